From an optimization exercise on the open Yosys and OpenROAD flow, aimed at small area; shortcuts taken in it are not production practice. Function was checked by simulation only, so behaviour that the tests miss may differ from the original. Order is by start time. A run may have started before the one above it ended, and the first run may already hold edits. The series may have gaps, and a smaller design here may also do less where the tests do not look. Power figures rest on the tool's default switching activity, not on a simulated workload.

==> flow/design.v <==
module ClK_initialize(
    input wire clk_in,
    input wire rst,          
    input wire sys_rst,      
    output wire en_1kHz,     
    output reg clk_10Hz      
    );
    reg [5:0] count2;
    assign en_1kHz = ~rst;
    always @(posedge clk_in) begin
        if (rst | sys_rst) begin
            count2 <= 0;
            clk_10Hz <= 0;
        end
        else if (count2 < 49) begin
            count2 <= count2 + 1;
        end
        else begin
            count2 <= 0;
            clk_10Hz <= ~clk_10Hz;
        end
    end
endmodule
module clk_divider(
    input clk,           
    input sys_rst,       
    input clk_in,        
    input rst,           
    output Tx2, Tx4, Tx8, Tx16, Tx32
);
    reg [4:0] T;
    reg clk_in_q;
    always @(posedge clk) begin
        if (sys_rst) clk_in_q <= 1'b0;
        else clk_in_q <= clk_in;
        if (sys_rst | !rst) begin
            T <= 5'b00000;
        end else if (clk_in & ~clk_in_q) begin
            T <= T + 1;
        end
    end
    assign Tx2 = T[0];
    assign Tx4 = T[1];
    assign Tx8 = T[2];
    assign Tx16 = T[3];
    assign Tx32 = T[4];
endmodule
module level_select(
    input clk,
    input en,
    input keypad_1,
    input keypad_2,
    input keypad_3,
    input keypad_0,
    output reg [2:0] level,
    output reg rst,
    output reg end_signal
);
    reg k1, k2, k3;
    wire k_on;
    assign k_on = keypad_1 | keypad_2 | keypad_3;
    wire verify, not_multi_inp, inp_on_signal;
    assign inp_on_signal = (k1 | k2 | k3);
    assign not_multi_inp = (k1 + k2 + k3 < 2);
    assign verify = inp_on_signal & not_multi_inp & (~end_signal);
    reg hold_rst;
    always @(posedge clk) begin
        if (keypad_0) begin
            rst <= 1'b0;
            hold_rst <= 1'b1;
            end_signal <= 1'b0;
            level <= 3'b000;
            k1 <= 1'b0;
            k2 <= 1'b0;
            k3 <= 1'b0;
        end else if (!en) begin
        end else if (k_on) begin
            if (keypad_1) k1 <= 1'b1;
            if (keypad_2) k2 <= 1'b1;
            if (keypad_3) k3 <= 1'b1;
        end else if (hold_rst) begin
            rst <= 1'b0;
            hold_rst <= 1'b0;
        end else begin
            rst <= 1'b1;
            if (verify) begin
                level <= {k3, k2, k1};
                end_signal <= 1'b1;
            end
            k3 <= 1'b0;
            k2 <= 1'b0;
            k1 <= 1'b0;
        end
    end
endmodule
module counter(
    input clk,
    input keypad_0,
    output reg [19:0] count
);
    always @(posedge clk) begin
        if (keypad_0) count <= 0;
        else count <= count + 20'b11001001101001001111;
    end
endmodule
module random_number(
    input clk_2,
    input sys_rst,
    input keypad_0,
    input inp,   
    output reg [19:0] random_num
);
    wire [19:0] count;
    counter counter(
        .clk(clk_2),
        .keypad_0(keypad_0),
        .count(count)
    );
    reg inp_q;
    always @(posedge clk_2) begin
        if (sys_rst) begin
            inp_q <= 1'b0;
            random_num <= 20'd0;
        end else begin
            inp_q <= inp;
            if (inp & ~inp_q)
                random_num <= count ^ (count << 7) ^ (count >> 5);
        end
    end
endmodule
module pattern_generator (
    input clk,
    input sys_rst,
    input rst,
    input enable,
    input keypad_0,
    input lv_sel,
    output reg [2:0] pattern_1,
    output reg [2:0] pattern_2,
    output reg [2:0] pattern_3,
    output reg [2:0] pattern_4,
    output reg [2:0] pattern_5,
    output reg [2:0] pattern_6,
    output reg [2:0] pattern_7,
    output reg [2:0] pattern_8,
    output reg [2:0] pattern_9,
    output reg [2:0] pattern_10,
    output reg [2:0] pattern_11,
    output reg [2:0] pattern_12,
    output reg [2:0] pattern_13,
    output reg [2:0] pattern_14,
    output reg [2:0] pattern_15,
    output reg [2:0] pattern_16,
    output reg pattern_gen_end
);
    wire [19:0] random_num;
    random_number random_number(
        .clk_2(clk),
        .sys_rst(sys_rst),
        .keypad_0(keypad_0),
        .inp(lv_sel),
        .random_num(random_num)
    );
    reg enable_q;
    always @(posedge clk) begin
        if (sys_rst) enable_q <= 1'b0;
        else enable_q <= enable;
    end
    always @(posedge clk) begin
        if (sys_rst) begin
            {pattern_1, pattern_2, pattern_3, pattern_4, pattern_5, pattern_6, pattern_7, pattern_8} <= 24'd0;
            {pattern_9, pattern_10, pattern_11, pattern_12, pattern_13, pattern_14, pattern_15, pattern_16} <= 24'd0;
            pattern_gen_end <= 0;
        end
        else if (!rst) pattern_gen_end <= 0;
        else if (enable & ~enable_q) begin
            pattern_1 <= random_num[2:0] ^ random_num[6:4];
            pattern_2 <= random_num[3:1] ^ random_num[7:5];
            pattern_3 <= random_num[4:2] ^ random_num[8:6]; 
            pattern_4 <= random_num[5:3] ^ random_num[9:7];
            pattern_5 <= random_num[6:4] ^ random_num[10:8];
            pattern_6 <= random_num[7:5] ^ random_num[11:9];
            pattern_7 <= random_num[8:6] ^ random_num[12:10]; 
            pattern_8 <= random_num[9:7] ^ random_num[13:11];
            pattern_9 <= random_num[10:8] ^ random_num[14:12];
            pattern_10 <= random_num[11:9] ^ random_num[15:13];
            pattern_11 <= random_num[12:10] ^ random_num[16:14]; 
            pattern_12 <= random_num[13:11] ^ random_num[17:15];
            pattern_13 <= random_num[14:12] ^ random_num[18:16];
            pattern_14 <= random_num[15:13] ^ random_num[19:17];
            pattern_15 <= random_num[16:14] ^ {random_num[0], random_num[19:18]}; 
            pattern_16 <= random_num[17:15] ^ {random_num[1:0], random_num[19]};
            pattern_gen_end <= 1;
        end
    end
endmodule
module print_pattern(
    input clk_1,     
    input sys_rst,   
    input clk_3,     
    input rst,
    input enable,
    input [2:0] level,
    input [2:0] pattern_1,
    input [2:0] pattern_2,
    input [2:0] pattern_3,
    input [2:0] pattern_4,
    input [2:0] pattern_5,
    input [2:0] pattern_6,
    input [2:0] pattern_7,
    input [2:0] pattern_8,
    input [2:0] pattern_9,
    input [2:0] pattern_10,
    input [2:0] pattern_11,
    input [2:0] pattern_12,
    input [2:0] pattern_13,
    input [2:0] pattern_14,
    input [2:0] pattern_15,
    input [2:0] pattern_16,
    output reg led_1,
    output reg led_2,
    output reg led_3,
    output reg led_4,
    output reg led_5,
    output reg led_6,
    output reg led_7,
    output reg led_8,
    output reg print_pattern_end
);
    wire clk_x2, clk_x4, clk_x8, clk_x16, clk_x32;
    clk_divider clk_divider(
        .clk(clk_1),
        .sys_rst(sys_rst),
        .clk_in(clk_3),
        .rst(enable),
        .Tx2(clk_x2),
        .Tx4(clk_x4),
        .Tx8(clk_x8),
        .Tx16(clk_x16),
        .Tx32(clk_x32)
    );
    wire [3:0] max;
    assign max = 3 + 12 * level[2] + 8 * level[1]  + 4 * level[0];
    wire clk;
    assign clk = ((clk_x8 & level[2]) | (clk_x16 & level[1]) | (clk_x32 & level[0])) & enable;
    reg [2:0] pattern [15:0];
    reg pulse;
    reg [4:0] i;
    reg [1:0] delay_enable;
    reg clk_q;
    always @(posedge clk_1) begin
        if (sys_rst) clk_q <= 1'b0;
        else clk_q <= clk;
    end
    always @(posedge clk_1) begin
        if (sys_rst | !rst) begin
            pulse <= 0;
            i <= 4'b0000;
            pattern[0] <= 3'b000;
            pattern[1] <= 3'b000;
            pattern[2] <= 3'b000;
            pattern[3] <= 3'b000;
            pattern[4] <= 3'b000;
            pattern[5] <= 3'b000;
            pattern[6] <= 3'b000;
            pattern[7] <= 3'b000;
            pattern[8] <= 3'b000;
            pattern[9] <= 3'b000;
            pattern[10] <= 3'b000;
            pattern[11] <= 3'b000;
            pattern[12] <= 3'b000;
            pattern[13] <= 3'b000;
            pattern[14] <= 3'b000;
            pattern[15] <= 3'b000;
            led_1 <= 0;
            led_2 <= 0;
            led_3 <= 0;
            led_4 <= 0;
            led_5 <= 0;
            led_6 <= 0;
            led_7 <= 0;
            led_8 <= 0;
            delay_enable <= 2'b00;
            print_pattern_end <= 0;
        end else if (!(clk & ~clk_q)) begin
        end else if ((delay_enable == 2'b11) & pulse & (i <= max)) begin
            case (pattern[i])
                3'b000: led_1 <= 1;
                3'b001: led_2 <= 1;
                3'b010: led_3 <= 1;
                3'b011: led_4 <= 1;
                3'b100: led_5 <= 1;
                3'b101: led_6 <= 1;
                3'b110: led_7 <= 1;
                3'b111: led_8 <= 1;
            endcase
            pulse <= 0;
            i <= i + 1;
        end else if ((delay_enable == 2'b11) & (~pulse) & (i <= max)) begin
            led_1 <= 0;
            led_2 <= 0;
            led_3 <= 0;
            led_4 <= 0;
            led_5 <= 0;
            led_6 <= 0;
            led_7 <= 0;
            led_8 <= 0;
            pulse <= 1;
        end else if ((delay_enable == 2'b11))begin
            led_1 <= 0;
            led_2 <= 0;
            led_3 <= 0;
            led_4 <= 0;
            led_5 <= 0;
            led_6 <= 0;
            led_7 <= 0;
            led_8 <= 0;
            print_pattern_end <= 1;
        end else if ((delay_enable != 2'b11) & enable) begin
            delay_enable <= delay_enable + 1;
            pattern[0] <= pattern_1;
            pattern[1] <= pattern_2;
            pattern[2] <= pattern_3;
            pattern[3] <= pattern_4;
            pattern[4] <= pattern_5;
            pattern[5] <= pattern_6;
            pattern[6] <= pattern_7;
            pattern[7] <= pattern_8;
            pattern[8] <= pattern_9;
            pattern[9] <= pattern_10;
            pattern[10] <= pattern_11;
            pattern[11] <= pattern_12;
            pattern[12] <= pattern_13;
            pattern[13] <= pattern_14;
            pattern[14] <= pattern_15;
            pattern[15] <= pattern_16;
            led_1 <= led_1;
            led_2 <= led_2;
            led_3 <= led_3;
            led_4 <= led_4;
            led_5 <= led_5;
            led_6 <= led_6;
            led_7 <= led_7;
            led_8 <= led_8;
        end else begin
            led_1 <= led_1;
            led_2 <= led_2;
            led_3 <= led_3;
            led_4 <= led_4;
            led_5 <= led_5;
            led_6 <= led_6;
            led_7 <= led_7;
            led_8 <= led_8;
        end
    end
endmodule
module input_trim(
    input clk,
    input en,
    input sys_rst,
    input rst,
    input enable,
    input [2:0] level,
    input botton_1,
    input botton_2,
    input botton_3,
    input botton_4,
    input botton_5,
    input botton_6,
    input botton_7,
    input botton_8,
    output reg [2:0] trimmed_inp_1,
    output reg [2:0] trimmed_inp_2,
    output reg [2:0] trimmed_inp_3,
    output reg [2:0] trimmed_inp_4,
    output reg [2:0] trimmed_inp_5,
    output reg [2:0] trimmed_inp_6,
    output reg [2:0] trimmed_inp_7,
    output reg [2:0] trimmed_inp_8,
    output reg [2:0] trimmed_inp_9,
    output reg [2:0] trimmed_inp_10,
    output reg [2:0] trimmed_inp_11,
    output reg [2:0] trimmed_inp_12,
    output reg [2:0] trimmed_inp_13,
    output reg [2:0] trimmed_inp_14,
    output reg [2:0] trimmed_inp_15,
    output reg [2:0] trimmed_inp_16,
    output reg end_signal
);
    reg b1, b2, b3, b4, b5, b6, b7, b8;
    reg [4:0] i;
    wire [3:0] max;
    assign max = 3 + 12 * level[2] + 8 * level[1]  + 4 * level[0];
    wire verify, inp_on_signal, not_multi_inp;
    assign inp_on_signal = b1|b2|b3|b4|b5|b6|b7|b8;
    assign not_multi_inp = (b1+b2+b3+b4+b5+b6+b7+b8 < 2);
    assign verify = enable & inp_on_signal & not_multi_inp & (~end_signal);
    wire inp_bt ;
    assign inp_bt = botton_1 | botton_2 | botton_3 | botton_4 | botton_5 | botton_6 | botton_7 | botton_8;
    reg [2:0] tmp_trim;
    reg load;
    always @(posedge clk) begin
        if (sys_rst | !rst) begin
            tmp_trim <= 3'b000;
            load <= 1'b0;
            trimmed_inp_1  <= 3'b000;
            trimmed_inp_2  <= 3'b000;
            trimmed_inp_3  <= 3'b000;
            trimmed_inp_4  <= 3'b000;
            trimmed_inp_5  <= 3'b000;
            trimmed_inp_6  <= 3'b000;
            trimmed_inp_7  <= 3'b000;
            trimmed_inp_8  <= 3'b000;
            trimmed_inp_9  <= 3'b000;
            trimmed_inp_10 <= 3'b000;
            trimmed_inp_11 <= 3'b000;
            trimmed_inp_12 <= 3'b000;
            trimmed_inp_13 <= 3'b000;
            trimmed_inp_14 <= 3'b000;
            trimmed_inp_15 <= 3'b000;
            trimmed_inp_16 <= 3'b000;
            b1 <= 1'b0;
            b2 <= 1'b0;
            b3 <= 1'b0;
            b4 <= 1'b0;
            b5 <= 1'b0;
            b6 <= 1'b0;
            b7 <= 1'b0;
            b8 <= 1'b0;
            i <= 5'b00000;
            end_signal <= 1'b0;
        end else if (!en) begin
        end else if (inp_bt) begin
            if (botton_1) b1 <= 1'b1;
            if (botton_2) b2 <= 1'b1;
            if (botton_3) b3 <= 1'b1;
            if (botton_4) b4 <= 1'b1;
            if (botton_5) b5 <= 1'b1;
            if (botton_6) b6 <= 1'b1;
            if (botton_7) b7 <= 1'b1;
            if (botton_8) b8 <= 1'b1;
        end else begin
            if (verify) begin    
                case({b1, b2, b3, b4, b5, b6, b7, b8})
                    8'b00000001: begin 
                        tmp_trim <= 7; 
                        b8 <= 0; 
                    end
                    8'b00000010: begin 
                        tmp_trim <= 6; 
                        b7 <= 0; 
                    end
                    8'b00000100: begin 
                        tmp_trim <= 5; 
                        b6 <= 0; 
                    end
                    8'b00001000: begin 
                        tmp_trim <= 4; 
                        b5 <= 0; 
                    end
                    8'b00010000: begin 
                        tmp_trim <= 3; 
                        b4 <= 0; 
                    end
                    8'b00100000: begin 
                        tmp_trim <= 2; 
                        b3 <= 0; 
                    end
                    8'b01000000: begin 
                        tmp_trim <= 1; 
                        b2 <= 0; 
                    end
                    8'b10000000: begin 
                        tmp_trim <= 0; 
                        b1 <= 0; 
                    end
                endcase
                if (i <= max) begin
                    i <= i + 1;
                    load <= 1;
                end
            end else begin
                {b1, b2, b3, b4, b5, b6, b7, b8} <= 8'b00000000;
                load <= 0;
            end
            if (i > max) begin
                end_signal <= 1;
            end
            if (load) begin
                case (i-1)
                    4'b0000: trimmed_inp_1  <= tmp_trim;
                    4'b0001: trimmed_inp_2  <= tmp_trim;
                    4'b0010: trimmed_inp_3  <= tmp_trim;
                    4'b0011: trimmed_inp_4  <= tmp_trim;
                    4'b0100: trimmed_inp_5  <= tmp_trim;
                    4'b0101: trimmed_inp_6  <= tmp_trim;
                    4'b0110: trimmed_inp_7  <= tmp_trim;
                    4'b0111: trimmed_inp_8  <= tmp_trim;
                    4'b1000: trimmed_inp_9  <= tmp_trim;
                    4'b1001: trimmed_inp_10 <= tmp_trim;
                    4'b1010: trimmed_inp_11 <= tmp_trim;
                    4'b1011: trimmed_inp_12 <= tmp_trim;
                    4'b1100: trimmed_inp_13 <= tmp_trim;
                    4'b1101: trimmed_inp_14 <= tmp_trim;
                    4'b1110: trimmed_inp_15 <= tmp_trim;
                    4'b1111: trimmed_inp_16 <= tmp_trim;
                endcase
            end
        end
    end
endmodule
module print_score_7seg(
	CLK,
	EN,
	a,
	N_Reset,
	SEG_COM, SEG_DATA
);
input CLK,EN,N_Reset;
input [6:0] a;
output [7:0] SEG_COM, SEG_DATA;  
wire [3:0] T_hunds,T_tens,T_ones;
wire [6:0] H, T, O; 
binary_to_BCD_7bit u1(a, T_hunds, T_tens, T_ones);
BCD_to_7segment u_100(T_ones[3],T_ones[2],T_ones[1],T_ones[0],H[6],H[5],H[4],H[3],H[2],H[1],H[0]);
BCD_to_7segment u_10(T_tens[3],T_tens[2],T_tens[1],T_tens[0],T[6],T[5],T[4],T[3],T[2],T[1],T[0]);
BCD_to_7segment u_1(T_hunds[3],T_hunds[2],T_hunds[1],T_hunds[0],O[6],O[5],O[4],O[3],O[2],O[1],O[0]);
SevenSeg_CTRL u4(CLK, EN, N_Reset,8'b0,8'b0,8'b0,8'b0,8'b0,{H,1'b0},{T,1'b0},{O,1'b0}, SEG_COM, SEG_DATA);
endmodule
module SevenSeg_CTRL(
	iCLK,
	iEN,
	nRST,
	iSEG7,
	iSEG6,
	iSEG5,
	iSEG4,
	iSEG3,
	iSEG2,
	iSEG1,
	iSEG0,
	oS_COM,
	oS_ENS
);
input iCLK, iEN, nRST;
input [7:0] iSEG7, iSEG6, iSEG5, iSEG4, iSEG3, iSEG2, iSEG1, iSEG0;
output [7:0] oS_COM;
output [7:0] oS_ENS;  
reg [7:0] oS_COM;
reg [7:0] oS_ENS;
integer CNT_SCAN; 
always @(posedge iCLK)
begin
	if (nRST)
	  begin
		oS_COM <= 8'b00000000;
		oS_ENS <= 0;
	    CNT_SCAN = 0;
	  end
	else if (iEN)
	  begin
	  	if (CNT_SCAN >= 7)
	  	  CNT_SCAN = 0;
	  	else
	  	  CNT_SCAN = CNT_SCAN + 1;
	  	case (CNT_SCAN)
	  	  0 : 
	  	    begin
				oS_COM <= 8'b11111110;
				oS_ENS <= iSEG0;
	  	    end
	  	  1 : 
	  	    begin
				oS_COM <= 8'b11111101;
				oS_ENS <= iSEG1;
	  	    end
	  	  2 : 
	  	    begin
				oS_COM <= 8'b11111011;
				oS_ENS <= iSEG2;
	  	    end
	  	  3 : 
	  	    begin
				oS_COM <= 8'b11110111;
				oS_ENS <= iSEG3;
	  	    end
	  	  4 : 
	  	    begin
				oS_COM <= 8'b11101111;
				oS_ENS <= iSEG4;
	  	    end
	  	  5 : 
	  	    begin
				oS_COM <= 8'b11011111;
				oS_ENS <= iSEG5;
	  	    end
	  	  6 : 
	  	    begin
				oS_COM <= 8'b10111111;
				oS_ENS <= iSEG6;
	  	    end
	  	  7 : 
	  	    begin
				oS_COM <= 8'b01111111;
				oS_ENS <= iSEG7;
	  	    end			 
	  	  default : 
	  	    begin
	  	      oS_COM <= 8'b11111111;
				oS_ENS <= iSEG7;
	  	    end
	  	endcase
      end
end
endmodule 
module BCD_to_7segment (T3,T2,T1,T0, A1,B1,C1,D1,E1,F1,G1); 
input T3,T2,T1,T0;   
output A1,B1,C1,D1,E1,F1,G1;  
reg [6:0] out; 
always @(T3,T2,T1,T0) 
begin
case({T3,T2,T1,T0})
4'b0000 : out <= 7'b1111110;  
4'b0001 : out <= 7'b0110000;  
4'b0010 : out <= 7'b1101101;  
4'b0011 : out <= 7'b1111001;  
4'b0100 : out <= 7'b0110011;  
4'b0101 : out <= 7'b1011011;  
4'b0110 : out <= 7'b1011111;  
4'b0111 : out <= 7'b1110010;  
4'b1000 : out <= 7'b1111111;  
4'b1001 : out <= 7'b1111011;  
default : out <= 7'b0000000;  
endcase 
end
assign {A1,B1,C1,D1,E1,F1,G1} = out;
endmodule 
module linedecoder 
(
	A3,A2,A1,A0,
	S3,S2,S1,S0
);
input A3,A2,A1,A0;  
output S3,S2,S1,S0;  
reg [3:0] out; 
always @(A3,A2,A1,A0)
begin
case({A3,A2,A1,A0})  
4'b0000 : out <= 4'b0000; 
4'b0001 : out <= 4'b0001; 
4'b0010 : out <= 4'b0010; 
4'b0011 : out <= 4'b0011; 
4'b0100 : out <= 4'b0100; 
4'b0101 : out <= 4'b1000; 
4'b0110 : out <= 4'b1001; 
4'b0111 : out <= 4'b1010; 
4'b1000 : out <= 4'b1011; 
4'b1001 : out <= 4'b1100; 
default : out <= 4'b0000; 
endcase 
end
assign {S3,S2,S1,S0} = out; 
endmodule 
module binary_to_BCD_7bit (
    input  [6:0] score,
    output [3:0] hundreds,
    output [3:0] tens,
    output [3:0] units
);
    assign hundreds = (score >= 7'd100) ? 4'd1 : 4'd0;
    assign tens = (score >= 7'd100) ? ((score - 7'd100) / 7'd10) : (score / 7'd10);
    assign units = (score >= 7'd100) ? ((score - 7'd100) % 7'd10) : (score % 7'd10);
endmodule
module GameManager(
    input clk_2,
    input botton_1,
    input botton_2,
    input botton_3,
    input botton_4,
    input botton_5,
    input botton_6,
    input botton_7,
    input botton_8,
    input dip1,
    input dip2,
    input dip3,
    input dip_rst,
    input dip_clk,
    output led_1,
    output led_2,
    output led_3,
    output led_4,
    output led_5,
    output led_6,
    output led_7,
    output led_8,
    output [7:0] SEG_COM,
    output [7:0] SEG_DATA
);
    wire clk_1, en_1, clk_3;
    assign clk_1 = clk_2;
    ClK_initialize ClK_initialize(
        .clk_in(clk_2),
        .rst(dip_clk),
        .sys_rst(dip_rst),
        .en_1kHz(en_1),
        .clk_10Hz(clk_3)
        );
    wire keypad_1, keypad_2, keypad_3;
    assign keypad_1 = dip1;
    assign keypad_2 = dip2;
    assign keypad_3 = dip3;
    wire [2:0] level;
    wire rst, level_select_end;
    level_select level_select(
        .clk(clk_1),
        .en(en_1),
        .keypad_1(keypad_1),
        .keypad_2(keypad_2),
        .keypad_3(keypad_3),
        .keypad_0(dip_rst),
        .level(level),
        .rst(rst),
        .end_signal(level_select_end)
    );
    reg [15:0] pattern_lv_enable;
    wire pattern_gen_end;
    always @(posedge clk_1) begin
        if (dip_rst | (en_1 & !rst)) pattern_lv_enable <=16'b0000000000000000;
        else if (en_1 & pattern_gen_end)
            case (level)
                3'b001: pattern_lv_enable <= 16'b0000000011111111;
                3'b010: pattern_lv_enable <= 16'b0000111111111111;
                3'b100: pattern_lv_enable <= 16'b1111111111111111;
            endcase
    end
    reg [4:0] round_count;
    reg [3:0] answer_count;
    wire game_end;
    assign game_end = (round_count > 9);
    reg lpge;
    reg lrst;
    wire update_pattern;
    wire input_trim_end;
    assign update_pattern = input_trim_end;
    wire lv_sel;
    assign lv_sel = keypad_1 | keypad_2 | keypad_3;
    wire [2:0] pattern_1, pattern_2, pattern_3, pattern_4, pattern_5, pattern_6, pattern_7, pattern_8;
    wire [2:0] pattern_9, pattern_10, pattern_11, pattern_12, pattern_13, pattern_14, pattern_15, pattern_16;
    pattern_generator pattern_generator(
        .clk(clk_2),
        .sys_rst(dip_rst),
        .rst(rst & lrst),
        .enable(level_select_end & lpge), 
        .keypad_0(dip_rst),
        .lv_sel(lv_sel | update_pattern),
        .pattern_1(pattern_1),
        .pattern_2(pattern_2),
        .pattern_3(pattern_3),
        .pattern_4(pattern_4),
        .pattern_5(pattern_5),
        .pattern_6(pattern_6),
        .pattern_7(pattern_7),
        .pattern_8(pattern_8),
        .pattern_9(pattern_9),
        .pattern_10(pattern_10),
        .pattern_11(pattern_11),
        .pattern_12(pattern_12),
        .pattern_13(pattern_13),
        .pattern_14(pattern_14),
        .pattern_15(pattern_15),
        .pattern_16(pattern_16),
        .pattern_gen_end(pattern_gen_end)
    );
    wire print_pattern_end;
    print_pattern print_pattern(
        .clk_1(clk_1),
        .sys_rst(dip_rst),
        .clk_3(clk_3),
        .rst(rst & lrst),
        .enable(pattern_gen_end & (!game_end)),
        .level(level),
        .pattern_1(pattern_1),
        .pattern_2(pattern_2),
        .pattern_3(pattern_3),
        .pattern_4(pattern_4),
        .pattern_5(pattern_5),
        .pattern_6(pattern_6),
        .pattern_7(pattern_7),
        .pattern_8(pattern_8),
        .pattern_9(pattern_9),
        .pattern_10(pattern_10),
        .pattern_11(pattern_11),
        .pattern_12(pattern_12),
        .pattern_13(pattern_13),
        .pattern_14(pattern_14),
        .pattern_15(pattern_15),
        .pattern_16(pattern_16),
        .led_1(led_1),
        .led_2(led_2),
        .led_3(led_3),
        .led_4(led_4),
        .led_5(led_5),
        .led_6(led_6),
        .led_7(led_7),
        .led_8(led_8),
        .print_pattern_end(print_pattern_end)
    );
    wire [2:0] trimmed_inp_1, trimmed_inp_2, trimmed_inp_3, trimmed_inp_4, trimmed_inp_5;
    wire [2:0] trimmed_inp_6, trimmed_inp_7, trimmed_inp_8, trimmed_inp_9, trimmed_inp_10, trimmed_inp_11; 
    wire [2:0] trimmed_inp_12, trimmed_inp_13, trimmed_inp_14, trimmed_inp_15, trimmed_inp_16;
    input_trim input_trim(
        .clk(clk_1),
        .en(en_1),
        .sys_rst(dip_rst),
        .rst(rst & lrst),
        .enable(print_pattern_end),
        .level(level),
        .botton_1(botton_1),
        .botton_2(botton_2),
        .botton_3(botton_3),
        .botton_4(botton_4),
        .botton_5(botton_5),
        .botton_6(botton_6),
        .botton_7(botton_7),
        .botton_8(botton_8),
        .trimmed_inp_1(trimmed_inp_1),
        .trimmed_inp_2(trimmed_inp_2),
        .trimmed_inp_3(trimmed_inp_3),
        .trimmed_inp_4(trimmed_inp_4),
        .trimmed_inp_5(trimmed_inp_5),
        .trimmed_inp_6(trimmed_inp_6),
        .trimmed_inp_7(trimmed_inp_7),
        .trimmed_inp_8(trimmed_inp_8),
        .trimmed_inp_9(trimmed_inp_9),
        .trimmed_inp_10(trimmed_inp_10),
        .trimmed_inp_11(trimmed_inp_11),
        .trimmed_inp_12(trimmed_inp_12),
        .trimmed_inp_13(trimmed_inp_13),
        .trimmed_inp_14(trimmed_inp_14),
        .trimmed_inp_15(trimmed_inp_15),
        .trimmed_inp_16(trimmed_inp_16),
        .end_signal(input_trim_end)
    );
    wire round_win; 
    assign round_win =  ((pattern_1 & {3{pattern_lv_enable[0]}}) == trimmed_inp_1) &
                        ((pattern_2 & {3{pattern_lv_enable[1]}}) == trimmed_inp_2) &
                        ((pattern_3 & {3{pattern_lv_enable[2]}}) == trimmed_inp_3) &
                        ((pattern_4 & {3{pattern_lv_enable[3]}}) == trimmed_inp_4) &
                        ((pattern_5 & {3{pattern_lv_enable[4]}}) == trimmed_inp_5) &
                        ((pattern_6 & {3{pattern_lv_enable[5]}}) == trimmed_inp_6) &
                        ((pattern_7 & {3{pattern_lv_enable[6]}}) == trimmed_inp_7) &
                        ((pattern_8 & {3{pattern_lv_enable[7]}}) == trimmed_inp_8) &
                        ((pattern_9 & {3{pattern_lv_enable[8]}}) == trimmed_inp_9) &
                        ((pattern_10 & {3{pattern_lv_enable[9]}}) == trimmed_inp_10) &
                        ((pattern_11 & {3{pattern_lv_enable[10]}}) == trimmed_inp_11) &
                        ((pattern_12 & {3{pattern_lv_enable[11]}}) == trimmed_inp_12) &
                        ((pattern_13 & {3{pattern_lv_enable[12]}}) == trimmed_inp_13) &
                        ((pattern_14 & {3{pattern_lv_enable[13]}}) == trimmed_inp_14) &
                        ((pattern_15 & {3{pattern_lv_enable[14]}}) == trimmed_inp_15) &
                        ((pattern_16 & {3{pattern_lv_enable[15]}}) == trimmed_inp_16);
    reg [1:0] delay;
    always @(posedge clk_1) begin
        if (dip_rst | (en_1 & !rst)) begin
            round_count <= 5'b00000;
            answer_count <= 4'b0000;
            delay <= 2'b00;
        end else if (!en_1) begin
        end else if (!lrst) delay <= 2'b00;
        else if (input_trim_end) begin
            if (delay == 2'b10) begin
                round_count <= round_count + 1;
                answer_count <= answer_count + round_win;
                delay <= delay + 1;
            end
            else if (delay != 2'b11)
                delay <= delay + 1;
        end
    end
    reg [1:0] delay_pge;
    reg inp_trim_end_enable;
    reg [2:0] pre_delay;
    always @(posedge clk_1) begin
    if (dip_rst) begin
        lrst <= 1'b1;
        lpge <= 1'b1;
        delay_pge <= 2'b00;
        inp_trim_end_enable <= 1'b1;
        pre_delay <= 3'b000;
    end
    else if (!en_1) begin
    end
    else if (!rst) begin
        delay_pge <= 2'b11;
        inp_trim_end_enable <= 1'b1;
        pre_delay <= 3'b000;
    end
    else if (!lrst) begin
        delay_pge <= 2'b00;
        lrst <= 1'b1;
        inp_trim_end_enable <= 1'b1;
        pre_delay <= 3'b000;
    end
    else begin
        if (delay_pge == 2'b10) begin
            lpge <= 1'b0;
            delay_pge <= delay_pge + 1;
        end
        else if (delay_pge != 2'b11) begin
            delay_pge <= delay_pge + 1;
        end
        else if (delay_pge == 2'b11) begin
            lpge <= 1'b1;
        end
        if (input_trim_end & inp_trim_end_enable) begin
            if (pre_delay[2]) begin
                lrst <= 1'b0;
                inp_trim_end_enable <= 1'b0;
            end
            else begin
                pre_delay <= pre_delay + 1;
            end
        end
    end
end
    reg [6:0] score;
    always @(posedge clk_1) begin
        if (dip_rst) score <= 0;
        else if (en_1) score <= 10 * answer_count;
    end
    print_score_7seg print_score_7seg(
        .CLK(clk_1),
        .EN(en_1),
	    .a(score),
	    .N_Reset(dip_rst),
	    .SEG_COM(SEG_COM), 
        .SEG_DATA(SEG_DATA)
    );
endmodule
==> flow/run.sh <==
#!/bin/bash
# synth_recipe.tcl (not shown) runs the flow's synth.tcl, then flattens the netlist and writes it again
# the make line also repeats each setting of config.mk as NAME=value (left out here)
make -C /OpenROAD-flow-scripts/flow DESIGN_CONFIG=/design/flow/config.mk WORK_HOME=/design/flow/orfs CLKGATE_MAP_FILE= SYNTH_SCRIPT=/design/flow/synth_recipe.tcl finish
==> flow/config.mk <==
export PLATFORM = sky130hd
export DESIGN_NAME = GameManager
export DESIGN_NICKNAME = GameManager
export VERILOG_FILES = /design/flow/design.v
export SDC_FILE = /design/flow/constraint.sdc
export NUM_CORES = 4
export LEC_CHECK = 0
export CAP_MARGIN = 20
export CORE_MARGIN = 2
export CORE_UTILIZATION = 40
export SLEW_MARGIN = 20
==> flow/constraint.sdc <==
create_clock -name core_clock -period 10.0 [get_ports {clk_2}]
set_input_delay 2.0000 -clock core_clock [delete_from_list [all_inputs] [get_ports {clk_2}]]
set_output_delay 2.0000 -clock core_clock [all_outputs]
set_load 0.01 [all_outputs]
==> results_dict.tcl, run 1 <==
set metrics [dict create \
    status "finished clean" \
    fin_ws_ns 5.120 \
    viasPerCell 5.456 \
    hp-class "flip-flop to flip-flop" \
    synth-edff-count 0 \
    maxSlewHeadroom 0.3117 \
    fmax_mhz 204.9 \
    fin_nets 1730 \
    cts_setup_buffers 0 \
    clock_skew_ns 0.01943 \
    post-route-min-period_ns 4.880 \
    io_pins 38 \
    start_util 0.4087 \
    place_congestion 0.8460 \
    leakagePower_nw 5.332 \
    yosys_register_bits 260 \
    crit_type "flip-flop to flip-flop" \
    synth.cell_area_um2 13770 \
    grtUsageTotal 0.1795 \
    dp_hpwl_um 22810 \
    die_area_um2 35930 \
    arrival_ns 5.31 \
    synth_cell_types 72 \
    yosys.area.top_type "dfxtp_1" \
    postSynthAreaPerCell_um2 8.097 \
    ys_seq_area_frac 0.3779 \
    netlist.area_leader.share 0.3779 \
    antenna_found_initial 1 \
    path_max_fanout 15 \
    cts_root_buffer "clkbuf_16" \
    cts_sinks 260 \
    post_cts_resized 0 \
    route.vias.total 11640 \
    tightest_slew_ns 1.032 \
    yosys-top-cells-area "dfxtp_1, nor2_1, mux2i_1" \
    rows 67 \
    port_buffers 36 \
    cts_hold_buf 0 \
    clock_latency_ns 0.55 \
    area_delta_synth_final_pct 11.47 \
    endpoint_kind "flip-flop" \
    grt_pass1_wl_um 54480 \
    finalCritPeriodShare 0.4880 \
    drtIter0Drc 716 \
    antennaDiodeCount 0 \
    htreeDepth 1 \
    die_y_um 189.6 \
    cts_tree "yes" \
    fillers 3327 \
    fp.dieW_um 189.6 \
    grt_max_degree 96 \
    startpoint_type "flip-flop" \
    ant_nets 0 \
    cts_buffers 30 \
    cp.required_ns 10.43 \
    clk_pin_slew_ns 0.06 \
    setup_viol 0 \
    rsz0062_at_grt "false" \
    grt_pass1_vias 10690 \
    grt-ovfl-total 0 \
    dp_slack_ns 5.229 \
    cts_max_path_buffers 3 \
    core-area_um2 33700 \
    fin_setup_tns_ns 0 \
    async_flop_share 0 \
    maxSlewViolCount 0 \
    syn_nets 1768 \
    ys_warn_count 12 \
    wl_um 32760 \
    dr.pass1.iters 6 \
    ir_drop_v 0.0001280 \
    synth_ff_type "dfxtp_1" \
    hold_viol 0 \
    drive_above_1_share 0.05279 \
    drv_cap 0 \
    power_density_nw_per_um2 158.6 \
    wire_per_inst_um 15.35 \
    synth_cells 1701 \
    drc 0 \
]
==> metal layers <==
metal / vias up / wire (um) / track usage
met5: - / 0 / 0
met4: 0 / 490 / 0.03697
met3: 38 / 1504 / 0.02380
met2: 254 / 14640 / 0.2987
met1: 5438 / 16130 / 0.2491
li1: 5913 / - / -
==> layout by cell type (no fill, tap or decap), types with 9 or more instances in the layout <==
master	netlist	final
and3_1	11	11
clkbuf_16	0	31
ha_1	49	49
o21ai_0	80	80
nand2_1	142	142
nand3_1	39	39
mux2i_1	87	87
a31oi_1	17	17
nor2b_1	15	15
nor2_1	285	284
xor2_1	29	29
or3_1	12	12
inv_1	58	58
nand2b_1	16	15
nor3_1	39	37
a22o_1	9	9
nand4_1	26	26
o211ai_1	9	9
o31ai_1	10	10
dfxtp_1	260	260
a22oi_1	13	13
a21oi_1	99	99
clkdlybuf4s50_1	0	34
nor4_1	16	16
a221oi_1	12	12
or2_2	13	13
a211oi_1	48	48
xnor2_1	71	71
==> sequential cells by signal, summed over array words and instances, names as in the netlist, 4 cells and up <==
register	cells
print_score_7seg.u4.CNT_SCAN	32
pattern_generator.random_number.counter.count	20
pattern_generator.random_number.random_num	20
print_pattern.pattern	18
print_score_7seg.u4.oS_COM	8
print_score_7seg.u4.oS_ENS	7
ClK_initialize.count2	6
score	6
input_trim.i	5
print_pattern.clk_divider.T	5
print_pattern.i	5
round_count	5
answer_count	4
==> cells by family after synthesis <==
family          share of synthesized area
buf+inv                           0.04787
simple gates                       0.2188
other cells                     0.0002723
flops                              0.3779
mux                               0.06568
xor+xnor                          0.06359
fa+ha+maj                         0.05033
compound gates                     0.1756
==> power by group <==
group	total [W]	internal [W]	switching, W
combinational	0.000184	0.0000938	0.0000904
clock	0.00113	0.000700	0.000431
sequential	0.00112	0.00107	0.0000482
==> cells in the mapped netlist, types with 11 or more instances <==
| library cell | instances |
|---|---|
| buf_1 | 11 |
| clkbuf_1 | 96 |
| and3_1 | 11 |
| nor2_1 | 285 |
| nor3_1 | 39 |
| nand2b_1 | 16 |
| nand2_1 | 142 |
| xnor2_1 | 71 |
| nor2b_1 | 15 |
| nand3_1 | 39 |
| a22oi_1 | 13 |
| nand4_1 | 26 |
| xor2_1 | 29 |
| dfxtp_1 | 260 |
| or3_1 | 12 |
| a211oi_1 | 48 |
| inv_1 | 58 |
| o21ai_0 | 80 |
| ha_1 | 49 |
| a221oi_1 | 12 |
| or2_2 | 13 |
| a21oi_1 | 99 |
| mux2i_1 | 87 |
| a31oi_1 | 17 |
| nor4_1 | 16 |
==> metrics by stage <==
stage	power [W]	utilization	cell area [um^2]	hold slack [ns]	cells
2_1_floorplan	0.001275	-	13770	0.4273	1701
3_3_place_gp	0.001323	0.4246	14310	0.4338	2079
3_5_place_dp	0.001327	0.4246	14310	0.4422	2079
4_1_cts	0.002465	0.4552	15340	0.4552	2134
5_1_grt	0.002537	0.4556	15350	0.4799	2134
6_report	0.002434	0.4556	15350	0.4511	2134
==> critical path: stages (launching register included) <==
cell and delay (ns):
dfxtp_1 0.65, clkinv_1 0.33, ha_1 0.34, nor2b_1 0.11, o21ai_0 0.20, nand3_1 0.18, nor3b_1 0.25, o32ai_1 0.19
ha_1 0.29, or3b_2 0.45, a211oi_1 0.22, o21ai_0 0.12, o2111ai_1 0.24, a31o_2 0.25, inv_1 0.09, ha_1 0.20
nor2_1 0.10, a211oi_1 0.08, a21oi_1 0.13, o21ai_0 0.10, a22oi_1 0.18, nand2b_1 0.07
==> path summary, 6_finish.rpt <==
| check | start | endpoint | slack [ns] | cells after the start |
|---|---|---|---|---|
| min | level_select.hold_rst | level_select.hold_rst | 0.45 | 1 |
| max reg2reg | score[2] | print_score_7seg.u4.oS_ENS[2] | 5.12 | 21 |
| min reg2reg | level_select.hold_rst | level_select.hold_rst | 0.45 | 1 |
| max | score[2] | print_score_7seg.u4.oS_ENS[2] | 5.12 | 21 |
==> layout make-up <==
| class | count | area (um^2) | area share |
|---|---|---|---|
| multi-input cells | 1270 | 7938 | 0.5170 |
| flip-flops and latches | 260 | 5205 | 0.3390 |
| clock buffers | 47 | 915.9 | 0.05965 |
| well taps | 448 | 560.5 | 0.03651 |
| repair buffers | 42 | 397.9 | 0.02591 |
| inverters | 59 | 221.5 | 0.01442 |
| clock inverters | 8 | 115.1 | 0.007497 |
==> inputs of run 2 (changes only) <==
==> flow/design.v (replaced) <==
module GameManager(
    input clk_2,
    input botton_1,
    input botton_2,
    input botton_3,
    input botton_4,
    input botton_5,
    input botton_6,
    input botton_7,
    input botton_8,
    input dip1,
    input dip2,
    input dip3,
    input dip_rst,
    input dip_clk,
    output led_1,
    output led_2,
    output led_3,
    output led_4,
    output led_5,
    output led_6,
    output led_7,
    output led_8,
    output [7:0] SEG_COM,
    output [7:0] SEG_DATA
);
    wire rs = dip_rst;
    wire en = ~dip_clk;
    wire [7:0] btn = {botton_8, botton_7, botton_6, botton_5,
                      botton_4, botton_3, botton_2, botton_1};
    reg [5:0] count2;
    reg clk10;
    always @(posedge clk_2) begin
        if (dip_clk | rs) begin
            count2 <= 6'd0;
            clk10 <= 1'b0;
        end else if (count2[5] & count2[4] & count2[0]) begin    
            count2 <= 6'd0;
            clk10 <= ~clk10;
        end else
            count2 <= count2 + 6'd1;
    end
    wire tick = clk10 & (count2 == 6'd0);
    reg [1:0] L;
    reg [2:0] k;
    reg grst, hold;
    wire dip_on = dip1 | dip2 | dip3;
    wire k_one = (k == 3'b001) | (k == 3'b010) | (k == 3'b100);
    always @(posedge clk_2) begin
        if (rs) begin
            grst <= 1'b0;
            hold <= 1'b1;
            L <= 2'd0;
            k <= 3'b000;
        end else if (en) begin
            if (dip_on)
                k <= k | {dip3, dip2, dip1};
            else if (hold) begin
                grst <= 1'b0;
                hold <= 1'b0;
            end else begin
                grst <= 1'b1;
                if (k_one & (L == 2'd0))
                    L <= {k[1] | k[2], k[0] | k[2]};
                k <= 3'b000;
            end
        end
    end
    wire [3:0] max = {L, 2'b11};
    reg [3:0] c;
    reg iend;
    wire lrst = (c != 4'd9);
    wire rr = grst & lrst;
    always @(posedge clk_2) begin
        if (rs)
            c <= 4'd4;
        else if (en) begin
            if (!grst)
                c <= 4'd4;
            else if (c == 4'd9)
                c <= 4'd0;
            else if (c < 4'd4)
                c <= c + 4'd1;
            else if (iend)
                c <= c + 4'd1;
        end
    end
    reg [3:0] rc;     
    reg [3:0] acd;    
    reg mm, cur;      
    wire win = ~mm & cur;
    wire game_end = rc[3] & rc[1];
    always @(posedge clk_2) begin
        if (rs) begin
            rc <= 4'd0;
            acd <= 4'd0;
        end else if (en & grst & iend & (c == 4'd8)) begin
            rc <= rc + 4'd1;
            acd <= acd + {3'd0, win};
        end
    end
    reg [19:0] count;
    always @(posedge clk_2) begin
        if (rs) count <= 20'd0;
        else count <= count + 20'b11001001101001001111;
    end
    wire lvs = dip_on | iend;
    reg inp_q;
    always @(posedge clk_2) begin
        if (rs) inp_q <= 1'b0;
        else inp_q <= lvs;
    end
    wire [15:0] P = count[15:0] ^ count[19:4];
    wire [17:0] rdn;
    assign rdn[0]  = P[0] ^ P[5];
    assign rdn[1]  = P[1] ^ P[6];
    assign rdn[2]  = P[2] ^ P[7];
    assign rdn[3]  = P[3] ^ P[8] ^ count[0];
    assign rdn[4]  = P[4] ^ P[9] ^ count[1];
    assign rdn[5]  = P[5] ^ P[10] ^ count[2];
    assign rdn[6]  = P[6] ^ P[11] ^ count[3];
    assign rdn[7]  = P[7] ^ P[12] ^ P[0];
    assign rdn[8]  = P[8] ^ P[13] ^ P[1];
    assign rdn[9]  = P[9] ^ P[14] ^ P[2];
    assign rdn[10] = P[10] ^ P[15] ^ P[3];
    assign rdn[11] = P[11] ^ P[4] ^ count[16];
    assign rdn[12] = P[12] ^ P[5] ^ count[17];
    assign rdn[13] = P[13] ^ P[6] ^ count[18];
    assign rdn[14] = P[14] ^ P[7] ^ count[19];
    assign rdn[15] = P[15] ^ P[8];
    assign rdn[16] = P[5] ^ count[0] ^ count[16];
    assign rdn[17] = P[6] ^ count[1] ^ count[17];
    reg [17:0] RD;
    always @(posedge clk_2) begin
        if (!rs & lvs & ~inp_q) RD <= rdn;
    end
    wire pen = (L != 2'd0) & (c != 4'd3);
    reg enq, pge;
    reg [17:0] D;
    wire cap = pen & ~enq;
    always @(posedge clk_2) begin
        if (rs) enq <= 1'b0;
        else enq <= pen;
        if (rs | ~rr) pge <= 1'b0;
        else if (cap) pge <= 1'b1;
        if (!rs & rr & cap) D <= RD;
    end
    wire ppen = pge & ~game_end;
    reg [4:0] T;
    always @(posedge clk_2) begin
        if (rs | ~ppen) T <= 5'd0;
        else if (tick) T <= T + 5'd1;
    end
    wire clkp = ppen & ((L == 2'd3) ? T[2] : (L == 2'd2) ? T[3] : (L == 2'd1) ? T[4] : 1'b0);
    reg clk_q;
    always @(posedge clk_2) begin
        if (rs) clk_q <= 1'b0;
        else clk_q <= clkp;
    end
    wire step = clkp & ~clk_q;
    reg [5:0] s;
    reg pend;
    wire s_last = (s == {1'b0, max, 1'b0});
    wire [2:0] w = D[s[4:1] +: 3];
    reg [7:0] b;
    reg [2:0] tmp;
    reg load;
    wire inp_bt = |btn;
    wire b_one = (b != 8'd0) & ((b & (b - 8'd1)) == 8'd0);
    wire verify = pend & b_one & ~iend;
    wire [2:0] benc = {b[4] | b[5] | b[6] | b[7], b[2] | b[3] | b[6] | b[7], b[1] | b[3] | b[5] | b[7]};
    wire match = (tmp == w);
    wire freeze = (c > 4'd5);
    always @(posedge clk_2) begin
        if (rs | ~rr) begin
            s <= 6'd59;
            pend <= 1'b0;
            b <= 8'd0;
            load <= 1'b0;
            iend <= 1'b0;
            mm <= 1'b0;
            cur <= 1'b1;
        end else begin
            if (step & ~pend) begin
                if (s_last) begin
                    pend <= 1'b1;
                    s <= 6'd62;
                end else
                    s <= s + 6'd1;
            end
            if (en) begin
                if (inp_bt)
                    b <= b | btn;
                else begin
                    b <= 8'd0;
                    if (verify) begin
                        tmp <= benc;
                        if (!s_last) begin
                            s <= s + 6'd2;
                            load <= 1'b1;
                            mm <= mm | ~(load ? match : cur);
                        end
                    end else
                        load <= 1'b0;
                    if (pend & s_last)
                        iend <= 1'b1;
                    if (load & ~freeze)
                        cur <= match;
                end
            end
        end
    end
    wire on = ~pend & ~s[5] & ~s[0];
    assign {led_8, led_7, led_6, led_5, led_4, led_3, led_2, led_1} = on ? (8'd1 << w) : 8'd0;
    reg [2:0] cnt;
    reg started;
    always @(posedge clk_2) begin
        if (rs) begin
            cnt <= 3'd0;
            started <= 1'b0;
        end else if (en) begin
            cnt <= cnt + 3'd1;
            started <= 1'b1;
        end
    end
    function [6:0] seg;
        input [3:0] v;
        case (v)
            4'd0: seg = 7'b1111110;
            4'd1: seg = 7'b0110000;
            4'd2: seg = 7'b1101101;
            4'd3: seg = 7'b1111001;
            4'd4: seg = 7'b0110011;
            4'd5: seg = 7'b1011011;
            4'd6: seg = 7'b1011111;
            4'd7: seg = 7'b1110010;
            4'd8: seg = 7'b1111111;
            4'd9: seg = 7'b1111011;
            default: seg = 7'b1111110;
        endcase
    endfunction
    wire hund = acd[3] & acd[1];
    reg [6:0] dig;
    always @(*) begin
        case (cnt)
            3'd0: dig = hund ? 7'b0110000 : 7'b1111110;
            3'd1: dig = seg(acd);
            3'd2: dig = 7'b1111110;
            default: dig = 7'b0000000;
        endcase
    end
    assign SEG_COM = started ? ~(8'd1 << cnt) : 8'd0;
    assign SEG_DATA = started ? {dig, 1'b0} : 8'd0;
endmodule
==> results_dict.tcl, run 2 <==
set metrics [dict create \
    dp_hpwl_um 8743 \
    wl_um 12100 \
    grtUsageTotal 0.1552 \
    rsz0062_at_grt "false" \
    rows 45 \
    die_area_um2 16700 \
    antennaDiodeCount 0 \
    clock_latency_ns 0.41 \
    core-area_um2 15260 \
    dr.pass1.iters 4 \
    yosys_register_bits 124 \
    layout_common_cells "dfxtp_1, nor2_1, xnor2_1" \
    wire_per_inst_um 13.78 \
    clock_skew_ns 0.009579 \
    synth_common_cells "dfxtp_1, nor2_1, xnor2_1, a21oi_1, nand2_1" \
    syn_nets 668 \
    viasPerCell 4.962 \
    start_util 0.4111 \
    ys_seq_area_frac 0.4580 \
    clk_pin_slew_ns 0.05 \
    power_density_nw_per_um2 193.7 \
    ant_nets 0 \
    stdcell_count 878 \
    setup_viol 0 \
    maxSlewHeadroom 0.3878 \
    hp-class "flip-flop to flip-flop" \
    cts_buffers 17 \
    postSynthAreaPerCell_um2 9.909 \
    drc 0 \
    drtIter0Drc 253 \
    fin_setup_tns_ns 0 \
    crit_type "flip-flop to output port" \
    synth-edff-count 39 \
    cts_setup_buffers 0 \
    grt_pass1_vias 4316 \
    fp.dieW_um 129.2 \
    antenna_found_initial 0 \
    port_buffers 36 \
    fin_util 0.4811 \
    cts_sinks 124 \
    area_delta_synth_final_pct 17.04 \
    post-route-min-period_ns 5.298 \
    io_pins 38 \
    maxSlewViolCount 0 \
    fillers 1414 \
    cp.required_ns 8.00 \
    leakagePower_nw 2.677 \
    status "finished clean" \
    place_congestion 0.8888 \
    grt_max_degree 62 \
    die_y_um 129.2 \
    async_flop_share 0 \
    endpoint_kind "output port" \
    cts_hold_buf 0 \
    route.vias.total 4357 \
    fin_nets 689 \
    yosysMostFrequentCell "dfxtp_1" \
    arrival_ns 3.30 \
    final_common_cell "dfxtp_1" \
    synth_ff_type "dfxtp_1" \
    cts_max_path_buffers 2 \
    grt-ovfl-total 0 \
    cts_tree "yes" \
    yosys.area.top_type "dfxtp_1" \
    drv_cap 0 \
    synth_cells 633 \
    synth.cell_area_um2 6272 \
    netlist.area_leader.share 0.2713 \
    hold_viol 0 \
    tightest_slew_ns 0.9170 \
    cts_root_buffer "clkbuf_16" \
    largest_reg_flops 20 \
    grt_pass1_wl_um 20510 \
    ir_drop_v 0.0001204 \
    synth_cell_types 68 \
    fmax_mhz 188.8 \
    post-place-cells 846 \
    path_max_fanout 19 \
    htreeDepth 4 \
    yosys-top-cells-area "dfxtp_1, edfxtp_1, xnor2_1" \
    ys_warn_count 1 \
    startpoint_type "flip-flop" \
    finalCritPeriodShare 0.5298 \
    post_cts_resized 0 \
    drive_above_1_share 0.09145 \
]
run 2: changes by cell type after synthesis, sizes merged, moves of 28 or more:
cell	change
edfxtp	+39
nand2	-97
dfxtp	-175
mux2i	-69
a211oi	-45
clkbuf	-72
a21oi	-52
inv	-40
nor2	-201
o21ai	-69
ha	-28
run 2: through the flow:
stage               area (um^2)  setup slack [ns]  total power, W  hold slack (ns)
floorplan                  6272             5.684       0.0007773           0.4003
global placement           6739             5.188       0.0008180           0.4097
detailed placement         6739             5.085       0.0008220           0.4063
CTS                        7341             4.668        0.001438           0.4154
global route               7341             4.467        0.001488           0.4241
finish                     7341             4.702        0.001422           0.4138
run 2: routing by layer:
| layer | GRT usage | vias up | share of wire | wire [um] |
|---|---|---|---|---|
| met5 | 0 | - | 0 | 0 |
| met4 | 0.05371 | 0 | 0.015 | 178 |
| met3 | 0.04459 | 14 | 0.033 | 404 |
| met2 | 0.2511 | 78 | 0.47 | 5692 |
| met1 | 0.1995 | 2021 | 0.48 | 5821 |
| li1 | - | 2244 | - | - |
run 2: cell families (layout without fill, tap and decap cells):
family                   Yosys count  in the layout  synth area share
AND/OR/NAND/NOR                  218            218            0.1692
AO/OA/AOI/OAI                    102            102            0.1077
other                              1              1         0.0005979
adder cells (fa/ha/maj)           22             22           0.04349
multiplexers                      30             30           0.06902
buffers and inverters             55             89           0.03890
XOR/XNOR                          81             81            0.1131
flip-flops                       124            124            0.4580
run 2: layout make-up:
type                    count  area [um^2]  area share
clock buffers              26        519.2     0.07073
inverters                  19        71.32    0.009715
flip-flops and latches    124         2873      0.3913
well taps                 211        264.0     0.03596
multi-input cells         454         3161      0.4305
clock inverters             6        82.58     0.01125
repair buffers             38        370.4     0.05045
run 2: where the power goes:
group / leakage (nW) / switching, W / internal, W
registers: 1.06 / 0.0000375 / 0.000572
logic: 1.32 / 0.0000938 / 0.000106
clock network: 0.296 / 0.000207 / 0.000405
run 2: path summary, 6_finish.rpt:
kind | start | endpoint | slack, ns | depth (start not counted)
setup / recovery | s[1] | led_2 | 4.70 | 6
hold / removal | RD[14] | D[14] | 0.41 | 0
setup reg to reg | s[1] | mm | 7.32 | 6
hold reg to reg | RD[14] | D[14] | 0.41 | 0
run 2: critical path: stages (launching register included):
cell             delay [ns]
dfxtp_1                0.92
mux4_2                 0.62
mux2i_1                0.23
mux2i_4                0.13
or2_2                  0.33
nor2_1                 0.11
clkdlybuf4s50_1        0.54
==> inputs of run 3 (changes only) <==
--- a/flow/design.v
+++ b/flow/design.v
@@ -135,16 +135,15 @@
         if (!rs & lvs & ~inp_q) RD <= rdn;
     end
     wire pen = (L != 2'd0) & (c != 4'd3);
-    reg enq, pge;
+    reg enq;
     reg [17:0] D;
     wire cap = pen & ~enq;
     always @(posedge clk_2) begin
         if (rs) enq <= 1'b0;
         else enq <= pen;
-        if (rs | ~rr) pge <= 1'b0;
-        else if (cap) pge <= 1'b1;
         if (!rs & rr & cap) D <= RD;
     end
+    wire pge = enq & (c >= 4'd4) & (c <= 4'd8);
     wire ppen = pge & ~game_end;
     reg [4:0] T;
     always @(posedge clk_2) begin
@@ -223,32 +222,16 @@
             started <= 1'b1;
         end
     end
-    function [6:0] seg;
-        input [3:0] v;
-        case (v)
-            4'd0: seg = 7'b1111110;
-            4'd1: seg = 7'b0110000;
-            4'd2: seg = 7'b1101101;
-            4'd3: seg = 7'b1111001;
-            4'd4: seg = 7'b0110011;
-            4'd5: seg = 7'b1011011;
-            4'd6: seg = 7'b1011111;
-            4'd7: seg = 7'b1110010;
-            4'd8: seg = 7'b1111111;
-            4'd9: seg = 7'b1111011;
-            default: seg = 7'b1111110;
-        endcase
-    endfunction
+    wire [3:0] v = acd;
+    wire v1 = (v == 4'd1), v2 = (v == 4'd2), v4 = (v == 4'd4), v5 = (v == 4'd5);
+    wire v6 = (v == 4'd6), v7 = (v == 4'd7), v3 = (v == 4'd3);
+    wire v0 = (v == 4'd0) | (v == 4'd10), v8 = (v == 4'd8);
+    wire [6:0] seg_t = {~(v1 | v4), ~(v5 | v6), ~v2, ~(v1 | v4 | v7),
+                        v0 | v2 | v6 | v8, ~(v1 | v2 | v3), ~(v0 | v1 | v7)};
     wire hund = acd[3] & acd[1];
-    reg [6:0] dig;
-    always @(*) begin
-        case (cnt)
-            3'd0: dig = hund ? 7'b0110000 : 7'b1111110;
-            3'd1: dig = seg(acd);
-            3'd2: dig = 7'b1111110;
-            default: dig = 7'b0000000;
-        endcase
-    end
+    wire [6:0] dig = (cnt == 3'd0) ? (hund ? 7'b0110000 : 7'b1111110) :
+                     (cnt == 3'd1) ? seg_t :
+                     (cnt == 3'd2) ? 7'b1111110 : 7'b0000000;
     assign SEG_COM = started ? ~(8'd1 << cnt) : 8'd0;
     assign SEG_DATA = started ? {dig, 1'b0} : 8'd0;
 endmodule
--- a/flow/config.mk
+++ b/flow/config.mk
@@ -8,4 +8,5 @@
 export CAP_MARGIN = 20
 export CORE_MARGIN = 2
 export CORE_UTILIZATION = 40
+export CTS_BUF_LIST = sky130_fd_sc_hd__clkbuf_4
 export SLEW_MARGIN = 20
==> results_dict.tcl, run 3 <==
set metrics [dict create \
    ys_seq_area_frac 0.4384 \
    viasPerCell 5.144 \
    hold_start "RD[8]" \
    dp_hpwl_um 8450 \
    cts_buffers 17 \
    yosysMostFrequentCell "nor2_1" \
    synth_ff_type "dfxtp_1" \
    tightest_slew_ns 0.9870 \
    status "finished clean" \
    synth_top_family_by_area "simple AND/OR/NAND/NOR gates" \
    post_cts_resized 0 \
    ys_warn_count 1 \
    path_max_fanout 22 \
    wl_met2_um 5690 \
    reg2reg_setup_slack_ns 7.12 \
    dr.max_layer_used "met4" \
    fin_ws_ns 4.459 \
    syn_nets 661 \
    stdcell_count 852 \
    wl_met3_um 366 \
    fmax_mhz 180.5 \
    crit_type "flip-flop to output port" \
    muxShareOfSynthArea 0.07968 \
    layout_common_cells "nor2_1, dfxtp_1, xnor2_1" \
    startpoint_type "flip-flop" \
    fin_setup_tns_ns 0 \
    cp.required_ns 8.00 \
    synth_compound_area_frac 0.1116 \
    met1Wirelength_um 5495 \
    yosys_register_bits 116 \
    cts_tree "yes" \
    r2r_cells 6 \
    min_path_cells 0 \
    cts_sinks 116 \
    rr_startpoint "s[1]" \
    rows 45 \
    synthAdderAreaFrac 0.03397 \
    grt-ovfl-total 0 \
    die_area_um2 16480 \
    post-place-cells 819 \
    grt_pass1_vias 4259 \
    final_area_um2 6923 \
    drv_cap 0 \
    largest_reg_flops 20 \
    clock_skew_ns 0.01422 \
    synth_cell_types 71 \
    ir_drop_v 0.00007886 \
    synthXorXnorAreaFrac 0.1232 \
    fp.dieW_um 128.4 \
    drive_above_1_share 0.1086 \
    clock_latency_ns 0.52 \
    clk_pin_slew_ns 0.10 \
    die_y_um 128.4 \
    drc 0 \
    async_flop_share 0 \
    r2r_end "s[5]" \
    cts_hold_buf 0 \
    synth_cells 631 \
    maxSlewHeadroom 0.3411 \
    route.vias.total 4383 \
    hp-class "flip-flop to flip-flop" \
    synth_common_cells "nor2_1, dfxtp_1, xnor2_1, edfxtp_1, a21oi_1" \
    dp_slack_ns 4.985 \
    synth-edff-count 39 \
    fin_nets 680 \
    place_congestion 0.8389 \
    final_common_cell "nor2_1" \
    netlist.area_leader.share 0.2491 \
    hold_path_end "D[8]" \
    area_delta_synth_final_pct 11.89 \
    dr.pass1.iters 4 \
    power_density_nw_per_um2 160.8 \
    cts_root_buffer "clkbuf_4" \
    synth.cell_area_um2 6187 \
    rsz0062_at_grt "false" \
    endpoint_kind "output port" \
    io_pins 38 \
    drtIter0Drc 246 \
    leakagePower_nw 2.462 \
    yosys-top-cells-area "dfxtp_1, edfxtp_1, xnor2_1" \
    cts_max_path_buffers 2 \
    fillers 1386 \
    htreeDepth 4 \
    cts_setup_buffers 0 \
    arrival_ns 3.54 \
    power.total_w 0.001113 \
    finalCritPeriodShare 0.5541 \
    ant_nets 0 \
    maxSlewViolCount 0 \
    setup_viol 0 \
    post-route-min-period_ns 5.541 \
    port_buffers 36 \
    start_util 0.4085 \
    wl_um 11700 \
    synthSimpleGateAreaFrac 0.1729 \
    antenna_found_initial 1 \
    hold_viol 0 \
    placed_cell_area_um2 6648 \
    core-area_um2 15150 \
    grt_max_degree 57 \
    yosys.area.top_type "dfxtp_1" \
    grt_pass1_wl_um 19810 \
    postSynthAreaPerCell_um2 9.805 \
    wire_per_inst_um 13.73 \
    grtUsageTotal 0.1508 \
]
-- run 3: changes by cell type after synthesis, moves of 6 or more --
cell | previous run | this run
mux2_2 | 2 | 11
nand2_1 | 44 | 35
a21oi_1 | 46 | 38
dfxtp_1 | 85 | 77
and2_1 | 0 | 7
xor2_1 | 21 | 28
nand3_1 | 15 | 9
-- run 3: metal layers --
metal	GRT usage	up-vias
met5	0	-
met4	0.05688	0
met3	0.04782	11
met2	0.2456	57
met1	0.1880	2058
li1	-	2257
-- run 3: worst max-delay path by stage --
stage	to	slack, ns	cells past startpoint	start
after global routing	led_1	4.11	6	s[1]
after floorplan	D[0]	5.77	3	dip_rst
final	led_4	4.46	7	s[1]
after global placement	led_4	5.09	7	s[1]
after detailed placement	led_7	4.99	6	s[1]
after CTS	led_4	4.38	7	s[1]
-- run 3: final cells by class --
type                       count  area, um^2  area share
antenna                        1       2.502   0.0003615
clock inverter                15       145.1     0.02097
inverter                      20       75.07     0.01084
tap                          188       235.2     0.03398
multi-input combinational    455        3239      0.4679
timing repair buffer          40       385.4     0.05567
sequential                   116        2713      0.3918
clock buffer                  17       127.6     0.01843
-- run 3: cells by family after synthesis --
group,after synthesis
simple gates,210
flops,116
compound gates,104
xor+xnor,87
buf+inv,60
mux,36
fa+ha+maj,17
other cells,1
-- run 3: worst max-delay path, stage by stage (launching register included) --
cell	delay (ns)
dfxtp_1	0.98
mux2_2	0.44
mux4_2	0.51
nor2_1	0.14
a21o_1	0.12
and2_1	0.13
and3_1	0.16
clkdlybuf4s50_1	0.53
-- run 3: report_power, final --
group	internal [W]	switching [W]
logic	0.000108	0.0000976
clock network	0.000166	0.000166
registers	0.000541	0.0000354
-- run 3: through the flow --
stage,hold slack [ns],util
floorplan,0.4003,-
global placement,0.4046,0.4389
detailed placement,0.4045,0.4389
CTS,0.4311,0.4569
global route,0.4388,0.4571
finish,0.4272,0.4571
==> inputs of run 4 (changes only) <==
==> flow/flow/run.sh (new file) <==
#!/bin/bash
# Own layout flow: the standard flow (standard.sh) with three changes:
#  * synthesis maps the logic with an area-oriented ABC script (flow/my_synth.tcl,
#    flow/abc_area.script); everything else in synthesis is the standard flow's
#  * the port buffers are sky130_fd_sc_hd__buf_1 (every port still gets one)
#  * clock tree synthesis uses clkbuf_4 buffers and inserts no dummy loads
# Each tool's full output goes to the ORFS logs (orfs/logs/...) and to
# flow_make.log / flow_def.log in this folder.
set -euo pipefail
W=$(pwd)
export MY_ABC_SCRIPT="$W/flow/abc_area.script"
export BUFFER_PORTS_ARGS="-buffer_cell sky130_fd_sc_hd__buf_1"
export CTS_ARGS="-sink_clustering_enable -repair_clock_nets -dont_use_dummy_load -buf_list sky130_fd_sc_hd__clkbuf_4"
# standard.sh with the synthesis script swapped for flow/my_synth.tcl
sed "s#SYNTH_SCRIPT=[^ ]*#SYNTH_SCRIPT=$W/flow/my_synth.tcl#" standard.sh > my_standard.sh
grep -q "SYNTH_SCRIPT=$W/flow/my_synth.tcl" my_standard.sh
bash my_standard.sh finish > flow_make.log 2>&1 || { tail -50 flow_make.log; exit 1; }
test -s out/final.def
==> flow/flow/abc_area.script (new file) <==
strash
&get -n
&fraig -x
&put
scorr
dc2
strash
&get -n
&dch -f
&nf
&put
==> flow/flow/my_synth.tcl (new file) <==
# The standard synthesis (synth_recipe.tcl), with one change: ABC maps the
# logic with flow/abc_area.script (an area-oriented script) in place of ORFS's
# abc_speed.script. Registers are mapped before ABC runs, so they are the
# standard synthesis's registers, with the same names and cells.
proc synth {args} { yosys synth -nofsm -noshare {*}$args }
proc abc {args} {
  set i [lsearch -exact $args -script]
  if {$i >= 0} { lset args [expr {$i + 1}] $::env(MY_ABC_SCRIPT) }
  yosys abc {*}$args
}
source $::env(SCRIPTS_DIR)/synth.tcl
# left out here: clear keep_hierarchy, flatten, clean up, hide names made inside functions, write 1_2_yosys.v
==> flow/standard.sh (new file) <==
#!/bin/bash
# synth_recipe.tcl (not shown) runs the flow's synth.tcl, then flattens the netlist and writes it again
# the make line also repeats each setting of config.mk as NAME=value (left out here)
make -C /OpenROAD-flow-scripts/flow DESIGN_CONFIG=/design/flow/config.mk WORK_HOME=/design/flow/orfs CLKGATE_MAP_FILE= SYNTH_SCRIPT=/design/flow/synth_recipe.tcl "${@:-finish}"
--- a/flow/config.mk
+++ b/flow/config.mk
@@ -8,5 +8,4 @@
 export CAP_MARGIN = 20
 export CORE_MARGIN = 2
 export CORE_UTILIZATION = 40
-export CTS_BUF_LIST = sky130_fd_sc_hd__clkbuf_4
 export SLEW_MARGIN = 20
removed: flow/run.sh
==> results_dict.tcl, run 4 <==
set metrics [dict create \
    fin_ws_ns 4.832 \
    ys_seq_area_frac 0.4800 \
    yosysMostFrequentCell "nor2_1" \
    maxSlewViolCount 0 \
    place_congestion 0.8350 \
    crit_type "flip-flop to output port" \
    seq_area_um2 2713 \
    grt_max_degree 52 \
    postSynthAreaPerCell_um2 9.881 \
    rr_startpoint "s[1]" \
    fin_util 0.4459 \
    fp.dieW_um 122.9 \
    synth.cell_area_um2 5652 \
    fin_nets 659 \
    synthSimpleGateAreaFrac 0.1886 \
    cts_max_path_buffers 2 \
    dr.pass1.iters 4 \
    fillers 1329 \
    io_pins 38 \
    synth_cells 572 \
    fin_setup_tns_ns 0 \
    reg2reg_setup_slack_ns 6.82 \
    async_flop_share 0 \
    startpoint_type "flip-flop" \
    rows 43 \
    final_area_um2 6166 \
    die_area_um2 15100 \
    area_delta_synth_final_pct 9.099 \
    largest_reg_flops 20 \
    grt_pass1_wl_um 18570 \
    fmax_mhz 193.5 \
    netlist.area_leader.share 0.2727 \
    multi_input_area_um2 2874 \
    post_cts_resized 0 \
    path_max_fanout 20 \
    start_util 0.4087 \
    endpoint_kind "output port" \
    rsz0062_at_grt "false" \
    layout_common_cells "nor2_1, dfxtp_1, xnor2_1" \
    antenna_found_initial 0 \
    cp-startpoint "s[1]" \
    hold_slack_ns 0.3902 \
    synth-edff-count 39 \
    setup_viol 0 \
    maxSlewHeadroom 0.3398 \
    drtIter0Drc 206 \
    ys_warn_count 1 \
    drive_above_1_share 0.04625 \
    ant_nets 0 \
    power_density_nw_per_um2 150.0 \
    dp_hpwl_um 8078 \
    cts_root_buffer "clkbuf_4" \
    yosys_register_bits 116 \
    synth_compound_area_frac 0.1282 \
    cts_setup_buffers 0 \
    clk_pin_slew_ns 0.10 \
    wire_per_inst_um 13.57 \
    hold_viol 0 \
    leakagePower_nw 2.136 \
    cts_hold_buf 0 \
    antennaDiodeCount 0 \
    viasPerCell 5.269 \
    crit_end "led_1" \
    synth_ff_type "dfxtp_1" \
    finalCritPeriodShare 0.5168 \
    cts_tree "yes" \
    placed_cell_area_um2 6038 \
    cp.required_ns 8.00 \
    dp_slack_ns 5.281 \
    arrival_ns 3.17 \
    yosys-top-cells-area "dfxtp_1, edfxtp_1, xnor2_1" \
    synthAdderAreaFrac 0.03719 \
    yosys.area.top_type "dfxtp_1" \
    status "finished clean" \
    port_buffers 36 \
    cts_sinks 116 \
    wl_um 10950 \
    r2r_cells 7 \
    ir_drop_v 0.00009668 \
    hold_start "RD[17]" \
    post-route-min-period_ns 5.168 \
    htreeDepth 4 \
    synth_common_cells "nor2_1, dfxtp_1, xnor2_1, a21oi_1, edfxtp_1" \
    hp-class "flip-flop to flip-flop" \
    grt_pass1_vias 4064 \
    route.vias.total 4252 \
    die_y_um 122.9 \
    grtUsageTotal 0.1564 \
    r2r_end "cur" \
    grt-ovfl-total 0 \
    synth_top_family_by_area "simple AND/OR/NAND/NOR gates" \
    drv_cap 0 \
    synthXorXnorAreaFrac 0.1100 \
    synth_cell_types 52 \
    final_common_cell "nor2_1" \
    muxShareOfSynthArea 0.04206 \
    cts_buffers 17 \
    syn_nets 602 \
    clock_latency_ns 0.50 \
    tightest_slew_ns 0.9813 \
    clock_skew_ns 0.04870 \
    drc 0 \
    core-area_um2 13830 \
]
## run 4: how the worst min path moves through the flow
| stage | cells past startpoint | end |
|---|---|---|
| global placement | 0 | D[16] |
| finish | 0 | D[17] |
| global route | 0 | D[16] |
| floorplan | 0 | D[0] |
| detailed placement | 0 | D[17] |
| CTS | 0 | D[17] |
## run 4: stage by stage
stage | instances | power [W]
2_1_floorplan | 572 | 0.0006843
4_1_cts | 807 | 0.0009409
3_5_place_dp | 790 | 0.0007235
3_3_place_gp | 790 | 0.0007198
6_report | 807 | 0.0009251
5_1_grt | 807 | 0.0009824
## run 4: cell type report
cell class,instances,area share
tap,180,0.03653
inverter,18,0.01096
clock buffer,17,0.02070
timing repair buffer,39,0.02577
multi-input combinational,437,0.4661
sequential,116,0.4399
## run 4: worst max-delay path, stage by stage (launching register included)
cell,delay (ns)
dfxtp_1,0.89
mux4_2,0.59
nor2b_1,0.14
o31ai_1,0.36
nand3_1,0.20
or2_0,0.27
nor2_1,0.11
buf_1,0.16
## run 4: per-layer routing
metal / wire length (um) / global-route usage / vias up
li1: - / - / 2173
met1: 4938 / 0.1832 / 1988
met2: 5353 / 0.2704 / 80
met3: 483 / 0.04554 / 11
met4: 177 / 0.05747 / 0
met5: 0 / 0 / -
## run 4: report_power, final
part | switching, W | internal, W
logic | 0.0000774 | 0.0000729
registers | 0.0000289 | 0.000531
clock network | 0.000137 | 0.0000775
total | 0.000244 | 0.000681
## run 4: kinds of logic after synthesis
| family | after synthesis |
|---|---|
| mux | 16 |
| other cells | 1 |
| fa+ha+maj | 17 |
| xor+xnor | 71 |
| flops | 116 |
| compound gates | 116 |
| simple gates | 216 |
| buf+inv | 19 |
==> inputs of run 5 (changes only) <==
--- a/flow/design.v
+++ b/flow/design.v
@@ -138,10 +138,12 @@
     reg enq;
     reg [17:0] D;
     wire cap = pen & ~enq;
+    wire rot;    
     always @(posedge clk_2) begin
         if (rs) enq <= 1'b0;
         else enq <= pen;
         if (!rs & rr & cap) D <= RD;
+        else if (!rs & rr & rot) D <= {D[0], D[17:1]};
     end
     wire pge = enq & (c >= 4'd4) & (c <= 4'd8);
     wire ppen = pge & ~game_end;
@@ -159,22 +161,28 @@
     wire step = clkp & ~clk_q;
     reg [5:0] s;
     reg pend;
-    wire s_last = (s == {1'b0, max, 1'b0});
-    wire [2:0] w = D[s[4:1] +: 3];
-    reg [7:0] b;
+    wire s_last = (s == {1'b0, max, 1'b1});
+    wire [2:0] w = ~pend ? {D[1], D[0], D[17]} :
+                   (L == 2'd1) ? D[11:9] : (L == 2'd2) ? D[7:5] : D[3:1];
+    reg bv, bm;
+    reg [2:0] bi;
     reg [2:0] tmp;
     reg load;
     wire inp_bt = |btn;
-    wire b_one = (b != 8'd0) & ((b & (b - 8'd1)) == 8'd0);
-    wire verify = pend & b_one & ~iend;
-    wire [2:0] benc = {b[4] | b[5] | b[6] | b[7], b[2] | b[3] | b[6] | b[7], b[1] | b[3] | b[5] | b[7]};
+    wire bl_any = |btn[3:0], bh_any = |btn[7:4];
+    wire bl_le1 = ~((btn[0] | btn[1]) & (btn[2] | btn[3])) & ~(btn[0] & btn[1]) & ~(btn[2] & btn[3]);
+    wire bh_le1 = ~((btn[4] | btn[5]) & (btn[6] | btn[7])) & ~(btn[4] & btn[5]) & ~(btn[6] & btn[7]);
+    wire btn_one = ~(bl_any & bh_any) & bl_le1 & bh_le1;
+    wire [2:0] btn_enc = {bh_any, btn[2] | btn[3] | btn[6] | btn[7], btn[1] | btn[3] | btn[5] | btn[7]};
+    wire verify = pend & bv & ~bm & ~iend;
     wire match = (tmp == w);
     wire freeze = (c > 4'd5);
     always @(posedge clk_2) begin
         if (rs | ~rr) begin
-            s <= 6'd59;
+            s <= 6'd60;
             pend <= 1'b0;
-            b <= 8'd0;
+            bv <= 1'b0;
+            bm <= 1'b0;
             load <= 1'b0;
             iend <= 1'b0;
             mm <= 1'b0;
@@ -183,17 +191,20 @@
             if (step & ~pend) begin
                 if (s_last) begin
                     pend <= 1'b1;
-                    s <= 6'd62;
+                    s <= 6'd63;
                 end else
                     s <= s + 6'd1;
             end
             if (en) begin
-                if (inp_bt)
-                    b <= b | btn;
-                else begin
-                    b <= 8'd0;
+                if (inp_bt) begin
+                    bv <= 1'b1;
+                    if (!bv) bi <= btn_enc;
+                    if (~btn_one | (bv & (btn_enc != bi))) bm <= 1'b1;
+                end else begin
+                    bv <= 1'b0;
+                    bm <= 1'b0;
                     if (verify) begin
-                        tmp <= benc;
+                        tmp <= bi;
                         if (!s_last) begin
                             s <= s + 6'd2;
                             load <= 1'b1;
@@ -209,7 +220,9 @@
             end
         end
     end
-    wire on = ~pend & ~s[5] & ~s[0];
+    assign rot = (step & ~pend & ~s[5] & ~s[0]) |
+                 (en & ~inp_bt & verify & ~s_last);
+    wire on = ~pend & ~s[5] & s[0];
     assign {led_8, led_7, led_6, led_5, led_4, led_3, led_2, led_1} = on ? (8'd1 << w) : 8'd0;
     reg [2:0] cnt;
     reg started;
==> flow/flow/abc_area.script (replaced) <==
strash
&get -n
&fraig -x
&put
scorr
dc2
dc2
strash
&get -n
&dch -f
&nf -a -R 1000
&put
==> results_dict.tcl, run 5 <==
set metrics [dict create \
    start_util 0.4099 \
    clk_pin_slew_ns 0.09 \
    maxSlewHeadroom 0.4400 \
    rsz0062_at_grt "false" \
    postSynthAreaPerCell_um2 9.785 \
    netlist.area_leader.share 0.2608 \
    status "finished clean" \
    fin_setup_tns_ns 0 \
    rows 42 \
    hp-class "flip-flop to flip-flop" \
    yosys.area.top_type "dfxtp_1" \
    arrival_ns 2.52 \
    dr.pass1.iters 5 \
    grtUsageTotal 0.1568 \
    fillers 1313 \
    fin_nets 645 \
    port_buffers 36 \
    antenna_found_initial 1 \
    area_delta_synth_final_pct 9.734 \
    reg2reg_setup_slack_ns 7.15 \
    grt-ovfl-total 0 \
    async_flop_share 0 \
    post_cts_resized 0 \
    tightest_slew_ns 0.8312 \
    cp_num_buf_inv 2 \
    cts_buffers 17 \
    dp_hpwl_um 7945 \
    layout_common_cells "dfxtp_1, nor2_1, xnor2_1" \
    wire_per_inst_um 13.64 \
    hold_viol 0 \
    fin_ws_ns 5.479 \
    endpoint_kind "output port" \
    syn_nets 586 \
    min_path_cells 2 \
    ys_warn_count 1 \
    ir_drop_v 0.00007058 \
    synth.cell_area_um2 5450 \
    viasPerCell 5.208 \
    largest_reg_flops 20 \
    path_max_fanout 6 \
    fmax_mhz 221.2 \
    cts_tree "yes" \
    leakagePower_nw 2.074 \
    die_y_um 120.7 \
    place_congestion 0.8913 \
    grt_max_degree 53 \
    cpLargestDelayFamily "simple AND/OR/NAND/NOR gates" \
    cp_cell_sequence "clkinv_1 -> nor2_1 -> nor3_1 -> o21ai_0 -> o21ai_0 -> or2_0 -> nor2_1 -> buf_1" \
    cts_root_buffer "clkbuf_4" \
    maxSlewViolCount 0 \
    cts_hold_buf 0 \
    synth_cell_types 45 \
    synth_ff_type "dfxtp_1" \
    drtIter0Drc 210 \
    r2r_cells 11 \
    hold_start "hold" \
    cts_max_path_buffers 2 \
    drv_cap 0 \
    drc 0 \
    core-area_um2 13300 \
    fp.dieW_um 120.7 \
    crit_type "flip-flop to output port" \
    hold_path_end "hold" \
    r2r_end "count[19]" \
    ant_nets 0 \
    cts_setup_buffers 0 \
    finalCritPeriodShare 0.4521 \
    synth_cells 557 \
    clock_skew_ns 0.03913 \
    synth_common_cells "dfxtp_1, nor2_1, xnor2_1, a21oi_1, edfxtp_1" \
    grt_pass1_vias 3871 \
    cpPeakStageDelay_ns 0.46 \
    setup_viol 0 \
    cp-startpoint "L[1]" \
    rr_startpoint "count[2]" \
    ys_seq_area_frac 0.4922 \
    io_pins 38 \
    drive_above_1_share 0.04072 \
    die_area_um2 14580 \
    dp_slack_ns 5.385 \
    startpoint_type "flip-flop" \
    post-route-min-period_ns 4.521 \
    cp.required_ns 8.00 \
    route.vias.total 4125 \
    yosys_register_bits 113 \
    clock_latency_ns 0.51 \
    wl_um 10800 \
    synth-edff-count 42 \
    slowest_stage "dfxtp_1" \
    cts_sinks 113 \
    htreeDepth 4 \
    grt_pass1_wl_um 18040 \
    power_density_nw_per_um2 151.3 \
    yosys-top-cells-area "dfxtp_1, edfxtp_1, xnor2_1" \
]
run 5: cell types whose count changed after synthesis, moves of 8 or more:
cell     change
xnor2_1      -8
o21ai_0     +14
xor2_1       +8
mux2_1      +16
nor3_1      +11
nor2_1       -9
run 5: worst max-delay path by stage:
stage,endpoint,slack [ns],depth (start not counted)
6_report,led_4,5.48,8
3_5_place_dp,D[11],5.39,9
3_3_place_gp,D[14],5.50,9
4_1_cts,led_3,5.42,8
5_1_grt,led_3,5.20,8
2_1_floorplan,D[0],4.77,7
run 5: stage by stage:
stage	hold slack, ns	utilization	instances	instance area [um^2]	power (W)
final	0.4729	0.4498	792	5981	0.0009047
after global routing	0.5058	0.4498	792	5981	0.0009625
after CTS	0.4747	0.4490	790	5969	0.0009191
after detailed placement	0.4581	0.4394	773	5842	0.0007053
after global placement	0.4558	0.4394	773	5842	0.0007026
after floorplan	0.4349	-	557	5450	0.0006645
run 5: cell type report:
cell class,count,area [um^2],share of cell area
Antenna cell,2,5.005,0.0008368
Inverter,22,82.58,0.01381
Tap cell,176,220.2,0.03682
Timing Repair Buffer,41,173.9,0.02908
Multi-Input combinational cell,421,2689,0.4496
Sequential cell,113,2683,0.4485
Clock buffer,17,127.6,0.02134
run 5: cells by family (layout without fill, tap and decap cells):
family / Yosys count / in the layout / synth area share
simple gates: 203 / 203 / 0.1777
flops: 113 / 113 / 0.4922
compound gates: 109 / 109 / 0.1198
xor+xnor: 71 / 71 / 0.1141
buf+inv: 23 / 80 / 0.01653
mux: 22 / 22 / 0.04454
fa+ha+maj: 15 / 15 / 0.03444
other cells: 1 / 3 / 0.0006880
run 5: tightest hold or removal path: stages (launching register included):
cell,delay (ns)
dfxtp_1,0.32
o21ai_0,0.07
nand2b_1,0.05
run 5: report_power, final:
part           internal, W  switching [W]
Sequential        0.000516      0.0000282
Combinational    0.0000701      0.0000778
Clock            0.0000774       0.000135
run 5: layer usage:
| metal | vias to the layer above | routed length, um | GRT usage |
|---|---|---|---|
| met5 | - | 0 | 0 |
| met4 | 0 | 134 | 0.06105 |
| met3 | 11 | 404 | 0.04953 |
| met2 | 76 | 5168 | 0.2592 |
| met1 | 1924 | 5094 | 0.1904 |
| li1 | 2114 | - | - |

==> re-timing with driven ports <==
In the flow no input, the clock included, has a driving cell. The finished layouts below were timed again as built, in two steps.
Step 1 assumes that a clkbuf_16 drives the clock port and a buf_2 every other input.
Step 2, shift: input delay + t, output delay - t, t = (earliest + latest rising clock arrival at the registers) / 2. This alone moves slack from input paths to output paths.
Three values: no drivers, after step 1, after step 2; two values: the first two.
| run | t (ns) | setup WS [ns] | slew at the worst register clock pin (ns) |
|---|---|---|---|
| run 1 | 0.593 | 5.120 / 5.120 / 5.120 | 0.06 / 0.06 |
| run 2 | 0.446 | 4.702 / 4.663 / 5.049 | 0.06 / 0.06 |
| run 3 | 0.544 | 4.459 / 4.427 / 4.971 | 0.10 / 0.10 |
| run 4 | 0.510 | 4.832 / 4.798 / 5.308 | 0.11 / 0.11 |
| run 5 | 0.524 | 5.479 / 5.444 / 5.376 | 0.11 / 0.11 |
After both steps setup and hold are still met in every run listed. For run 5, which loses most, drivers alone change the setup slack by -0.035 ns; drivers and shift together by -0.103 ns.
